From an optimization exercise on the open Yosys and OpenROAD flow, aimed at small area; shortcuts taken in it are not production practice.
RTL that was checked went through simulation tests only; none was proved equivalent to the original.
Runs are listed by start time; runs that overlapped did not see each other's results, and the first one shown may already differ from the original design.
The series may have gaps, and a smaller design here may also do less where the tests do not look.
The RTL of runs 2, 3 and 7 was laid out without a check of its function.
Power figures rest on the tool's default switching activity, not on a simulated workload.

### design/flow/design.v
`timescale 1ns / 1ps
module debouncer(input clk, input [4:0]btn, input reset, output [4:0]debounced_btn);
	wire hidden, brake, driver, passenger, reprogram;
	synchronize s1(.clk(clk), .in(btn[1]), .out(hidden));
	synchronize s2 (.clk(clk), .in(btn[3]), .out(brake));
	synchronize s3 (.clk(clk), .in(btn[2]), .out(driver));
	synchronize s4 (.clk(clk), .in(btn[4]), .out(passenger));
	synchronize s5 (.clk(clk), .in(btn[0]), .out(reprogram));
	debounce d1 (.clock_in(clk), .noisy_in(hidden), .clean_out(debounced_btn[1]), .reset_in(reset));
	debounce d2 (.clock_in(clk), .noisy_in(brake), .clean_out(debounced_btn[3]), .reset_in(reset));
	debounce d3 (.clock_in(clk), .noisy_in(driver), .clean_out(debounced_btn[2]), .reset_in(reset));
	debounce d4 (.clock_in(clk), .noisy_in(passenger), .clean_out(debounced_btn[4]), .reset_in(reset));
	debounce d5 (.clock_in(clk), .noisy_in(reprogram), .clean_out(debounced_btn[0]), .reset_in(reset));
endmodule
module synchronize 
#(parameter NSYNC = 3)   
(input clk,in, output reg out);
  reg [NSYNC-2:0] sync;
  always @ (posedge clk)
  begin
    {out,sync} <= {sync[NSYNC-2:0],in};
  end
endmodule
module debounce (input reset_in, clock_in, noisy_in,output reg clean_out);
   reg [9:0] count;
   reg new_input;
   always @(posedge clock_in)
     if (reset_in) begin 
        new_input <= noisy_in; 
        clean_out <= noisy_in; 
        count <= 0; end
     else if (noisy_in != new_input) begin new_input<=noisy_in; count <= 0; end
     else if (count == 1000) clean_out <= new_input;
     else count <= count+1;
endmodule
module time_parameters(input clk, input reset, input [1:0]interval_signal, input reprogram, 
input [1:0]time_parameter_selector, input [3:0]time_value, 
output reg[3:0]delay);
reg [3:0] time_values [0:3];
reg reprogram_q;
always @(*) begin
	delay = time_values[interval_signal];
end
always @(posedge clk) begin
	reprogram_q <= reprogram;
	if (reset) begin
		time_values[0] <= 4'd6;    
		time_values[1] <= 4'd8;    
		time_values[2] <= 4'd15;   
		time_values[3] <= 4'd10;   
	end else if (reprogram && !reprogram_q) begin
		time_values[time_parameter_selector] <= time_value;
	end
end
endmodule
module timer(input clk, input start_timer, input [3:0]countdown_amount, input reset, input sys_reset,
output reg expired_signal, output reg one_hz_enable, output reg [3:0]internal_counter);
reg [26:0]clk_counter;
reg timer_on;
always @ (posedge clk) begin
	if (reset) begin
		internal_counter <= 0;
		clk_counter <= 0;
		timer_on <= 1;
	end
	if (start_timer) begin
		internal_counter <= countdown_amount;
		clk_counter <= 0;
		timer_on <= 1;
	end
	expired_signal <= 0;
	if (timer_on && internal_counter == 4'b0000) begin
		expired_signal <= 1;
		timer_on <= 0;
	end
	clk_counter <= clk_counter + 1'b1;
	one_hz_enable <= 0;
	if (clk_counter == 5 - 1) begin
		clk_counter <= 0;
		one_hz_enable <= 1;
		if (internal_counter != 4'b0000) begin
			internal_counter <= internal_counter - 4'b0001;
		end
	end
	if (sys_reset) begin
		clk_counter <= 0;
		timer_on <= 0;
		expired_signal <= 0;
	end
end
endmodule
module anti_theft_fsm(input clk, input [4:0]btn, input [3:0]time_value, 
input [1:0]time_parameter_selector, input ignition, input reset, output reg[1:0]led, output power, output [6:0]seg, output [3:0]an);
reg [2:0] state;
wire one_hz_enable, expired_signal;
reg start_timer, timer_reset;
wire [3:0]countdown_amount, internal_counter;
timer t(.clk(clk), .start_timer(start_timer), .countdown_amount(countdown_amount), .reset(timer_reset), .sys_reset(reset),
.expired_signal(expired_signal), .one_hz_enable(one_hz_enable), .internal_counter(internal_counter));
wire hidden, brake, driver, passenger, reprogram;
debouncer d(.clk(clk), .btn(btn), .reset(reset), .debounced_btn({passenger, brake, driver, hidden, reprogram}));
reg [1:0]countdown_type;
time_parameters tp(.clk(clk), .reset(reset), .interval_signal(countdown_type), .reprogram(reprogram), 
.time_parameter_selector(time_parameter_selector), .time_value(time_value),
.delay(countdown_amount));
seven_segment_display ssd(.clk(clk), .number({internal_counter, 1'b0, state}), .reset(reset), .anode(an), .seg(seg));
fuel_pump fp(.clk(clk), .reset(reset), .ignition(ignition), .brake(brake), .hidden(hidden), .power(power));
always @(posedge clk) begin
	start_timer <= 1'b0;
	timer_reset <= 1'b0;
	if (reprogram || reset) begin
		timer_reset <= 1'b1;
		state <= 3'b000;
	end
	if (state == 3'b000) begin	 
		if (one_hz_enable) begin
			led[0] <= !led[0];
		end
		led[1] <= 0;
		if (ignition) begin
			state <= 3'b100;
		end
		if (driver || passenger) begin 
			countdown_type <= driver ? 2'd1:2'd2;
			start_timer <= 1'b1;
			state <= 3'b001;
		end
	end
	if (state == 3'b001) begin	 
		led[0] <= 1;
		led[1] <= 0;
		if (ignition) begin
			state <= 3'b100;
			timer_reset <= 1'b1;
		end
		if (expired_signal && !ignition) begin
			state <= 3'b010;
		end
	end
	if (state == 3'b010) begin	 
		led[0] <= 1;
		led[1] <= 1;
		if (!driver && !passenger) begin
			start_timer <= 1'b1;
			countdown_type <= 2'd3;
			state <= 3'b011;
		end
		if (ignition) begin 
			led[1] <= 0;
			state <= 3'b100;
		end
	end
	if (state == 3'b011) begin	 
		if (expired_signal) begin
			led[1] <= 0;
			state <= 3'b000;
		end
	end
	if (state == 3'b100) begin	 
		led[0] <= 0;
		led[1] <= 0;
		if (!ignition) begin
			state <= 3'b101;
		end
	end
	if (state == 3'b101) begin	 
		if (driver) begin
			state <= 3'b110;
		end
	end
	if (state == 3'b110) begin	 
		if (!driver) begin
			countdown_type <= 2'd0;
			start_timer <= 1'b1;
			state <= 3'b111;
		end
	end
	if (state == 3'b111) begin	 
		if (driver) begin
			state <= 3'b110;
		end
		if (expired_signal) begin
			state <= 3'b000;
		end
	end
	if (reset) begin
		state <= 3'b000;
		led <= 2'b00;
	end
end
endmodule
module fuel_pump (input clk, input reset, input ignition, input brake, input hidden, output reg power);
reg [1:0]state;
always @ (posedge clk) begin
	if (state == 2'b00) begin
		power <= 1'b0;
		if (ignition) begin
			state <= 2'b01;
		end
	end
	if (state == 2'b01) begin
		if (hidden && brake) begin
			state <= 2'b10;
		end
	end
	if (state == 2'b10) begin
		power <= 1'b1;
		if (!ignition) begin
			state <= 2'b00;
		end
	end
	if (reset) begin
		state <= 2'b00;
		power <= 1'b0;
	end
end
endmodule
module seven_segment_display(input clk, input [7:0] number, input reset,
output reg [3:0] anode, output reg [6:0] seg);
reg [3:0] LED_BCD;
reg [19:0] refresh_counter;
wire [1:0] LED_activating_counter;
always @(posedge clk)
begin 
  if(reset==1)
		refresh_counter <= 0;
  else
		refresh_counter <= refresh_counter + 1;
end 
assign LED_activating_counter = refresh_counter[19:18];
always @(*)
begin
  case(LED_activating_counter)
  2'b00: begin
		anode = 4'b1110; 
		LED_BCD = number[3:0];
  end
  2'b10: begin
		anode = 4'b1101; 
		LED_BCD = number[7:4];
  end
  default: begin
		anode = 4'b1111; 
		LED_BCD = 4'b0000;
  end
  endcase
end
always @(*)
begin
  case(LED_BCD)
	  4'b0000: seg = 7'b1000000;  
	  4'b0001: seg = 7'b1111001;  
	  4'b0010: seg = 7'b0100100;  
	  4'b0011: seg = 7'b0110000;  
	  4'b0100: seg = 7'b0011001;  
	  4'b0101: seg = 7'b0010010;  
	  4'b0110: seg = 7'b0000010;  
	  4'b0111: seg = 7'b1111000;  
	  4'b1000: seg = 7'b0000000;  
	  4'b1001: seg = 7'b0010000;  
	  4'b1010: seg = 7'b0001000;  
	  4'b1011: seg = 7'b0000000;  
	  4'b1100: seg = 7'b1000110;  
	  4'b1101: seg = 7'b1000000;  
	  4'b1110: seg = 7'b0000110;  
	  4'b1111: seg = 7'b0001110;  
	  default: seg = 7'b1000000;  
  endcase
end
endmodule
### design/flow/run.sh
#!/bin/bash
# synth_recipe.tcl (not shown) runs the flow's synth.tcl, then flattens the netlist and writes it again
# the make line also repeats each setting of config.mk as NAME=value (left out here)
make -C /OpenROAD-flow-scripts/flow DESIGN_CONFIG=/design/flow/config.mk WORK_HOME=/design/flow/orfs CLKGATE_MAP_FILE= SYNTH_SCRIPT=/design/flow/synth_recipe.tcl finish
### design/flow/config.mk
export PLATFORM = sky130hd
export DESIGN_NAME = anti_theft_fsm
export DESIGN_NICKNAME = anti_theft_fsm
export VERILOG_FILES = /design/flow/design.v
export SDC_FILE = /design/flow/constraint.sdc
export NUM_CORES = 4
export LEC_CHECK = 0
export CAP_MARGIN = 20
export CORE_MARGIN = 2
export CORE_UTILIZATION = 40
export SLEW_MARGIN = 20
### design/flow/constraint.sdc
create_clock -name core_clock -period 10.0 [get_ports {clk}]
set_input_delay 2.0000 -clock core_clock [delete_from_list [all_inputs] [get_ports {clk}]]
set_output_delay 2.0000 -clock core_clock [all_outputs]
set_load 0.01 [all_outputs]
==> summary.txt, run 1 <==
Outcome -> complete, no violations
Routed wire length per instance -> 13.4 um
Tmin final -> 4940 ps
Die area -> 19500 um^2
Post-route DRC -> 0
Htree depth -> 4
CTS Buf Count -> 17
Diode count -> 0
First-pass GRT wire length -> 23800 um
Drt pass-1 iters -> 4
Worst-Margin Slew -> 731 ps
Crit path largest cell delay -> 730 ps
Kind of end point of the critical path -> primary output
Root Buffer -> clkbuf_16
Maxcap violations -> 0
Async SR Flop Fraction -> 0%
Worst clock skew -> 11.7 ps
Slew HR -> 51.2%
Initial antenna violation count -> 0
Die width -> 140 um
Area Overhead vs Synth -> 12.7%
CTS resizes -> 0
Dominant cells by area after synthesis -> dfxtp_1 (36%), edfxtp_1 (11%), nor2_1 (4.3%)
Pleak -> 2.80 nW
Final slew viol count -> 0
Clock Tree Buf Depth -> 2
Seq/Total Area, Yosys -> 46.5%
Number of cell rows -> 49
Mean Syn Cell Area -> 9.54 um^2
Clock transition at the registers of the reported paths -> 70 ps
Dominant synthesized flop cell -> dfxtp_1
Synth top area share -> 35.9%
Yosys warning count -> 7
Worst-skew pair later-pin latency -> 430 ps
Hpwl dp -> 9640 um
PD cells -> 182 nW/um^2
Setup TNS Final -> 0 ps
Yosys top cell by area -> dfxtp_1
Post-synth EDFFs -> 26
Share of cells above drive strength 1 -> 9.47%
RSZ-0062 raised after global routing -> no
Final ANT Viol Nets -> 0
First DRT Iteration DRCs -> 245
Final Power -> 1.51 mW
Postcts setup bufs -> 0
Worst path cell trace -> mux2i_1 > nor2_1 > inv_1 > ha_1 > or2_2 > a21oi_1 > clkdlybuf4s50_1
Final setup viols -> 0
Total Routing Usage GR -> 14.7%
Peak VDD IR -> 0.000122 V
Vias in the first global route -> 5223
Detailed-route via count -> 5388
Largest net degree at the start of global routing -> 52
Core area -> 18000 um^2
GPL Wtd Cong -> 0.758
Register bit total from synthesis -> 158
Req. time, crit path -> 8000 ps
Worst Path Arrival -> 2940 ps
Final worst-path cycle share -> 49.4%
IO Port Bufs -> 25
Via density per instance -> 5.28
# IOs -> 28
Final Hold Viols -> 0
Syn Inst Count -> 772
Type of the most critical hold path -> register to register
Startpoint Class -> register
# hold bufs at CTS -> 0
Clock sinks -> 158
Yosys cell types -> 63
Post-synthesis cell area -> 7370 um^2
CP max stage cell -> dfxtp_1
CTS tree -> yes
WS Path Type -> register to primary output
Remaining global-route overflow -> 0
Starting Density -> 40.9%
Fill cells -> 1731
Worst Path Max Fanout -> 22
Fmax -> 0.202 GHz
DRT Wirelength -> 13700 um
Die height -> 140 um
Crit path buf inv count -> 2
Nets -> 812
Delay-heaviest family, CP -> flip-flops
-- layout make-up --
cell class	count	area, um^2	area share [%]
Clock buffer	19	464	5.59
Tap cell	229	287	3.45
Multi-Input combinational cell	543	3610	43.5
Timing Repair Buffer	26	253	3.04
Clock inverter	13	138	1.66
Sequential cell	158	3420	41.2
Inverter	33	124	1.49
-- state kept, by name, summed over array words and instances (netlist names), 3 cells and up --
signal	flops
t.clk_counter	27
ssd.refresh_counter	20
tp.time_values	16
d.d1.count	10
d.d2.count	10
d.d3.count	10
d.d4.count	10
d.d5.count	10
t.internal_counter	4
state	3
-- cells in the mapped netlist (all sizes together), types with 12 or more instances --
cell / number
dfxtp: 132
nor2: 85
a21oi: 45
nand3: 41
nand2: 34
xnor2: 34
inv: 33
xor2: 32
edfxtp: 26
clkbuf: 25
o21ai: 25
nand4: 21
or3: 21
ha: 19
nor3: 18
o31ai: 16
or4: 15
buf: 14
or2: 14
mux2i: 13
nand2b: 12
-- worst register-to-register path, cell delays in order (launching register included) --
cell and delay (ps):
dfxtp_1 360, inv_1 70, ha_1 170, nor4b_1 260, nand3_1 290, o21bai_4 630, nor2_1 130
-- cells in the final DEF (no fill, tap or decap), drive strengths merged, types with 18 or more instances in the layout --
master and n:
dfxtp 132, nor2 85, a21oi 45, inv 42
nand3 41, xnor2 34, nand2 34, xor2 32
edfxtp 26, o21ai 25, clkdlybuf4s50 24, or3 21
nand4 21, ha 19, clkbuf 19, nor3 18
-- final timing paths --
check,startpoint,to,slack (ps),cells after the start
setup reg to reg,t.clk_counter[0],t.clk_counter[14],7950,6
hold / removal,d.s4.sync[0],d.s4.sync[1],330,0
setup / recovery,state[1],seg[5],5060,7
hold reg to reg,d.s4.sync[0],d.s4.sync[1],330,0
-- logic make-up after synthesis --
logic type | synth area share, %
other cells | 0.0509
simple gates | 24.2
flops | 46.5
compound gates | 9.51
xor+xnor | 7.85
fa+ha+maj | 3.23
mux | 4.21
buf+inv | 4.53
-- where the power goes --
part / total, mW / internal [mW] / switching, mW
sequential: 0.715 / 0.676 / 0.0390
clock: 0.652 / 0.374 / 0.278
combinational: 0.146 / 0.0748 / 0.0713
-- metal layers --
layer / vias up / track usage, % / share of wire (%) / wire [um]
met3: 18 / 4.03 / 3.5 / 486
met1: 2538 / 17.8 / 47 / 6380
met5: - / 0 / 0 / 0
li1: 2753 / - / - / -
met4: 0 / 5.58 / 1.8 / 250
met2: 79 / 24.9 / 48 / 6600
-- per-stage QoR --
| step | utilization (%) | worst slack [ps] | hold WS (ps) | instance area, um^2 | cells |
|---|---|---|---|---|---|
| 2_1_floorplan | - | 5980 | 310 | 7370 | 773 |
| 3_3_place_gp | 42.7 | 5590 | 311 | 7700 | 989 |
| 3_5_place_dp | 42.7 | 5510 | 314 | 7700 | 989 |
| 4_1_cts | 46.1 | 5040 | 330 | 8300 | 1021 |
| 5_1_grt | 46.1 | 4850 | 334 | 8300 | 1021 |
| 6_report | 46.1 | 5060 | 327 | 8300 | 1021 |
==> inputs of run 2 (changes only) <==
==> design/flow/design.v (replaced) <==
`timescale 1ns / 1ps
module btn_debounce(input clk, input reset, input in, output reg clean);
	reg s0, s1, o;
	reg [9:0] c;
	wire chg = s1 ^ o;
	wire hit = (c == 10'd880);
	always @(posedge clk) begin
		s0 <= in;
		s1 <= s0;
		o  <= s1;
		c  <= chg ? 10'd0 : {~c[8:0], c[9] ^ c[6]};
		if (reset | hit) clean <= o;
	end
endmodule
module time_params(input clk, input reset, input reprogram, input [1:0] sel,
	input [3:0] value, input [1:0] rsel, output reg [3:0] amount);
	reg [3:0] tp0, tp1, tp2, tp3;
	reg rq;
	wire we = reprogram & ~rq;
	always @(posedge clk) begin
		rq <= reprogram;
		if (reset) begin
			tp0 <= 4'd6;
			tp1 <= 4'd8;
			tp2 <= 4'd15;
			tp3 <= 4'd10;
		end else if (we) begin
			case (sel)
				2'd0: tp0 <= value;
				2'd1: tp1 <= value;
				2'd2: tp2 <= value;
				2'd3: tp3 <= value;
			endcase
		end
	end
	always @(*) begin
		case (rsel)
			2'd0: amount = tp0;
			2'd1: amount = tp1;
			2'd2: amount = tp2;
			default: amount = tp3;
		endcase
	end
endmodule
module timer(input clk, input reset, input start_timer, input timer_reset,
	input [3:0] amount, output one_hz, output reg expired, output reg [3:0] ic);
	reg [2:0] dv;
	reg timer_on;
	wire dec_tick = dv[1] & ~dv[0];
	assign one_hz = dv[2] & ~dv[1];
	wire ic_zero = (ic == 4'd0);
	always @(posedge clk) begin
		if (reset) dv <= 3'b000;
		else dv <= {dv[1:0], ~(dv[2] & dv[1])};
		if (dec_tick && !ic_zero) ic <= ic - 4'd1;
		else if (start_timer) ic <= amount;
		else if (timer_reset) ic <= 4'd0;
		if (reset) timer_on <= 1'b0;
		else if (timer_on && ic_zero) timer_on <= 1'b0;
		else if (start_timer || timer_reset) timer_on <= 1'b1;
		expired <= !reset && timer_on && ic_zero;
	end
endmodule
module main_fsm(input clk, input reset, input reprogram, input driver, input passenger,
	input ignition, input one_hz, input expired,
	output reg [2:0] state, output reg [1:0] led, output reg start_timer,
	output reg timer_reset, output reg [1:0] ctype);
	always @(posedge clk) begin
		start_timer <= 1'b0;
		timer_reset <= reprogram | reset;
		ctype[0] <= ~state[2] & (state[1] | driver);
		ctype[1] <= ~state[2] & (state[1] | ~driver);
		if (reprogram || reset)
			state <= 3'b000;
		case (state)
		3'b000: begin
			if (one_hz) led[0] <= !led[0];
			led[1] <= 1'b0;
			if (ignition) state <= 3'b100;
			if (driver || passenger) begin
				start_timer <= 1'b1;
				state <= 3'b001;
			end
		end
		3'b001: begin
			led <= 2'b01;
			if (ignition) begin
				state <= 3'b100;
				timer_reset <= 1'b1;
			end
			if (expired && !ignition) state <= 3'b010;
		end
		3'b010: begin
			led <= 2'b11;
			if (!driver && !passenger) begin
				start_timer <= 1'b1;
				state <= 3'b011;
			end
			if (ignition) begin
				led[1] <= 1'b0;
				state <= 3'b100;
			end
		end
		3'b011: begin
			if (expired) begin
				led[1] <= 1'b0;
				state <= 3'b000;
			end
		end
		3'b100: begin
			led <= 2'b00;
			if (!ignition) state <= 3'b101;
		end
		3'b101: begin
			if (driver) state <= 3'b110;
		end
		3'b110: begin
			if (!driver) begin
				start_timer <= 1'b1;
				state <= 3'b111;
			end
		end
		3'b111: begin
			if (driver) state <= 3'b110;
			if (expired) state <= 3'b000;
		end
		endcase
		if (reset) begin
			state <= 3'b000;
			led <= 2'b00;
		end
	end
endmodule
module fuel_pump(input clk, input reset, input ignition, input hidden, input brake,
	output reg power);
	reg [1:0] fp;
	always @(posedge clk) begin
		power <= !reset && fp[1];
		if (reset) fp <= 2'b00;
		else if (fp[1]) begin
			if (!ignition) fp <= 2'b00;
		end else if (fp[0]) begin
			if (hidden && brake) fp <= 2'b10;
		end else if (ignition) fp <= 2'b01;
	end
endmodule
module refresh(input clk, input reset, output reg [1:0] digit);
	localparam [17:0] RP = 18'b101010101010101010;   
	reg [17:0] rf;
	wire [17:0] rr = rf ^ RP;                   
	wire rz = (rr[16:0] == 17'd0);
	wire wrap = rz & rr[17];                    
	always @(posedge clk) begin
		if (reset) begin
			rf <= RP;
			digit <= 2'b00;
		end else begin
			rf <= {~rf[16:0], RP[0] ^ rr[17] ^ rr[10] ^ rz};
			digit <= digit + wrap;
		end
	end
endmodule
module display(input [1:0] digit, input [2:0] state, input [3:0] ic,
	output [3:0] an, output reg [6:0] seg);
	assign an = {2'b11, ~(digit == 2'b10), ~(digit == 2'b00)};
	reg [3:0] bcd;
	always @(*) begin
		case (digit)
			2'b00: bcd = {1'b0, state};
			2'b10: bcd = ic;
			default: bcd = 4'b0000;
		endcase
	end
	always @(*) begin
		case (bcd)
			4'h0: seg = 7'b1000000;
			4'h1: seg = 7'b1111001;
			4'h2: seg = 7'b0100100;
			4'h3: seg = 7'b0110000;
			4'h4: seg = 7'b0011001;
			4'h5: seg = 7'b0010010;
			4'h6: seg = 7'b0000010;
			4'h7: seg = 7'b1111000;
			4'h8: seg = 7'b0000000;
			4'h9: seg = 7'b0010000;
			4'hA: seg = 7'b0001000;
			4'hB: seg = 7'b0000000;
			4'hC: seg = 7'b1000110;
			4'hD: seg = 7'b1000000;
			4'hE: seg = 7'b0000110;
			default: seg = 7'b0001110;
		endcase
	end
endmodule
module anti_theft_fsm(input clk, input [4:0]btn, input [3:0]time_value,
input [1:0]time_parameter_selector, input ignition, input reset, output [1:0]led, output power, output [6:0]seg, output [3:0]an);
wire reprogram, hidden, driver, brake, passenger;
btn_debounce d0(.clk(clk), .reset(reset), .in(btn[0]), .clean(reprogram));
btn_debounce d1(.clk(clk), .reset(reset), .in(btn[1]), .clean(hidden));
btn_debounce d2(.clk(clk), .reset(reset), .in(btn[2]), .clean(driver));
btn_debounce d3(.clk(clk), .reset(reset), .in(btn[3]), .clean(brake));
btn_debounce d4(.clk(clk), .reset(reset), .in(btn[4]), .clean(passenger));
wire [1:0] ctype;
wire [3:0] amount, ic;
wire [2:0] state;
wire start_timer, timer_reset, one_hz, expired;
wire [1:0] digit;
time_params tp(.clk(clk), .reset(reset), .reprogram(reprogram), .sel(time_parameter_selector),
	.value(time_value), .rsel(ctype), .amount(amount));
timer t(.clk(clk), .reset(reset), .start_timer(start_timer), .timer_reset(timer_reset),
	.amount(amount), .one_hz(one_hz), .expired(expired), .ic(ic));
main_fsm f(.clk(clk), .reset(reset), .reprogram(reprogram), .driver(driver), .passenger(passenger),
	.ignition(ignition), .one_hz(one_hz), .expired(expired), .state(state), .led(led),
	.start_timer(start_timer), .timer_reset(timer_reset), .ctype(ctype));
fuel_pump fp(.clk(clk), .reset(reset), .ignition(ignition), .hidden(hidden), .brake(brake), .power(power));
refresh r(.clk(clk), .reset(reset), .digit(digit));
display ds(.digit(digit), .state(state), .ic(ic), .an(an), .seg(seg));
endmodule
--- a/design/flow/config.mk
+++ b/design/flow/config.mk
@@ -7,5 +7,8 @@
 export LEC_CHECK = 0
 export CAP_MARGIN = 20
 export CORE_MARGIN = 2
-export CORE_UTILIZATION = 40
+export CORE_UTILIZATION = 70
+export CTS_BUF_LIST = sky130_fd_sc_hd__clkbuf_4
+export CTS_CLUSTER_DIAMETER = 100
+export CTS_CLUSTER_SIZE = 40
 export SLEW_MARGIN = 20
==> summary.txt, run 2 <==
Outcome -> complete, no violations (unchanged)
Dominant synthesized flop cell -> dfxtp_1 (unchanged)
Delay-heaviest family, CP -> flip-flops (unchanged)
GPL Wtd Cong -> 0.861 (was 0.758)
Detailed-route via count -> 3045 (was 5388)
Slew HR -> 37.1% (was 51.2%)
Dominant cells by area after synthesis -> dfxtp_1 (53%), nor2_1 (7.0%), edfxtp_1 (6.0%) (was dfxtp_1 (36%), edfxtp_1 (11%), nor2_1 (4.3%))
Post-Route Utilization -> 80.9% (was 46.1%)
PD cells -> 217 nW/um^2 (was 182 nW/um^2)
# IOs -> 28 (unchanged)
Type of the most critical hold path -> register to register (unchanged)
Die area -> 7120 um^2 (was 19500 um^2)
Final Power -> 1.11 mW (was 1.51 mW)
Most common cell in the netlist -> dfxtp_1 (unchanged)
Req. time, crit path -> 8000 ps (about the same)
DP Area -> 4790 um^2 (was 7700 um^2)
Async SR Flop Fraction -> 0% (unchanged)
R2R setup slack -> 7970 ps (was 7950 ps)
Final worst-path cycle share -> 49.2% (was 49.4%)
Vias in the first global route -> 2942 (was 5223)
Crit path buf inv count -> 2 (unchanged)
Total Routing Usage GR -> 22.3% (was 14.7%)
Maxcap violations -> 0 (unchanged)
Initial antenna violation count -> 0 (unchanged)
Max reg flops -> 18 (was 27)
Post-synthesis cell area -> 4520 um^2 (was 7370 um^2)
Pleak -> 2.00 nW (was 2.80 nW)
First DRT Iteration DRCs -> 172 (was 245)
Setup TNS Final -> 0 ps (unchanged)
Post-route DRC -> 0 (unchanged)
Most common cell after layout, fill and taps aside -> dfxtp_1 (unchanged)
Die width -> 84.4 um (was 140 um)
CTS Buf Count -> 17 (unchanged)
Starting Density -> 71.6% (was 40.9%)
CTS resizes -> 0 (unchanged)
Final Hold Viols -> 0 (unchanged)
Number of cell rows -> 29 (was 49)
CTS tree -> yes (unchanged)
RSZ-0062 raised after global routing -> no (unchanged)
Synth top area share -> 52.7% (was 35.9%)
Seq/Total Area, Yosys -> 58.7% (was 46.5%)
Crit path largest cell delay -> 670 ps (was 730 ps)
CP max stage cell -> dfxtp_1 (unchanged)
Syn Inst Count -> 428 (was 772)
Yosys warning count -> 7 (unchanged)
Worst Path Max Fanout -> 18 (was 22)
IO Port Bufs -> 25 (unchanged)
Remaining global-route overflow -> 0 (unchanged)
WS Path Type -> register to primary output (unchanged)
Via density per instance -> 5.58 (was 5.28)
Clock sinks -> 128 (was 158)
Startpoint Class -> register (unchanged)
Register bit total from synthesis -> 128 (was 158)
Largest net degree at the start of global routing -> 59 (was 52)
Htree depth -> 4 (unchanged)
Worst-skew pair later-pin latency -> 490 ps (was 430 ps)
Hpwl dp -> 5080 um (was 9640 um)
Mean Syn Cell Area -> 10.6 um^2 (was 9.54 um^2)
Diode count -> 0 (unchanged)
Area Overhead vs Synth -> 13.0% (was 12.7%)
Yosys cell types -> 52 (was 63)
Fmax -> 0.203 GHz (was 0.202 GHz)
Postcts setup bufs -> 0 (unchanged)
Clock Tree Buf Depth -> 2 (unchanged)
Finished layout cell area -> 5110 um^2 (was 8300 um^2)
Peak VDD IR -> 0.000202 V (was 0.000122 V)
Die height -> 84.4 um (was 140 um)
Worst path cell trace -> mux2i_1 > nor2_1 > inv_1 > ha_1 > mux4_2 > clkdlybuf4s50_1 (was mux2i_1 > nor2_1 > inv_1 > ha_1 > or2_2 > a21oi_1 > clkdlybuf4s50_1)
# hold bufs at CTS -> 0 (unchanged)
Worst Path Arrival -> 2920 ps (was 2940 ps)
Share of cells above drive strength 1 -> 9.81% (was 9.47%)
Most frequent cells in the layout -> dfxtp_1 (119), nor2_1 (84), clkdlybuf4s50_1 (24), clkbuf_4 (17), a21oi_1 (16) (was dfxtp_1 (132), nor2_1 (84), a21oi_1 (44), nand3_1 (40), xnor2_1 (34))
Root Buffer -> clkbuf_4 (was clkbuf_16)
Worst clock skew -> 14.6 ps (was 11.7 ps)
Final ANT Viol Nets -> 0 (unchanged)
Drt pass-1 iters -> 5 (was 4)
Post-synth EDFFs -> 9 (was 26)
Yosys top cell by area -> dfxtp_1 (unchanged)
Synth cell count leaders -> dfxtp_1 (119), nor2_1 (84), a21oi_1 (16) (was dfxtp_1 (132), nor2_1 (84), a21oi_1 (44))
Final slew viol count -> 0 (unchanged)
Worst-Margin Slew -> 943 ps (was 731 ps)
Core area -> 6310 um^2 (was 18000 um^2)
DRT Wirelength -> 7440 um (was 13700 um)
Largest Register -> r.rf (was t.clk_counter)
Kind of end point of the critical path -> primary output (unchanged)
Clock transition at the registers of the reported paths -> 120 ps (was 70 ps)
Nets -> 478 (was 812)
Routed wire length per instance -> 13.6 um (was 13.4 um)
First-pass GRT wire length -> 12700 um (was 23800 um)
Tmin final -> 4920 ps (was 4940 ps)
Final setup viols -> 0 (unchanged)
## run 2: cell types whose count changed after synthesis, moves of 13 or more
cell / delta
a21oi_1: -28
clkbuf_1: -16
dfxtp_1: -13
edfxtp_1: -17
inv_1: -24
nand2_1: -18
nand3_1: -33
o21ai_0: -14
o31ai_1: -14
or3_1: -19
or4_1: -13
xnor2_1: -24
xor2_1: -27
## run 2: worst paths after layout
kind              start  endpoint  cells past startpoint
min reg2reg       d2.s0     d2.s1                      0
min               d2.s0     d2.s1                      0
max          f.state[1]    seg[3]                      6
max reg2reg     t.ic[0]   t.ic[0]                      5
## run 2: final cells by class
| type | instances | area, um^2 |
|---|---|---|
| Clock buffer | 17 | 128 |
| Timing Repair Buffer | 26 | 253 |
| Multi-Input combinational cell | 274 | 1750 |
| Inverter | 9 | 33.8 |
| Sequential cell | 128 | 2650 |
| Clock inverter | 15 | 193 |
| Tap cell | 77 | 96.3 |
| Fill cell | 387 | 1200 |
## run 2: report_power, final
group	leakage (nW)	switching [mW]	internal [mW]
clock network	0.175	0.202	0.182
registers	1.08	0.0393	0.567
logic	0.745	0.0559	0.0610
## run 2: cells by family (layout without fill, tap and decap cells)
family,after synthesis,count (layout),share of synthesized area [%]
fa+ha+maj,8,8,2.21
other cells,1,2,0.0829
compound gates,57,57,8.38
flops,128,128,58.7
xor+xnor,15,15,2.91
simple gates,175,175,19.9
mux,17,17,5.17
buf+inv,27,67,2.66
## run 2: routing by layer
metal	vias up	global-route usage (%)	wire, um
met5	-	0	0
met4	0	9.81	159
met3	18	7.18	301
met2	73	37.0	3580
met1	1411	26.8	3400
li1	1543	-	-
## run 2: per-stage QoR
stage / hold WS [ps] / instances / setup WS (ps)
after global routing: 344 / 546 / 4860
after floorplan: 310 / 429 / 6150
after detailed placement: 312 / 514 / 5600
after CTS: 342 / 546 / 5050
final: 341 / 546 / 5080
after global placement: 310 / 514 / 5680
## run 2: worst reg2reg max path, cell delays in order (launching register included)
cell and delay (ps):
edfxtp_1 450, inv_1 90, ha_1 180, or3b_2 510, nand3b_1 310, nand2_1 220
==> inputs of run 3 (changes only) <==
==> design/flow/config.mk (replaced) <==
export PLATFORM = sky130hd
export DESIGN_NAME = anti_theft_fsm
export DESIGN_NICKNAME = anti_theft_fsm
export VERILOG_FILES = /design/flow/design.v
export SDC_FILE = /design/flow/constraint.sdc
export NUM_CORES = 4
export LEC_CHECK = 0
export CAP_MARGIN = 20
export CORE_MARGIN = 2
export CORE_UTILIZATION = 40
export SLEW_MARGIN = 20
==> summary.txt, run 3 <==
Outcome -> complete, no violations (unchanged)
Share of cells above drive strength 1 -> 10.0% (was 9.81%)
Max reg flops -> 18 (unchanged)
Most common cell after layout, fill and taps aside -> dfxtp_1 (unchanged)
Vias in the first global route -> 2892 (was 2942)
Sequential power share -> 46.1% (was 54.8%)
Worst Path Max Fanout -> 18 (unchanged)
Pleak -> 2.10 nW (was 2.00 nW)
Req. time, crit path -> 8000 ps (about the same)
Most frequent cells in the layout -> dfxtp_1 (119), nor2_1 (84), clkdlybuf4s50_1 (24), clkbuf_16 (17), a21oi_1 (16) (was dfxtp_1 (119), nor2_1 (84), clkdlybuf4s50_1 (24), clkbuf_4 (17), a21oi_1 (16))
Slew HR -> 33.8% (was 37.1%)
Critical R2R Launch -> t.ic[0] (unchanged)
Peak VDD IR -> 0.000189 V (was 0.000202 V)
Diode count -> 0 (unchanged)
Fmax -> 0.207 GHz (was 0.203 GHz)
Htree depth -> 4 (unchanged)
Largest Register -> r.rf (unchanged)
Global route hottest layer -> met2 (unchanged)
Register bit total from synthesis -> 128 (unchanged)
# hold bufs at CTS -> 0 (unchanged)
Hold Startpoint -> d1.s0 (was d2.s0)
P_int -> 0.985 mW (was 0.810 mW)
Async SR Flop Fraction -> 0% (unchanged)
Worst-Margin Slew -> 993 ps (was 943 ps)
PD cells -> 241 nW/um^2 (was 217 nW/um^2)
Final worst-path cycle share -> 48.3% (was 49.2%)
Met2 usage -> 22.7% (was 37.0%)
Die area -> 12200 um^2 (was 7120 um^2)
Dominant synthesized flop cell -> dfxtp_1 (unchanged)
Type of the most critical hold path -> register to register (unchanged)
Synth cell count leaders -> dfxtp_1 (119), nor2_1 (84), a21oi_1 (16) (unchanged)
Remaining global-route overflow -> 0 (unchanged)
Worst Path Arrival -> 2830 ps (was 2920 ps)
CTS tree -> yes (unchanged)
Routed wire length per instance -> 12.3 um (was 13.6 um)
First DRT Iteration DRCs -> 121 (was 172)
CP max stage cell -> dfxtp_1 (unchanged)
Met1 GRT Util -> 17.4% (was 26.8%)
Post-route DRC -> 0 (unchanged)
Final ANT Viol Nets -> 0 (unchanged)
Final slew viol count -> 0 (unchanged)
Starting Density -> 41.4% (was 71.6%)
Post-synthesis cell area -> 4520 um^2 (unchanged)
Core area -> 10900 um^2 (was 6310 um^2)
Net Sw Frac -> 25.0% (was 26.8%)
Setup TNS Final -> 0 ps (unchanged)
Yosys top cell by area -> dfxtp_1 (unchanged)
Worst clock skew -> 13.9 ps (was 14.6 ps)
Mean Syn Cell Area -> 10.6 um^2 (unchanged)
Seq/Total Area, Yosys -> 58.7% (unchanged)
Hpwl dp -> 4990 um (was 5080 um)
First-pass GRT wire length -> 13100 um (was 12700 um)
Post-synth EDFFs -> 9 (unchanged)
Worst path cell trace -> mux2i_1 > nor2_1 > inv_1 > ha_1 > mux4_2 > clkdlybuf4s50_1 (unchanged)
GPL Wtd Cong -> 0.787 (was 0.861)
Clock sinks -> 128 (unchanged)
Critical Path Start -> f.state[1] (unchanged)
Startpoint Class -> register (unchanged)
Worst-skew pair later-pin latency -> 400 ps (was 490 ps)
Kind of end point of the critical path -> primary output (unchanged)
CTS resizes -> 0 (unchanged)
Met3 Resource Use GR -> 4.47% (was 7.18%)
Clock Tree Buf Depth -> 2 (unchanged)
DRT Wirelength -> 7520 um (was 7440 um)
Via density per instance -> 4.91 (was 5.58)
CTS Buf Count -> 17 (unchanged)
Most common cell in the netlist -> dfxtp_1 (unchanged)
Postcts setup bufs -> 0 (unchanged)
Detailed-route via count -> 2989 (was 3045)
Syn Inst Count -> 428 (unchanged)
Clock transition at the registers of the reported paths -> 60 ps (was 120 ps)
Maxcap violations -> 0 (unchanged)
RSZ-0062 raised after global routing -> no (unchanged)
Final setup viols -> 0 (unchanged)
WS Path Type -> register to primary output (unchanged)
Synth top area share -> 52.7% (unchanged)
Delay-heaviest family, CP -> flip-flops (unchanged)
Initial antenna violation count -> 0 (unchanged)
Area Overhead vs Synth -> 20.5% (was 13.0%)
Comb pwr share -> 8.7% (was 10.6%)
Die width -> 110 um (was 84.4 um)
Number of cell rows -> 38 (was 29)
Largest net degree at the start of global routing -> 59 (unchanged)
Total Routing Usage GR -> 14.0% (was 22.3%)
Psw -> 0.329 mW (was 0.297 mW)
Yosys cell types -> 52 (unchanged)
Dominant cells by area after synthesis -> dfxtp_1 (53%), nor2_1 (7.0%), edfxtp_1 (6.0%) (unchanged)
Root Buffer -> clkbuf_16 (was clkbuf_4)
Final hold slack -> 326 ps (was 341 ps)
Die height -> 110 um (was 84.4 um)
IO Port Bufs -> 25 (unchanged)
Tmin final -> 4830 ps (was 4920 ps)
# IOs -> 28 (unchanged)
Final Hold Viols -> 0 (unchanged)
Yosys warning count -> 7 (unchanged)
Crit path largest cell delay -> 640 ps (was 670 ps)
Drt pass-1 iters -> 5 (unchanged)
Nets -> 478 (unchanged)
Crit path buf inv count -> 2 (unchanged)
Power share of the clock group -> 45.2% (was 34.7%)
## run 3: cell counts after synthesis
Identical to the previous run, type by type.
## run 3: power groups by stage
stage / Sequential [mW] / Combinational (mW) / Clock (mW)
after CTS: 0.606 / 0.117 / 0.607
after global routing: 0.614 / 0.130 / 0.632
after floorplan: 0.602 / 0.0895 / 0
after global placement: 0.615 / 0.113 / 0
after detailed placement: 0.616 / 0.116 / 0
final: 0.606 / 0.115 / 0.594
## run 3: stage by stage
step           std cells  power [mW]  instance area [um^2]  setup WS [ps]  util [%]
2_1_floorplan        429       0.692                  4530           6150         -
4_1_cts              609        1.33                  5450           5140      49.8
6_report             609        1.31                  5450           5170      49.8
5_1_grt              609        1.38                  5450           4950      49.8
3_5_place_dp         577       0.732                  4870           5580      44.5
3_3_place_gp         577       0.728                  4870           5650      44.5
## run 3: worst register-to-register path: cells and delay by family, from the launching register on
family | cells | cell delay [ps]
fa+ha+maj | 1 | 170
buf+inv | 1 | 90
flops | 1 | 430
simple gates | 3 | 960
## run 3: metal layers
layer  up-vias  wire [um]
met3         8        287
met2        39       3570
li1       1532          -
met4         0         98
met1      1410       3560
met5         -          0
## run 3: cells by family after synthesis
kind of cell               count (synthesis)  synth area share (%)
AOI/OAI and AO/OA                         57                  8.38
xor gates and xnor gates                  15                  2.91
adders and majority gates                  8                  2.21
buffers and inverters                     27                  2.66
DFF                                      128                  58.7
muxes                                     17                  5.17
other                                      1                0.0829
and+or+nand+nor                          175                  19.9
## run 3: final timing paths
path	to	slack, ps	cells past startpoint
setup / recovery	seg[3]	5170	6
hold / removal	d1.s1	330	0
setup reg to reg	t.ic[1]	8070	5
hold reg to reg	d1.s1	330	0
## run 3: layout make-up
| cell class | instances | area (um^2) |
|---|---|---|
| timing repair buffer | 26 | 253 |
| clock inverter | 14 | 144 |
| inverter | 9 | 33.8 |
| clock buffer | 18 | 439 |
| multi-input combinational | 274 | 1750 |
| fill | 1027 | 5490 |
| sequential | 128 | 2650 |
| tap | 140 | 175 |
==> inputs of run 4 (changes only) <==
--- a/design/flow/design.v
+++ b/design/flow/design.v
@@ -17,21 +17,18 @@
 	reg [3:0] tp0, tp1, tp2, tp3;
 	reg rq;
 	wire we = reprogram & ~rq;
+	wire [3:0] d1 = value | {4{reset}};     
+	wire [3:0] d0 = value & ~{4{reset}};    
+	wire e0 = reset | (we & (sel == 2'd0));
+	wire e1 = reset | (we & (sel == 2'd1));
+	wire e2 = reset | (we & (sel == 2'd2));
+	wire e3 = reset | (we & (sel == 2'd3));
 	always @(posedge clk) begin
 		rq <= reprogram;
-		if (reset) begin
-			tp0 <= 4'd6;
-			tp1 <= 4'd8;
-			tp2 <= 4'd15;
-			tp3 <= 4'd10;
-		end else if (we) begin
-			case (sel)
-				2'd0: tp0 <= value;
-				2'd1: tp1 <= value;
-				2'd2: tp2 <= value;
-				2'd3: tp3 <= value;
-			endcase
-		end
+		if (e0) tp0 <= {d0[3], d1[2], d1[1], d0[0]};   
+		if (e1) tp1 <= {d1[3], d0[2], d0[1], d0[0]};   
+		if (e2) tp2 <= {d1[3], d1[2], d1[1], d1[0]};   
+		if (e3) tp3 <= {d1[3], d0[2], d1[1], d0[0]};   
 	end
 	always @(*) begin
 		case (rsel)
@@ -50,15 +47,14 @@
 	assign one_hz = dv[2] & ~dv[1];
 	wire ic_zero = (ic == 4'd0);
 	always @(posedge clk) begin
-		if (reset) dv <= 3'b000;
-		else dv <= {dv[1:0], ~(dv[2] & dv[1])};
+		dv <= {dv[1:0], ~reset & ~(dv[2] & dv[1])};
 		if (dec_tick && !ic_zero) ic <= ic - 4'd1;
 		else if (start_timer) ic <= amount;
 		else if (timer_reset) ic <= 4'd0;
 		if (reset) timer_on <= 1'b0;
 		else if (timer_on && ic_zero) timer_on <= 1'b0;
 		else if (start_timer || timer_reset) timer_on <= 1'b1;
-		expired <= !reset && timer_on && ic_zero;
+		expired <= timer_on && ic_zero;
 	end
 endmodule
 module main_fsm(input clk, input reset, input reprogram, input driver, input passenger,
@@ -150,14 +146,16 @@
 	wire [17:0] rr = rf ^ RP;                   
 	wire rz = (rr[16:0] == 17'd0);
 	wire wrap = rz & rr[17];                    
-	always @(posedge clk) begin
+	wire [17:0] nx = {~rf[16:0], RP[0] ^ rr[17] ^ rr[10] ^ rz};
+	always @(posedge clk) begin
+		rf <= nx;
 		if (reset) begin
-			rf <= RP;
-			digit <= 2'b00;
-		end else begin
-			rf <= {~rf[16:0], RP[0] ^ rr[17] ^ rr[10] ^ rz};
-			digit <= digit + wrap;
-		end
+			rf[0] <= RP[0];
+			rf[8] <= RP[8];
+			rf[16] <= RP[16];
+		end
+		if (reset) digit <= 2'b00;
+		else digit <= digit + wrap;
 	end
 endmodule
 module display(input [1:0] digit, input [2:0] state, input [3:0] ic,
--- a/design/flow/config.mk
+++ b/design/flow/config.mk
@@ -7,5 +7,6 @@
 export LEC_CHECK = 0
 export CAP_MARGIN = 20
 export CORE_MARGIN = 2
-export CORE_UTILIZATION = 40
+export CORE_UTILIZATION = 70
+export CTS_BUF_LIST = sky130_fd_sc_hd__clkbuf_4
 export SLEW_MARGIN = 20
==> summary.txt, run 4 <==
Worst-skew pair later-pin latency -> 500 ps (was 400 ps)
Yosys cell types -> 50 (was 52)
Multi-input logic area -> 1490 um^2 (was 1750 um^2)
Post-synth EDFFs -> 25 (was 9)
Clock Tree Buf Depth -> 2 (unchanged)
# IOs -> 28 (unchanged)
Final Hold Viols -> 0 (unchanged)
Dominant cells by area after synthesis -> dfxtp_1 (46%), edfxtp_1 (17%), nor2_1 (5.8%) (was dfxtp_1 (53%), nor2_1 (7.0%), edfxtp_1 (6.0%))
Dominant synthesized flop cell -> dfxtp_1 (unchanged)
Startpoint Class -> register (unchanged)
First-pass GRT wire length -> 12100 um (was 13100 um)
Postcts setup bufs -> 0 (unchanged)
Post-synthesis cell area -> 4450 um^2 (was 4520 um^2)
Hpwl dp -> 4840 um (was 4990 um)
Most common cell in the netlist -> dfxtp_1 (unchanged)
Final ANT Viol Nets -> 0 (unchanged)
Htree depth -> 4 (unchanged)
Largest net degree at the start of global routing -> 40 (was 59)
Share of cells above drive strength 1 -> 11.0% (was 10.0%)
PnR worst setup slack -> 5000 ps (was 5170 ps)
Root Buffer -> clkbuf_4 (was clkbuf_16)
Worst clock skew -> 14.3 ps (was 13.9 ps)
Worst slack at placement -> 5580 ps (about the same)
Nets -> 456 (was 478)
Total Routing Usage GR -> 22.0% (was 14.0%)
Pleak -> 1.98 nW (was 2.10 nW)
PD cells -> 227 nW/um^2 (was 241 nW/um^2)
WS Path Type -> register to primary output (unchanged)
Synth top area share -> 46.3% (was 52.7%)
Async SR Flop Fraction -> 0% (unchanged)
Die width -> 83.8 um (was 110 um)
Via density per instance -> 5.51 (was 4.91)
Core area -> 6240 um^2 (was 10900 um^2)
Max reg flops -> 18 (unchanged)
Clock transition at the registers of the reported paths -> 120 ps (was 60 ps)
Type of the most critical hold path -> register to register (unchanged)
CTS resizes -> 0 (unchanged)
Final slew viol count -> 0 (unchanged)
Syn Inst Count -> 403 (was 428)
Yosys warning count -> 7 (unchanged)
Most common cell after layout, fill and taps aside -> dfxtp_1 (unchanged)
Drt pass-1 iters -> 5 (unchanged)
Outcome -> complete, no violations (unchanged)
Worst Path Arrival -> 3000 ps (was 2830 ps)
DRT Wirelength -> 7150 um (was 7520 um)
Sequential cell area -> 2810 um^2 (was 2650 um^2)
Post-route DRC -> 0 (unchanged)
Number of cell rows -> 29 (was 38)
Starting Density -> 71.4% (was 41.4%)
Peak VDD IR -> 0.000192 V (was 0.000189 V)
Initial antenna violation count -> 0 (unchanged)
Vias in the first global route -> 2779 (was 2892)
Final setup viols -> 0 (unchanged)
Detailed-route via count -> 2888 (was 2989)
Maxcap violations -> 0 (unchanged)
Synth cell count leaders -> dfxtp_1 (103), nor2_1 (69), edfxtp_1 (25) (was dfxtp_1 (119), nor2_1 (84), a21oi_1 (16))
Area Overhead vs Synth -> 12.5% (was 20.5%)
Setup TNS Final -> 0 ps (unchanged)
Clock sinks -> 128 (unchanged)
CTS tree -> yes (unchanged)
Seq/Total Area, Yosys -> 63.1% (was 58.7%)
Die height -> 83.8 um (was 110 um)
Worst-Margin Slew -> 713 ps (was 993 ps)
Kind of end point of the critical path -> primary output (unchanged)
Worst Path Max Fanout -> 19 (was 18)
GPL Wtd Cong -> 0.834 (was 0.787)
Slew HR -> 52.3% (was 33.8%)
Register-to-Register Path Depth -> 5 (unchanged)
Yosys top cell by area -> dfxtp_1 (unchanged)
Diode count -> 0 (unchanged)
Tmin final -> 5000 ps (was 4830 ps)
IO Port Bufs -> 25 (unchanged)
Die area -> 7020 um^2 (was 12200 um^2)
WHS Path Cells -> 0 (unchanged)
Most frequent cells in the layout -> dfxtp_1 (103), nor2_1 (69), edfxtp_1 (25), clkdlybuf4s50_1 (25), inv_1 (23) (was dfxtp_1 (119), nor2_1 (84), clkdlybuf4s50_1 (24), clkbuf_16 (17), a21oi_1 (16))
Final worst-path cycle share -> 50.0% (was 48.3%)
Fmax -> 0.200 GHz (was 0.207 GHz)
Req. time, crit path -> 8000 ps (about the same)
Remaining global-route overflow -> 0 (unchanged)
Mean Syn Cell Area -> 11.1 um^2 (was 10.6 um^2)
Largest Register -> r.rf (unchanged)
Routed wire length per instance -> 13.6 um (was 12.3 um)
RSZ-0062 raised after global routing -> no (unchanged)
First DRT Iteration DRCs -> 129 (was 121)
Register bit total from synthesis -> 128 (unchanged)
CTS Buf Count -> 17 (unchanged)
Fill cells -> 387 (was 1027)
# hold bufs at CTS -> 0 (unchanged)
[run 4: cell type report]
cell class                 count  share of cell area [%]
sequential                   128                    56.1
clock buffer                  18                    2.70
tap                           77                    1.92
timing repair buffer          26                    5.14
clock inverter                14                    2.57
multi-input combinational    238                    29.8
inverter                      23                    1.72
[run 4: cell families (layout without fill, tap and decap cells)]
kind of cell,count (synthesis),count (layout),share of synthesized area [%]
AND/OR/NAND/NOR,145,145,16.1
flip-flops,128,128,63.1
AO/OA/AOI/OAI,59,59,8.60
buffers and inverters,38,81,3.43
XOR/XNOR,15,15,2.95
multiplexers,9,9,3.46
adder cells (fa/ha/maj),8,8,2.25
other,1,2,0.0842
[run 4: per-layer routing]
metal	vias to the layer above	part of all wire [%]	GRT usage [%]
li1	1455	-	-
met1	1351	44	26.7
met2	71	50	36.7
met3	11	4.7	7.52
met4	0	1.3	7.62
met5	-	0	0
[run 4: worst paths after layout]
path,from,end,slack [ps]
worst min register to register,d1.s0,d1.s1,340
worst max-delay path,f.state[1],seg[3],5000
worst max register to register,t.ic[0],t.ic[1],8050
worst min-delay path,d1.s0,d1.s1,340
[run 4: power breakdown]
part | internal, mW | leakage, nW | switching [mW]
combinational | 0.0814 | 0.737 | 0.0775
sequential | 0.600 | 1.10 | 0.0520
clock | 0.130 | 0.143 | 0.195
total | 0.811 | 1.98 | 0.324
[run 4: critical path, stage by stage, from the launching register on]
cell             delay (ps)
dfxtp_1                 700
mux2i_1                 140
nor2_1                  310
inv_1                   140
ha_1                    250
mux4_2                  460
clkdlybuf4s50_1         480
[run 4: through the flow]
stage	utilization (%)	instances	hold WS [ps]	power, mW	instance area, um^2
2_1_floorplan	-	404	310	0.765	4460
3_3_place_gp	76.0	492	311	0.809	4750
3_5_place_dp	76.0	492	315	0.821	4750
4_1_cts	80.3	524	343	1.14	5010
5_1_grt	80.3	524	351	1.19	5010
6_report	80.3	524	340	1.14	5010
==> inputs of run 5 (changes only) <==
==> design/flow/flow/run.sh (new file) <==
#!/bin/bash
# Standard ORFS layout with two changes: the clock tree is built without
# dummy balancing loads from small clock buffers, and the port buffers are
# the smallest buffer. Each tool's output goes to the ORFS logs under orfs/.
set -euo pipefail
export CTS_ARGS="-sink_clustering_enable -repair_clock_nets -dont_use_dummy_load -buf_list sky130_fd_sc_hd__clkbuf_4"
export BUFFER_PORTS_ARGS="-buffer_cell sky130_fd_sc_hd__buf_1"
bash standard.sh > flow_make.log 2>&1
==> design/flow/standard.sh (new file) <==
#!/bin/bash
# synth_recipe.tcl (not shown) runs the flow's synth.tcl, then flattens the netlist and writes it again
# the make line also repeats each setting of config.mk as NAME=value (left out here)
make -C /OpenROAD-flow-scripts/flow DESIGN_CONFIG=/design/flow/config.mk WORK_HOME=/design/flow/orfs CLKGATE_MAP_FILE= SYNTH_SCRIPT=/design/flow/synth_recipe.tcl "${@:-finish}"
--- a/design/flow/config.mk
+++ b/design/flow/config.mk
@@ -8,5 +8,4 @@
 export CAP_MARGIN = 20
 export CORE_MARGIN = 2
 export CORE_UTILIZATION = 70
-export CTS_BUF_LIST = sky130_fd_sc_hd__clkbuf_4
 export SLEW_MARGIN = 20
removed: design/flow/run.sh
==> summary.txt, run 5 <==
Setup TNS Final -> 0 ps (unchanged)
Worst Path Max Fanout -> 19 (unchanged)
Final setup viols -> 0 (unchanged)
Post-synth EDFFs -> 25 (unchanged)
Htree depth -> 4 (unchanged)
Diode count -> 0 (unchanged)
Comb pwr share -> 14.4% (was 14.0%)
Peak VDD IR -> 0.000164 V (was 0.000192 V)
Worst Path Arrival -> 2660 ps (was 3000 ps)
Drt pass-1 iters -> 5 (unchanged)
Startpoint Class -> register (unchanged)
Most common cell in the netlist -> dfxtp_1 (unchanged)
GPL Wtd Cong -> 0.842 (was 0.834)
Worst-Margin Slew -> 664 ps (was 713 ps)
Sequential cell area -> 2810 um^2 (unchanged)
Hpwl dp -> 4730 um (was 4840 um)
PnR worst setup slack -> 5340 ps (was 5000 ps)
CTS tree -> yes (unchanged)
Power share of the clock group -> 21.4% (was 28.6%)
Compound-gate portion of the synthesized area -> 8.60% (unchanged)
Outcome -> complete, no violations (unchanged)
Fmax -> 0.214 GHz (was 0.200 GHz)
Starting Density -> 71.4% (unchanged)
Slew HR -> 55.6% (was 52.3%)
Pleak -> 1.85 nW (was 1.98 nW)
Clock transition at the registers of the reported paths -> 100 ps (was 120 ps)
RSZ-0062 raised after global routing -> no (unchanged)
Share of cells above drive strength 1 -> 8.10% (was 11.0%)
First-pass GRT wire length -> 11700 um (was 12100 um)
IO Port Bufs -> 25 (unchanged)
Yosys top cell by area -> dfxtp_1 (unchanged)
Detailed-route via count -> 2853 (was 2888)
PD cells -> 215 nW/um^2 (was 227 nW/um^2)
Global route hottest layer -> met2 (unchanged)
Multi-input logic area -> 1490 um^2 (unchanged)
WHS Path Cells -> 0 (unchanged)
Met2 usage -> 34.7% (was 36.7%)
# hold bufs at CTS -> 0 (unchanged)
WS Path Type -> register to primary output (unchanged)
Type of the most critical hold path -> register to register (unchanged)
Adder-Cell Fraction of Synth Area -> 2.25% (unchanged)
Vias in the first global route -> 2709 (was 2779)
Post-route DRC -> 0 (unchanged)
Via density per instance -> 5.61 (was 5.51)
Largest net degree at the start of global routing -> 40 (unchanged)
Synth cell count leaders -> dfxtp_1 (103), nor2_1 (69), edfxtp_1 (25) (unchanged)
CTS Buf Count -> 17 (unchanged)
Final Hold Viols -> 0 (unchanged)
Synth top area share -> 46.3% (unchanged)
Remaining global-route overflow -> 0 (unchanged)
Core area -> 6240 um^2 (unchanged)
Routed wire length per instance -> 13.4 um (was 13.6 um)
# IOs -> 28 (unchanged)
Syn Inst Count -> 403 (unchanged)
Met3 Resource Use GR -> 6.92% (was 7.52%)
Number of cell rows -> 29 (unchanged)
Worst-skew pair later-pin latency -> 490 ps (was 500 ps)
Yosys cell types -> 50 (unchanged)
CTS resizes -> 0 (unchanged)
Mean Syn Cell Area -> 11.1 um^2 (unchanged)
Fill cells -> 457 (was 387)
Initial antenna violation count -> 0 (unchanged)
Most common cell after layout, fill and taps aside -> dfxtp_1 (unchanged)
Clock sinks -> 128 (unchanged)
Largest Register -> r.rf (unchanged)
Net Sw Frac -> 26.2% (was 28.6%)
Worst slack at placement -> 5840 ps (was 5580 ps)
First DRT Iteration DRCs -> 165 (was 129)
Clock Tree Buf Depth -> 2 (unchanged)
Seq/Total Area, Yosys -> 63.1% (unchanged)
Die area -> 7020 um^2 (unchanged)
Sequential power share -> 64.2% (was 57.4%)
Dominant cells by area after synthesis -> dfxtp_1 (46%), edfxtp_1 (17%), nor2_1 (5.8%) (unchanged)
Psw -> 0.266 mW (was 0.324 mW)
Nets -> 456 (unchanged)
Dominant synthesized flop cell -> dfxtp_1 (unchanged)
Area Overhead vs Synth -> 5.90% (was 12.5%)
Tmin final -> 4660 ps (was 5000 ps)
Req. time, crit path -> 8000 ps (about the same)
Most frequent cells in the layout -> dfxtp_1 (103), nor2_1 (69), edfxtp_1 (25), buf_1 (25), inv_1 (23) (was dfxtp_1 (103), nor2_1 (69), edfxtp_1 (25), clkdlybuf4s50_1 (25), inv_1 (23))
Die width -> 83.8 um (unchanged)
Met1 GRT Util -> 25.7% (was 26.7%)
P_int -> 0.747 mW (was 0.811 mW)
Total Routing Usage GR -> 20.9% (was 22.0%)
Register-to-Register Path Depth -> 5 (unchanged)
Worst clock skew -> 33.0 ps (was 14.3 ps)
Register bit total from synthesis -> 128 (unchanged)
Post-synthesis cell area -> 4450 um^2 (unchanged)
DRT Wirelength -> 6810 um (was 7150 um)
Kind of end point of the critical path -> primary output (unchanged)
Die height -> 83.8 um (unchanged)
Maxcap violations -> 0 (unchanged)
Post-Route Utilization -> 75.6% (was 80.3%)
Yosys warning count -> 7 (unchanged)
Mux share of post-synthesis cell area -> 3.46% (unchanged)
Final slew viol count -> 0 (unchanged)
Synth Area in Simple Gates -> 16.1% (unchanged)
Final worst-path cycle share -> 46.6% (was 50.0%)
Root Buffer -> clkbuf_4 (unchanged)
Postcts setup bufs -> 0 (unchanged)
Max reg flops -> 18 (unchanged)
Post-Synth XOR/XNOR Area -> 2.95% (unchanged)
Final ANT Viol Nets -> 0 (unchanged)
Async SR Flop Fraction -> 0% (unchanged)
Largest family of logic cells by synthesized area -> simple AND/OR/NAND/NOR gates (unchanged)
## run 5: cell counts after synthesis
No cell type changed its count.
## run 5: cell type report
cell class / instances / share of cell area (%)
Sequential cell: 128 / 59.6
Tap cell: 77 / 2.04
Inverter: 23 / 1.83
Clock buffer: 17 / 2.71
Multi-Input combinational cell: 238 / 31.6
Timing Repair Buffer: 26 / 2.15
## run 5: cells by family after synthesis
family | after synthesis
simple gates | 145
flops | 128
compound gates | 59
buf+inv | 38
xor+xnor | 15
mux | 9
fa+ha+maj | 8
other cells | 1
## run 5: metrics by stage
| step | std cells | hold WS, ps | power (mW) | cell area [um^2] |
|---|---|---|---|---|
| 2_1_floorplan | 404 | 310 | 0.765 | 4460 |
| 3_3_place_gp | 492 | 310 | 0.798 | 4590 |
| 3_5_place_dp | 492 | 316 | 0.807 | 4590 |
| 4_1_cts | 509 | 331 | 1.02 | 4720 |
| 5_1_grt | 509 | 338 | 1.07 | 4720 |
| 6_report | 509 | 327 | 1.01 | 4720 |
## run 5: layer usage
metal,vias up,routed length (um)
met1,1350,3120
li1,1438,-
met2,58,3320
met4,0,83
met5,-,0
met3,7,291
## run 5: power groups by stage
| stage | sequential [mW] | clock, mW | combinational, mW |
|---|---|---|---|
| floorplan | 0.642 | 0 | 0.123 |
| finish | 0.650 | 0.217 | 0.146 |
| global placement | 0.659 | 0 | 0.139 |
| detailed placement | 0.661 | 0 | 0.145 |
| global route | 0.660 | 0.244 | 0.167 |
| CTS | 0.651 | 0.225 | 0.147 |
## run 5: worst paths after layout
path,startpoint,to,slack (ps)
max,f.state[1],seg[3],5340
min,d3.s0,d3.s1,330
max reg2reg,t.ic[0],t.ic[3],8110
min reg2reg,d3.s0,d3.s1,330
## run 5: critical path, stage by stage, from the launching register on
cell and delay, ps:
dfxtp_1 690, mux2i_1 140, nor2_1 320, inv_1 150, ha_1 270, mux4_2 480
buf_1 140
==> inputs of run 6 (changes only) <==
==> design/flow/flow/run.sh (replaced) <==
#!/bin/bash
# The standard layout (standard.sh) with three changes:
# - synthesis maps logic with an area-oriented ABC script (flow/synth.tcl);
# - port buffers use the smallest buffer;
# - the clock tree uses small clock buffers and no dummy balancing loads.
# make's output goes to flow_make.log; each tool's log is under orfs/logs/.
set -euo pipefail
HERE=$(pwd)
export CTS_ARGS="-sink_clustering_enable -repair_clock_nets -dont_use_dummy_load -buf_list sky130_fd_sc_hd__clkbuf_4"
export BUFFER_PORTS_ARGS="-buffer_cell sky130_fd_sc_hd__buf_1"
sed "s|SYNTH_SCRIPT=[^ ]*|SYNTH_SCRIPT=$HERE/flow/synth.tcl|" standard.sh > own_standard.sh
grep -q "SYNTH_SCRIPT=$HERE/flow/synth.tcl" own_standard.sh
bash own_standard.sh > flow_make.log 2>&1
==> design/flow/flow/area.abc (new file) <==
strash
&get -n
&st
&syn2
&dch -f
&nf -R 1000
&put
==> design/flow/flow/synth.tcl (new file) <==
# synth_recipe.tcl with one change: the technology-mapping ABC call uses an
# area-oriented script (flow/area.abc) instead of ORFS's speed script. The
# flip-flops are mapped before ABC runs, so the registers are unchanged.
set ::my_abc_script [file join [file dirname [file normalize [info script]]] area.abc]
proc synth {args} { yosys synth -nofsm -noshare {*}$args }
proc abc {args} {
  set i [lsearch -exact $args -script]
  if { $i >= 0 } { set args [lreplace $args [expr {$i + 1}] [expr {$i + 1}] $::my_abc_script] }
  yosys abc {*}$args
}
source $::env(SCRIPTS_DIR)/synth.tcl
# left out here: clear keep_hierarchy, flatten, clean up, hide names made inside functions, write 1_2_yosys.v
==> summary.txt, run 6 <==
Outcome -> complete, no violations (unchanged)
Die width -> 82.4 um (was 83.8 um)
Hpwl dp -> 4800 um (was 4730 um)
Maxcap violations -> 0 (unchanged)
Adder-Cell Fraction of Synth Area -> 2.33% (was 2.25%)
RSZ-0062 raised after global routing -> no (unchanged)
First-pass GRT wire length -> 11000 um (was 11700 um)
Seq/Total Area, Yosys -> 65.4% (was 63.1%)
Nets -> 453 (was 456)
Final Hold Viols -> 0 (unchanged)
Synth top area share -> 47.9% (was 46.3%)
Fill cells -> 410 (was 457)
Clock transition at the registers of the reported paths -> 90 ps (was 100 ps)
Dominant synthesized flop cell -> dfxtp_1 (unchanged)
Slew HR -> 49.2% (was 55.6%)
Yosys top cell by area -> dfxtp_1 (unchanged)
Post-Synth XOR/XNOR Area -> 2.44% (was 2.95%)
Final setup viols -> 0 (unchanged)
# IOs -> 28 (unchanged)
Final worst-path cycle share -> 47.4% (was 46.6%)
Synth cell count leaders -> dfxtp_1 (103), nor2_1 (73), clkinv_1 (28) (was dfxtp_1 (103), nor2_1 (69), edfxtp_1 (25))
Worst clock skew -> 37.6 ps (was 33.0 ps)
Peak VDD IR -> 0.000203 V (was 0.000164 V)
Initial antenna violation count -> 0 (unchanged)
Root Buffer -> clkbuf_4 (unchanged)
Starting Density -> 72.6% (was 71.4%)
Syn Inst Count -> 387 (was 403)
Startpoint Class -> register (unchanged)
CTS Buf Count -> 17 (unchanged)
Worst-skew pair later-pin latency -> 490 ps (about the same)
Kind of end point of the critical path -> primary output (unchanged)
CTS tree -> yes (unchanged)
Worst Path Arrival -> 2740 ps (was 2660 ps)
Vias in the first global route -> 2634 (was 2709)
Largest Register -> r.rf (unchanged)
Area Overhead vs Synth -> 7.24% (was 5.90%)
Largest net degree at the start of global routing -> 36 (was 40)
Die height -> 82.4 um (was 83.8 um)
Yosys warning count -> 7 (unchanged)
WS Path Type -> register to primary output (unchanged)
Post-synth EDFFs -> 25 (unchanged)
Clock sinks -> 128 (unchanged)
Compound-gate portion of the synthesized area -> 9.02% (was 8.60%)
Max reg flops -> 18 (unchanged)
Drt pass-1 iters -> 4 (was 5)
Core area -> 5920 um^2 (was 6240 um^2)
Final slew viol count -> 0 (unchanged)
First DRT Iteration DRCs -> 76 (was 165)
Most common cell after layout, fill and taps aside -> dfxtp_1 (unchanged)
Number of cell rows -> 28 (was 29)
Htree depth -> 4 (unchanged)
Routed wire length per instance -> 13.6 um (was 13.4 um)
Req. time, crit path -> 8000 ps (about the same)
Remaining global-route overflow -> 0 (unchanged)
Setup TNS Final -> 0 ps (unchanged)
Diode count -> 0 (unchanged)
Largest family of logic cells by synthesized area -> simple AND/OR/NAND/NOR gates (unchanged)
Postcts setup bufs -> 0 (unchanged)
Share of cells above drive strength 1 -> 5.36% (was 8.10%)
Yosys cell types -> 40 (was 50)
PD cells -> 217 nW/um^2 (was 215 nW/um^2)
Synth Area in Simple Gates -> 15.3% (was 16.1%)
Register bit total from synthesis -> 128 (unchanged)
Async SR Flop Fraction -> 0% (unchanged)
Detailed-route via count -> 2773 (was 2853)
Clock Tree Buf Depth -> 2 (unchanged)
Via density per instance -> 5.50 (was 5.61)
# hold bufs at CTS -> 0 (unchanged)
Most frequent cells in the layout -> dfxtp_1 (103), nor2_1 (73), clkinv_1 (28), edfxtp_1 (25), buf_1 (25) (was dfxtp_1 (103), nor2_1 (69), edfxtp_1 (25), buf_1 (25), inv_1 (23))
Type of the most critical hold path -> register to register (unchanged)
Final ANT Viol Nets -> 0 (unchanged)
Mean Syn Cell Area -> 11.1 um^2 (about the same)
Die area -> 6790 um^2 (was 7020 um^2)
GPL Wtd Cong -> 0.802 (was 0.842)
CTS resizes -> 0 (unchanged)
Fmax -> 0.211 GHz (was 0.214 GHz)
Most common cell in the netlist -> dfxtp_1 (unchanged)
Dominant cells by area after synthesis -> dfxtp_1 (48%), edfxtp_1 (17%), nor2_1 (6.4%) (was dfxtp_1 (46%), edfxtp_1 (17%), nor2_1 (5.8%))
Pleak -> 1.80 nW (was 1.85 nW)
Worst Path Max Fanout -> 6 (was 19)
DRT Wirelength -> 6850 um (was 6810 um)
Tmin final -> 4740 ps (was 4660 ps)
PnR worst setup slack -> 5260 ps (was 5340 ps)
Mux share of post-synthesis cell area -> 2.62% (was 3.46%)
Total Routing Usage GR -> 22.0% (was 20.9%)
Post-synthesis cell area -> 4300 um^2 (was 4450 um^2)
Post-route DRC -> 0 (unchanged)
Worst slack at placement -> 5730 ps (was 5840 ps)
IO Port Bufs -> 25 (unchanged)
Worst-Margin Slew -> 754 ps (was 664 ps)
## run 6: cell count changes in the layout (fill, tap and decap cells not counted), moves of 4 or more
cell / before / now
a41o_1: 0 / 5
nand4_1: 6 / 2
nor4b_1: 1 / 5
or2_2: 8 / 0
nand3b_1: 7 / 1
o21bai_1: 7 / 3
or2_0: 0 / 6
inv_1: 23 / 0
a22oi_1: 0 / 5
clkinv_1: 0 / 28
nor3_1: 5 / 14
nor2_1: 69 / 73
## run 6: path summary, 6_finish.rpt
path | startpoint | endpoint | slack [ps] | cells after the start
max | r.digit[1] | seg[3] | 5260 | 7
min | d0.s0 | d0.s1 | 330 | 0
max reg2reg | r.rf[11] | r.digit[0] | 8180 | 5
min reg2reg | d0.s0 | d0.s1 | 330 | 0
## run 6: power by group
part	internal [mW]	switching, mW
clock network	0.0778	0.142
registers	0.601	0.0481
logic	0.0593	0.0734
total	0.738	0.264
## run 6: per-layer routing
layer / routed length [um] / share of wire (%) / global-route usage [%] / vias up
li1: - / - / - / 1418
met5: 0 / 0 / 0 / -
met4: 94 / 1.4 / 9.67 / 0
met1: 3170 / 46 / 26.5 / 1283
met2: 3270 / 48 / 35.8 / 62
met3: 314 / 4.6 / 7.72 / 10
## run 6: layout make-up
cell class / instances / area (um^2) / area share, %
Clock buffer: 17 / 128 / 2.77
Sequential cell: 128 / 2810 / 61.0
Timing Repair Buffer: 26 / 101 / 2.20
Inverter: 28 / 105 / 2.28
Tap cell: 75 / 93.8 / 2.03
Multi-Input combinational cell: 230 / 1370 / 29.7
## run 6: logic make-up (layout without fill, tap and decap cells)
| logic type | Yosys count | count (layout) |
|---|---|---|
| compound gates | 60 | 60 |
| xor+xnor | 12 | 12 |
| fa+ha+maj | 8 | 8 |
| buf+inv | 30 | 71 |
| flops | 128 | 128 |
| mux | 5 | 5 |
| other cells | 1 | 2 |
| simple gates | 143 | 143 |
## run 6: per-stage QoR
stage	cell area [um^2]	hold slack [ps]	total power, mW	utilization, %	std cells
global route	4610	337	1.06	77.9	504
floorplan	4300	310	0.750	-	388
global placement	4480	311	0.784	75.7	487
finish	4610	335	1.00	77.9	504
CTS	4610	336	1.01	77.9	504
detailed placement	4480	313	0.793	75.7	487
## run 6: critical path, stage by stage, from the launching register on
cell and delay [ps]:
dfxtp_1 360, nor2b_1 350, clkinv_1 150, o22ai_1 340, clkinv_1 230, ha_1 260
mux4_2 460, buf_1 140
==> inputs of run 7 (changes only) <==
--- a/design/flow/design.v
+++ b/design/flow/design.v
@@ -61,71 +61,89 @@
 	input ignition, input one_hz, input expired,
 	output reg [2:0] state, output reg [1:0] led, output reg start_timer,
 	output reg timer_reset, output reg [1:0] ctype);
-	always @(posedge clk) begin
-		start_timer <= 1'b0;
-		timer_reset <= reprogram | reset;
-		ctype[0] <= ~state[2] & (state[1] | driver);
-		ctype[1] <= ~state[2] & (state[1] | ~driver);
-		if (reprogram || reset)
-			state <= 3'b000;
-		case (state)
-		3'b000: begin
-			if (one_hz) led[0] <= !led[0];
-			led[1] <= 1'b0;
-			if (ignition) state <= 3'b100;
-			if (driver || passenger) begin
-				start_timer <= 1'b1;
-				state <= 3'b001;
-			end
-		end
-		3'b001: begin
-			led <= 2'b01;
-			if (ignition) begin
-				state <= 3'b100;
-				timer_reset <= 1'b1;
-			end
-			if (expired && !ignition) state <= 3'b010;
-		end
-		3'b010: begin
-			led <= 2'b11;
-			if (!driver && !passenger) begin
-				start_timer <= 1'b1;
-				state <= 3'b011;
-			end
-			if (ignition) begin
-				led[1] <= 1'b0;
-				state <= 3'b100;
-			end
-		end
-		3'b011: begin
-			if (expired) begin
-				led[1] <= 1'b0;
-				state <= 3'b000;
-			end
-		end
-		3'b100: begin
-			led <= 2'b00;
-			if (!ignition) state <= 3'b101;
-		end
-		3'b101: begin
-			if (driver) state <= 3'b110;
-		end
-		3'b110: begin
-			if (!driver) begin
-				start_timer <= 1'b1;
-				state <= 3'b111;
-			end
-		end
-		3'b111: begin
-			if (driver) state <= 3'b110;
-			if (expired) state <= 3'b000;
-		end
-		endcase
-		if (reset) begin
-			state <= 3'b000;
-			led <= 2'b00;
-		end
-	end
+	wire [2:0] state_n;
+	wire [1:0] led_n, ctype_n;
+	wire start_n, treset_n;
+	fsm_next nx(.state(state), .led(led), .reset(reset), .reprogram(reprogram),
+		.driver(driver), .passenger(passenger), .ignition(ignition), .one_hz(one_hz),
+		.expired(expired), .state_n(state_n), .led_n(led_n), .start_n(start_n),
+		.treset_n(treset_n), .ctype_n(ctype_n));
+	always @(posedge clk) begin
+		state <= state_n;
+		led <= led_n;
+		start_timer <= start_n;
+		timer_reset <= treset_n;
+		ctype <= ctype_n;
+	end
+endmodule
+module fsm_next(state, led, reset, reprogram, driver, passenger, ignition, one_hz, expired, state_n, led_n, start_n, treset_n, ctype_n);
+	input [2:0] state;
+	input [1:0] led;
+	input reset;
+	input reprogram;
+	input driver;
+	input passenger;
+	input ignition;
+	input one_hz;
+	input expired;
+	output [2:0] state_n;
+	output [1:0] led_n;
+	output start_n;
+	output treset_n;
+	output [1:0] ctype_n;
+	wire _00_;
+	wire _01_;
+	wire _02_;
+	wire _03_;
+	wire _04_;
+	wire _05_;
+	wire _06_;
+	wire _07_;
+	wire _08_;
+	wire _09_;
+	wire _10_;
+	wire _11_;
+	wire _12_;
+	wire _13_;
+	wire _14_;
+	wire _15_;
+	wire _16_;
+	wire _17_;
+	wire _18_;
+	wire _19_;
+	wire _20_;
+	wire _21_;
+	assign _00_ = ~state[2];
+	assign _01_ = ~state[1];
+	assign _02_ = ~(state[0] | state[1]);
+	assign _03_ = ~((passenger | driver) & _02_);
+	assign _04_ = ~(~driver & state[2]);
+	assign _05_ = ~((passenger & _00_) | state[0] | _01_ | driver);
+	assign start_n = ~((state[2] | _03_) & ~_05_);
+	assign _06_ = ~((state[2] | expired) & _04_);
+	assign _07_ = ~((state[2] | expired) & _04_ & state[0]);
+	assign _08_ = ~(state[0] & state[1]);
+	assign _09_ = ~(state[0] & state[1] & expired);
+	assign _10_ = _00_ & ignition & _08_;
+	assign _11_ = ~((state[0] & state[1] & expired) | _10_ | reset);
+	assign _12_ = ~(reprogram & _07_);
+	assign _13_ = ~((start_n | _12_) & _11_);
+	assign state_n[1] = ~((_01_ & _07_) | _13_);
+	assign _14_ = ~(_03_ & _10_);
+	assign _15_ = ~(_00_ | state[0] | state[1] | ignition);
+	assign _16_ = ~((start_n & _14_) | _15_);
+	assign treset_n = (state[0] & _10_) | reprogram | reset;
+	assign _17_ = ~(state[0] & _06_ & _09_);
+	assign state_n[0] = ~((reset | _16_) & (treset_n | _17_));
+	assign _18_ = ~(~one_hz & led[0]);
+	assign _19_ = ~(~led[0] & one_hz);
+	assign led_n[0] = ~((_02_ & _18_ & _19_) | reset | state[2]);
+	assign _20_ = ~((_03_ & _10_) | _15_);
+	assign state_n[2] = ~((_00_ | _13_) & (_20_ | reset));
+	assign led_n[1] = _00_ & state[1] & _11_;
+	assign ctype_n[1] = ~((driver & _01_) | state[2]);
+	assign _21_ = ~(driver | state[1]);
+	assign ctype_n[0] = ~(state[2] | _21_);
 endmodule
 module fuel_pump(input clk, input reset, input ignition, input hidden, input brake,
 	output reg power);
@@ -158,37 +176,50 @@
 		else digit <= digit + wrap;
 	end
 endmodule
-module display(input [1:0] digit, input [2:0] state, input [3:0] ic,
-	output [3:0] an, output reg [6:0] seg);
-	assign an = {2'b11, ~(digit == 2'b10), ~(digit == 2'b00)};
-	reg [3:0] bcd;
-	always @(*) begin
-		case (digit)
-			2'b00: bcd = {1'b0, state};
-			2'b10: bcd = ic;
-			default: bcd = 4'b0000;
-		endcase
-	end
-	always @(*) begin
-		case (bcd)
-			4'h0: seg = 7'b1000000;
-			4'h1: seg = 7'b1111001;
-			4'h2: seg = 7'b0100100;
-			4'h3: seg = 7'b0110000;
-			4'h4: seg = 7'b0011001;
-			4'h5: seg = 7'b0010010;
-			4'h6: seg = 7'b0000010;
-			4'h7: seg = 7'b1111000;
-			4'h8: seg = 7'b0000000;
-			4'h9: seg = 7'b0010000;
-			4'hA: seg = 7'b0001000;
-			4'hB: seg = 7'b0000000;
-			4'hC: seg = 7'b1000110;
-			4'hD: seg = 7'b1000000;
-			4'hE: seg = 7'b0000110;
-			default: seg = 7'b0001110;
-		endcase
-	end
+module display(digit, state, ic, an, seg);
+	input [1:0] digit;
+	input [2:0] state;
+	input [3:0] ic;
+	output [3:0] an;
+	output [6:0] seg;
+	wire _00_;
+	wire _01_;
+	wire _02_;
+	wire _03_;
+	wire _04_;
+	wire _05_;
+	wire _06_;
+	wire _07_;
+	wire _08_;
+	wire _09_;
+	wire _10_;
+	wire _11_;
+	wire _12_;
+	wire _13_;
+	assign _00_ = ~(digit[1] | digit[0]);
+	assign an[0] = ~_00_;
+	assign _01_ = ~(digit[0] | ~digit[1]);
+	assign an[1] = ~_01_;
+	assign _02_ = ic[3] & _01_;
+	assign _03_ = ~(ic[3] & _01_);
+	assign _04_ = ~((state[2] & _00_) | (_01_ & ic[2]));
+	assign _05_ = ~((state[0] & _00_) | (_01_ & ic[0]));
+	assign _06_ = _04_ ^ _05_;
+	assign _07_ = ~((state[1] & _00_) | (_01_ & ic[1]));
+	assign _08_ = ~(_06_ & _07_);
+	assign seg[0] = ~(_02_ | _08_);
+	assign _09_ = (_03_ & _04_) | _06_ | _07_;
+	assign seg[3] = ~((_02_ | _08_) & _09_);
+	assign _10_ = ~(_02_ | _04_ | _05_ | _07_);
+	assign _11_ = ~(_03_ ^ _04_);
+	assign seg[6] = (_07_ & _11_) | _10_;
+	assign _12_ = ~(_06_ | ~seg[6]);
+	assign _13_ = ~((_02_ | _05_) & _11_);
+	assign seg[2] = ~(_12_ | _13_);
+	assign seg[1] = ~(_04_ | seg[0] | _12_);
+	assign seg[4] = ~((_02_ | _05_) & (_08_ | _11_));
+	assign seg[5] = ~((_05_ & _07_) | seg[1] | _02_);
+	assign an[3:2] = 2'h3;
 endmodule
 module anti_theft_fsm(input clk, input [4:0]btn, input [3:0]time_value,
 input [1:0]time_parameter_selector, input ignition, input reset, output [1:0]led, output power, output [6:0]seg, output [3:0]an);
==> design/flow/flow/area.abc (replaced) <==
strash
&get -n
&dch -f
&nf -R 1000
&put
==> summary.txt, run 7 <==
Mux share of post-synthesis cell area -> 0.244% (was 2.62%)
GPL Wtd Cong -> 0.867 (was 0.802)
Mean Syn Cell Area -> 11.2 um^2 (was 11.1 um^2)
Worst Path Max Fanout -> 6 (unchanged)
Share of cells above drive strength 1 -> 4.40% (was 5.36%)
Syn Inst Count -> 367 (was 387)
Peak VDD IR -> 0.000171 V (was 0.000203 V)
# IOs -> 28 (unchanged)
Hpwl dp -> 4470 um (was 4800 um)
Final setup viols -> 0 (unchanged)
Kind of end point of the critical path -> primary output (unchanged)
Startpoint Class -> register (unchanged)
Yosys cell types -> 37 (was 40)
IO Port Bufs -> 25 (unchanged)
Final worst-path cycle share -> 47.9% (was 47.4%)
Via density per instance -> 5.40 (was 5.50)
Area Overhead vs Synth -> 7.51% (was 7.24%)
Total Routing Usage GR -> 22.9% (was 22.0%)
Adder-Cell Fraction of Synth Area -> 1.22% (was 2.33%)
Compound-gate portion of the synthesized area -> 8.61% (was 9.02%)
First-pass GRT wire length -> 10800 um (was 11000 um)
Htree depth -> 4 (unchanged)
First DRT Iteration DRCs -> 169 (was 76)
Yosys top cell by area -> dfxtp_1 (unchanged)
Final slew viol count -> 0 (unchanged)
Synth cell count leaders -> dfxtp_1 (103), nor2_1 (67), clkinv_1 (28) (was dfxtp_1 (103), nor2_1 (73), clkinv_1 (28))
Post-route DRC -> 0 (unchanged)
Largest Register -> r.rf (unchanged)
Die height -> 80.5 um (was 82.4 um)
Outcome -> complete, no violations (unchanged)
Diode count -> 0 (unchanged)
CTS tree -> yes (unchanged)
Critical R2R Launch -> r.rf[13] (was r.rf[11])
R2R setup slack -> 8110 ps (was 8180 ps)
Largest net degree at the start of global routing -> 33 (was 36)
Slew HR -> 53.4% (was 49.2%)
Dominant synthesized flop cell -> dfxtp_1 (unchanged)
Clock transition at the registers of the reported paths -> 80 ps (was 90 ps)
Die width -> 80.5 um (was 82.4 um)
Number of cell rows -> 27 (was 28)
PD cells -> 235 nW/um^2 (was 217 nW/um^2)
Worst path cell trace -> nor2b_1 > clkinv_1 > o22ai_1 > xnor2_1 > clkinv_1 > nand2_1 > a21oi_1 > a211oi_1 > a221oi_1 > buf_1 (was nor2b_1 > clkinv_1 > o22ai_1 > clkinv_1 > ha_1 > mux4_2 > buf_1)
Fill cells -> 371 (was 410)
Crit path largest cell delay -> 360 ps (was 460 ps)
Seq/Total Area, Yosys -> 68.7% (was 65.4%)
Postcts setup bufs -> 0 (unchanged)
Dominant cells by area after synthesis -> dfxtp_1 (50%), edfxtp_1 (18%), nor2_1 (6.1%) (was dfxtp_1 (48%), edfxtp_1 (17%), nor2_1 (6.4%))
Vias in the first global route -> 2517 (was 2634)
Most frequent cells in the layout -> dfxtp_1 (103), nor2_1 (67), clkinv_1 (28), edfxtp_1 (25), buf_1 (25) (was dfxtp_1 (103), nor2_1 (73), clkinv_1 (28), edfxtp_1 (25), buf_1 (25))
DRT Wirelength -> 6360 um (was 6850 um)
Largest family of logic cells by synthesized area -> simple AND/OR/NAND/NOR gates (unchanged)
Remaining global-route overflow -> 0 (unchanged)
Synth Area in Simple Gates -> 15.2% (was 15.3%)
Initial antenna violation count -> 0 (unchanged)
Core area -> 5570 um^2 (was 5920 um^2)
WS Path Type -> register to primary output (unchanged)
Max reg flops -> 18 (unchanged)
# hold bufs at CTS -> 0 (unchanged)
Worst-skew pair later-pin latency -> 480 ps (was 490 ps)
Routed wire length per instance -> 13.2 um (was 13.6 um)
Clock sinks -> 128 (unchanged)
Most common cell after layout, fill and taps aside -> dfxtp_1 (unchanged)
Type of the most critical hold path -> register to register (unchanged)
Detailed-route via count -> 2595 (was 2773)
Nets -> 429 (was 453)
Final ANT Viol Nets -> 0 (unchanged)
Post-synthesis cell area -> 4100 um^2 (was 4300 um^2)
CP max stage cell -> dfxtp_1 (was mux4_2)
CTS resizes -> 0 (unchanged)
Die area -> 6480 um^2 (was 6790 um^2)
Most frequent CP cell -> clkinv_1 (unchanged)
Pleak -> 1.73 nW (was 1.80 nW)
Register bit total from synthesis -> 128 (unchanged)
Worst R2R End -> r.digit[0] (unchanged)
CTS Buf Count -> 17 (unchanged)
Final Power -> 1.03 mW (was 1.00 mW)
Async SR Flop Fraction -> 0% (unchanged)
Post-Synth XOR/XNOR Area -> 2.99% (was 2.44%)
Root Buffer -> clkbuf_4 (unchanged)
Synth top area share -> 50.3% (was 47.9%)
Drt pass-1 iters -> 5 (was 4)
Clock Tree Buf Depth -> 2 (unchanged)
Worst clock skew -> 30.6 ps (was 37.6 ps)
Hold path endpoint -> d1.s1 (was d0.s1)
Maxcap violations -> 0 (unchanged)
Post-synth EDFFs -> 25 (unchanged)
Hold Startpoint -> d1.s0 (was d0.s0)
Most common cell in the netlist -> dfxtp_1 (unchanged)
WHS Path Cells -> 0 (unchanged)
Worst Path Arrival -> 2790 ps (was 2740 ps)
Final Hold Viols -> 0 (unchanged)
Register-to-Register Path Depth -> 7 (was 5)
Yosys warning count -> 6 (was 7)
Tmin final -> 4790 ps (was 4740 ps)
Req. time, crit path -> 8000 ps (about the same)
Setup TNS Final -> 0 ps (unchanged)
Starting Density -> 73.5% (was 72.6%)
Fmax -> 0.209 GHz (was 0.211 GHz)
Worst-Margin Slew -> 697 ps (was 754 ps)
RSZ-0062 raised after global routing -> no (unchanged)
## run 7: power by group
part           total (mW)  switching [mW]  internal [mW]
Clock               0.218           0.140         0.0777
Sequential          0.655          0.0494          0.605
Combinational       0.162          0.0939         0.0678
Total                1.03           0.283          0.751
## run 7: area by class of cell
type	instances	area, um^2	area share [%]
timing repair buffer	26	101	2.30
inverter	28	105	2.39
clock buffer	17	128	2.90
multi-input combinational	210	1170	26.5
tap	72	90.1	2.05
sequential	128	2810	63.9
## run 7: per-layer routing
metal / vias to the layer above / part of all wire [%] / global-route usage, %
met3: 7 / 5.0 / 7.98
met2: 66 / 48 / 36.0
li1: 1328 / - / -
met5: - / 0 / 0
met1: 1194 / 46 / 27.1
met4: 0 / 1.2 / 13.4
## run 7: logic make-up (layout without fill, tap and decap cells)
| logic type | count (synthesis) | in the layout |
|---|---|---|
| and+or+nand+nor | 136 | 136 |
| DFF | 128 | 128 |
| AOI/OAI and AO/OA | 53 | 53 |
| buffers and inverters | 30 | 71 |
| xor gates and xnor gates | 14 | 14 |
| adders and majority gates | 4 | 4 |
| other | 1 | 2 |
| muxes | 1 | 1 |
## run 7: critical path, delay by kind of cell (launching register included)
family                 cells  cell delay, ps
AO/OA/AOI/OAI              4             780
AND/OR/NAND/NOR            2             480
buffers and inverters      3             450
flip-flops                 1             360
XOR/XNOR                   1             260
## run 7: worst max path at each step
stage                     startpoint  endpoint  slack, ps  depth (start not counted)
after global placement    r.digit[1]    seg[5]       5880                         10
final                     r.digit[1]    seg[5]       5210                         10
after floorplan           r.digit[1]    seg[5]       5760                          9
after CTS                 r.digit[1]    seg[5]       5190                         10
after global routing      r.digit[1]    seg[5]       4880                         10
after detailed placement  r.digit[1]    seg[5]       5720                         10
## run 7: metrics by stage
step	instance area, um^2	cells	hold slack, ps	setup WS [ps]	utilization (%)
after floorplan	4100	368	310	5760	-
after global placement	4280	464	311	5880	76.7
after detailed placement	4280	464	313	5720	76.7
after CTS	4400	481	337	5190	79.0
after global routing	4400	481	339	4880	79.0
final	4400	481	332	5210	79.0
==> inputs of run 8 (changes only) <==
--- a/design/flow/design.v
+++ b/design/flow/design.v
@@ -59,24 +59,19 @@
 endmodule
 module main_fsm(input clk, input reset, input reprogram, input driver, input passenger,
 	input ignition, input one_hz, input expired,
-	output reg [2:0] state, output reg [1:0] led, output reg start_timer,
-	output reg timer_reset, output reg [1:0] ctype);
-	wire [2:0] state_n;
-	wire [1:0] led_n, ctype_n;
-	wire start_n, treset_n;
+	output reg [2:0] state, output reg [1:0] led, output reg [2:0] tcmd);
+	wire [2:0] state_n, tcmd_n;
+	wire [1:0] led_n;
 	fsm_next nx(.state(state), .led(led), .reset(reset), .reprogram(reprogram),
 		.driver(driver), .passenger(passenger), .ignition(ignition), .one_hz(one_hz),
-		.expired(expired), .state_n(state_n), .led_n(led_n), .start_n(start_n),
-		.treset_n(treset_n), .ctype_n(ctype_n));
+		.expired(expired), .state_n(state_n), .led_n(led_n), .tcmd_n(tcmd_n));
 	always @(posedge clk) begin
 		state <= state_n;
 		led <= led_n;
-		start_timer <= start_n;
-		timer_reset <= treset_n;
-		ctype <= ctype_n;
-	end
-endmodule
-module fsm_next(state, led, reset, reprogram, driver, passenger, ignition, one_hz, expired, state_n, led_n, start_n, treset_n, ctype_n);
+		tcmd <= tcmd_n;
+	end
+endmodule
+module fsm_next(state, led, reset, reprogram, driver, passenger, ignition, one_hz, expired, state_n, led_n, tcmd_n);
 	input [2:0] state;
 	input [1:0] led;
 	input reset;
@@ -88,9 +83,7 @@
 	input expired;
 	output [2:0] state_n;
 	output [1:0] led_n;
-	output start_n;
-	output treset_n;
-	output [1:0] ctype_n;
+	output [2:0] tcmd_n;
 	wire _00_;
 	wire _01_;
 	wire _02_;
@@ -113,37 +106,44 @@
 	wire _19_;
 	wire _20_;
 	wire _21_;
+	wire _22_;
+	wire _23_;
+	wire _24_;
+	wire _25_;
 	assign _00_ = ~state[2];
 	assign _01_ = ~state[1];
-	assign _02_ = ~(state[0] | state[1]);
-	assign _03_ = ~((passenger | driver) & _02_);
-	assign _04_ = ~(~driver & state[2]);
-	assign _05_ = ~((passenger & _00_) | state[0] | _01_ | driver);
-	assign start_n = ~((state[2] | _03_) & ~_05_);
-	assign _06_ = ~((state[2] | expired) & _04_);
-	assign _07_ = ~((state[2] | expired) & _04_ & state[0]);
-	assign _08_ = ~(state[0] & state[1]);
-	assign _09_ = ~(state[0] & state[1] & expired);
-	assign _10_ = _00_ & ignition & _08_;
-	assign _11_ = ~((state[0] & state[1] & expired) | _10_ | reset);
-	assign _12_ = ~(reprogram & _07_);
-	assign _13_ = ~((start_n | _12_) & _11_);
-	assign state_n[1] = ~((_01_ & _07_) | _13_);
-	assign _14_ = ~(_03_ & _10_);
-	assign _15_ = ~(_00_ | state[0] | state[1] | ignition);
-	assign _16_ = ~((start_n & _14_) | _15_);
-	assign treset_n = (state[0] & _10_) | reprogram | reset;
-	assign _17_ = ~(state[0] & _06_ & _09_);
-	assign state_n[0] = ~((reset | _16_) & (treset_n | _17_));
-	assign _18_ = ~(~one_hz & led[0]);
-	assign _19_ = ~(~led[0] & one_hz);
-	assign led_n[0] = ~((_02_ & _18_ & _19_) | reset | state[2]);
-	assign _20_ = ~((_03_ & _10_) | _15_);
-	assign state_n[2] = ~((_00_ | _13_) & (_20_ | reset));
-	assign led_n[1] = _00_ & state[1] & _11_;
-	assign ctype_n[1] = ~((driver & _01_) | state[2]);
-	assign _21_ = ~(driver | state[1]);
-	assign ctype_n[0] = ~(state[2] | _21_);
+	assign _02_ = ~(passenger & _00_);
+	assign _03_ = ~(driver | state[0]);
+	assign _04_ = ~(state[1] & _02_ & _03_);
+	assign _05_ = ~(state[0] | state[1]);
+	assign _06_ = ~((state[1] | _03_) & _04_);
+	assign _07_ = ~((passenger | _06_) & _05_ & _00_);
+	assign tcmd_n[2] = ~(_04_ & _07_);
+	assign _08_ = state[2] ? driver : expired;
+	assign _09_ = ~(state[0] & _08_);
+	assign _10_ = ~(reset | reprogram);
+	assign _11_ = ~((tcmd_n[2] | _10_) & state[1]);
+	assign _12_ = ~(state[0] & state[1]);
+	assign _13_ = ~(ignition & _12_);
+	assign _14_ = ~((state[0] & state[1] & expired) | reset);
+	assign _15_ = ~((state[2] | _13_) & _14_);
+	assign state_n[1] = ~((_09_ & _11_) | _15_);
+	assign _16_ = ~((state[1] | reset) & _15_);
+	assign _17_ = ~((state[2] | _13_) & state[0]);
+	assign _18_ = ~(state[2] & _05_);
+	assign _19_ = ~((reprogram | _08_ | _17_) & (_18_ | ignition));
+	assign state_n[0] = (tcmd_n[2] | _19_) & _16_;
+	assign _20_ = ~(~one_hz & led[0]);
+	assign _21_ = ~(~led[0] & one_hz);
+	assign led_n[0] = ~((_05_ & _20_ & _21_) | reset | state[2]);
+	assign _22_ = ~(~state_n[0] & ignition);
+	assign _23_ = ~((state[2] & reprogram) | reset);
+	assign _24_ = ~((_12_ & _23_) | state_n[0] | state_n[1]);
+	assign state_n[2] = ~((_00_ & _22_) | _24_);
+	assign led_n[1] = ~(state[2] | _01_ | _15_);
+	assign _25_ = ~(_00_ & _06_ & _17_);
+	assign tcmd_n[0] = ~((tcmd_n[2] | _10_) & _25_);
+	assign tcmd_n[1] = ~((driver & _01_) | state[2]);
 endmodule
 module fuel_pump(input clk, input reset, input ignition, input hidden, input brake,
 	output reg power);
@@ -159,18 +159,15 @@
 	end
 endmodule
 module refresh(input clk, input reset, output reg [1:0] digit);
-	localparam [17:0] RP = 18'b101010101010101010;   
 	reg [17:0] rf;
-	wire [17:0] rr = rf ^ RP;                   
-	wire rz = (rr[16:0] == 17'd0);
-	wire wrap = rz & rr[17];                    
-	wire [17:0] nx = {~rf[16:0], RP[0] ^ rr[17] ^ rr[10] ^ rz};
-	always @(posedge clk) begin
-		rf <= nx;
+	wire rz = (rf[16:0] == 17'd0);
+	wire wrap = rz & rf[17];                    
+	always @(posedge clk) begin
+		rf <= {rf[16:0], rf[17] ^ rf[10] ^ rz};
 		if (reset) begin
-			rf[0] <= RP[0];
-			rf[8] <= RP[8];
-			rf[16] <= RP[16];
+			rf[0] <= 1'b0;
+			rf[8] <= 1'b0;
+			rf[16] <= 1'b0;
 		end
 		if (reset) digit <= 2'b00;
 		else digit <= digit + wrap;
@@ -229,18 +226,18 @@
 btn_debounce d2(.clk(clk), .reset(reset), .in(btn[2]), .clean(driver));
 btn_debounce d3(.clk(clk), .reset(reset), .in(btn[3]), .clean(brake));
 btn_debounce d4(.clk(clk), .reset(reset), .in(btn[4]), .clean(passenger));
-wire [1:0] ctype;
+wire [2:0] tcmd;
 wire [3:0] amount, ic;
 wire [2:0] state;
-wire start_timer, timer_reset, one_hz, expired;
+wire one_hz, expired;
 wire [1:0] digit;
 time_params tp(.clk(clk), .reset(reset), .reprogram(reprogram), .sel(time_parameter_selector),
-	.value(time_value), .rsel(ctype), .amount(amount));
-timer t(.clk(clk), .reset(reset), .start_timer(start_timer), .timer_reset(timer_reset),
+	.value(time_value), .rsel(tcmd[1:0]), .amount(amount));
+timer t(.clk(clk), .reset(reset), .start_timer(tcmd[2]), .timer_reset(tcmd[0]),
 	.amount(amount), .one_hz(one_hz), .expired(expired), .ic(ic));
 main_fsm f(.clk(clk), .reset(reset), .reprogram(reprogram), .driver(driver), .passenger(passenger),
 	.ignition(ignition), .one_hz(one_hz), .expired(expired), .state(state), .led(led),
-	.start_timer(start_timer), .timer_reset(timer_reset), .ctype(ctype));
+	.tcmd(tcmd));
 fuel_pump fp(.clk(clk), .reset(reset), .ignition(ignition), .hidden(hidden), .brake(brake), .power(power));
 refresh r(.clk(clk), .reset(reset), .digit(digit));
 display ds(.digit(digit), .state(state), .ic(ic), .an(an), .seg(seg));
==> summary.txt, run 8 <==
First-pass GRT wire length -> 11000 um (was 10800 um)
Yosys cell types -> 38 (was 37)
Syn Inst Count -> 351 (was 367)
Worst Path Max Fanout -> 6 (unchanged)
Largest net degree at the start of global routing -> 33 (unchanged)
Post-route DRC -> 0 (unchanged)
Root Buffer -> clkbuf_4 (unchanged)
WHS Path Cells -> 0 (unchanged)
WS Path Type -> register to primary output (unchanged)
Hpwl dp -> 4640 um (was 4470 um)
Most common cell in the netlist -> dfxtp_1 (unchanged)
Final setup viols -> 0 (unchanged)
Diode count -> 0 (unchanged)
Final Power -> 1.11 mW (was 1.03 mW)
Final worst-path cycle share -> 49.2% (was 47.9%)
RSZ-0062 raised after global routing -> no (unchanged)
Number of cell rows -> 27 (unchanged)
Startpoint Class -> register (unchanged)
Most common cell after layout, fill and taps aside -> dfxtp_1 (unchanged)
Worst Path Arrival -> 2920 ps (was 2790 ps)
Max reg flops -> 18 (unchanged)
Met2 wire len -> 3180 um (was 3060 um)
GPL Wtd Cong -> 0.785 (was 0.867)
Slew HR -> 51.6% (was 53.4%)
Pleak -> 1.68 nW (was 1.73 nW)
Mean Syn Cell Area -> 11.5 um^2 (was 11.2 um^2)
Largest Register -> r.rf (unchanged)
Die area -> 6370 um^2 (was 6480 um^2)
Final Hold Viols -> 0 (unchanged)
Remaining global-route overflow -> 0 (unchanged)
Synth top area share -> 50.8% (was 50.3%)
Htree depth -> 4 (unchanged)
Dominant cells by area after synthesis -> dfxtp_1 (51%), edfxtp_1 (19%), nor2_1 (6.1%) (was dfxtp_1 (50%), edfxtp_1 (18%), nor2_1 (6.1%))
Post-synth EDFFs -> 25 (unchanged)
DRT Wirelength -> 6750 um (was 6360 um)
M1 wire length -> 3130 um (was 2910 um)
Nets -> 413 (was 429)
Starting Density -> 72.6% (was 73.5%)
Tmin final -> 4920 ps (was 4790 ps)
Initial antenna violation count -> 0 (unchanged)
IO Port Bufs -> 25 (unchanged)
Area Overhead vs Synth -> 7.65% (was 7.51%)
Outcome -> complete, no violations (unchanged)
Share of cells above drive strength 1 -> 4.58% (was 4.40%)
Met3 wire len -> 355 um (was 317 um)
Req. time, crit path -> 8000 ps (about the same)
Top sig layer -> met4 (unchanged)
CTS tree -> yes (unchanged)
Vias in the first global route -> 2506 (was 2517)
Yosys warning count -> 6 (unchanged)
Fmax -> 0.203 GHz (was 0.209 GHz)
# IOs -> 28 (unchanged)
Final slew viol count -> 0 (unchanged)
CTS resizes -> 0 (unchanged)
Register-to-Register Path Depth -> 8 (was 7)
Register bit total from synthesis -> 127 (was 128)
Die height -> 79.8 um (was 80.5 um)
Worst-Margin Slew -> 723 ps (was 697 ps)
Core area -> 5540 um^2 (was 5570 um^2)
Post-synthesis cell area -> 4020 um^2 (was 4100 um^2)
# hold bufs at CTS -> 0 (unchanged)
CTS Buf Count -> 17 (unchanged)
Routed wire length per instance -> 14.5 um (was 13.2 um)
Clock sinks -> 127 (was 128)
Setup TNS Final -> 0 ps (unchanged)
Fill cells -> 370 (was 371)
Via density per instance -> 5.65 (was 5.40)
Peak VDD IR -> 0.000180 V (was 0.000171 V)
Critical R2R Launch -> f.state[2] (was r.rf[13])
Worst clock skew -> 47.8 ps (was 30.6 ps)
Total Routing Usage GR -> 23.5% (was 22.9%)
Seq/Total Area, Yosys -> 69.4% (was 68.7%)
Dominant synthesized flop cell -> dfxtp_1 (unchanged)
Clock Tree Buf Depth -> 2 (unchanged)
Clock transition at the registers of the reported paths -> 120 ps (was 80 ps)
Synth cell count leaders -> dfxtp_1 (102), nor2_1 (65), edfxtp_1 (25) (was dfxtp_1 (103), nor2_1 (67), clkinv_1 (28))
Maxcap violations -> 0 (unchanged)
Type of the most critical hold path -> register to register (unchanged)
Die width -> 79.8 um (was 80.5 um)
Final ANT Viol Nets -> 0 (unchanged)
Kind of end point of the critical path -> primary output (unchanged)
Yosys top cell by area -> dfxtp_1 (unchanged)
Worst-skew pair later-pin latency -> 500 ps (was 480 ps)
Critical Path Start -> r.digit[1] (unchanged)
Postcts setup bufs -> 0 (unchanged)
Async SR Flop Fraction -> 0% (unchanged)
Post-Route Utilization -> 78.2% (was 79.0%)
PD cells -> 256 nW/um^2 (was 235 nW/um^2)
Drt pass-1 iters -> 4 (was 5)
Detailed-route via count -> 2626 (was 2595)
Hold Startpoint -> r.rf[3] (was d1.s0)
First DRT Iteration DRCs -> 164 (was 169)
Most frequent cells in the layout -> dfxtp_1 (102), nor2_1 (65), edfxtp_1 (25), buf_1 (25), nand2_1 (24) (was dfxtp_1 (103), nor2_1 (67), clkinv_1 (28), edfxtp_1 (25), buf_1 (25))
run 8: final timing paths:
kind / endpoint / slack, ps
max reg2reg: f.state[2] / 7950
max: seg[5] / 5080
min: r.rf[4] / 310
min reg2reg: r.rf[4] / 310
run 8: critical path: stages (launching register included):
cell,delay (ps)
dfxtp_1,360
nor2b_1,380
clkinv_1,150
o21ai_0,420
xor2_1,340
clkinv_1,110
nand2_1,90
a21oi_1,70
a211oi_1,300
a221oi_1,90
buf_1,160
run 8: cell families after synthesis:
kind of cell,count (synthesis),synth area share (%)
muxes,1,0.280
buffers and inverters,13,1.40
xor gates and xnor gates,13,2.83
adders and majority gates,4,1.24
DFF,127,69.4
AOI/OAI and AO/OA,58,9.49
and+or+nand+nor,134,15.2
other,1,0.0932
run 8: stage by stage:
| step | setup slack, ps | hold WS [ps] | instances | cell area (um^2) |
|---|---|---|---|---|
| 3_5_place_dp | 5640 | 312 | 448 | 4200 |
| 3_3_place_gp | 5730 | 311 | 448 | 4200 |
| 2_1_floorplan | 5650 | 310 | 352 | 4030 |
| 4_1_cts | 5120 | 318 | 465 | 4330 |
| 5_1_grt | 4870 | 322 | 465 | 4330 |
| 6_report | 5080 | 315 | 465 | 4330 |
run 8: metal layers:
metal  vias to the layer above  global-route usage (%)
li1                       1308                       -
met3                        10                    9.84
met1                      1238                    28.8
met5                         -                       0
met4                         0                    9.49
met2                        70                    36.8
run 8: layout make-up:
type	instances	area (um^2)	share of cell area, %
flip-flops and latches	127	2790	64.5
well taps	72	90.1	2.08
inverters	11	41.3	0.953
clock buffers	17	128	2.95
multi-input cells	212	1180	27.2
repair buffers	26	101	2.34
run 8: report_power, final:
group | internal, mW | switching, mW | total (mW)
Sequential | 0.609 | 0.0631 | 0.672
Clock | 0.0777 | 0.141 | 0.219
Combinational | 0.0890 | 0.128 | 0.217
Total | 0.775 | 0.333 | 1.11
==> inputs of run 9 (changes only) <==
--- a/design/flow/config.mk
+++ b/design/flow/config.mk
@@ -7,5 +7,5 @@
 export LEC_CHECK = 0
 export CAP_MARGIN = 20
 export CORE_MARGIN = 2
-export CORE_UTILIZATION = 70
+export CORE_UTILIZATION = 80
 export SLEW_MARGIN = 20
==> summary.txt, run 9 <==
Power share of the clock group -> 19.8% (about the same)
Comb pwr share -> 20.0% (was 19.6%)
Async SR Flop Fraction -> 0% (unchanged)
Via density per instance -> 5.84 (was 5.65)
CTS tree -> yes (unchanged)
Yosys top cell by area -> dfxtp_1 (unchanged)
First DRT Iteration DRCs -> 169 (was 164)
Peak VDD IR -> 0.000158 V (was 0.000180 V)
Final worst-path cycle share -> 49.7% (was 49.2%)
Total Routing Usage GR -> 29.8% (was 23.5%)
Final Hold Viols -> 0 (unchanged)
P_int -> 0.775 mW (about the same)
Postcts setup bufs -> 0 (unchanged)
Sequential power share -> 60.2% (was 60.6%)
# IOs -> 28 (unchanged)
# hold bufs at CTS -> 0 (unchanged)
Nets -> 413 (unchanged)
Worst-Margin Slew -> 726 ps (was 723 ps)
Diode count -> 0 (unchanged)
Worst Path Max Fanout -> 6 (unchanged)
Share of cells above drive strength 1 -> 4.58% (unchanged)
Core area -> 4790 um^2 (was 5540 um^2)
Syn Inst Count -> 351 (unchanged)
Hpwl dp -> 4820 um (was 4640 um)
Maxcap violations -> 0 (unchanged)
Worst-skew pair later-pin latency -> 510 ps (was 500 ps)
Routed wire length per instance -> 16.0 um (was 14.5 um)
CTS Buf Count -> 17 (unchanged)
IO Port Bufs -> 25 (unchanged)
CP max stage cell -> o21ai_0 (unchanged)
Most common cell in the netlist -> dfxtp_1 (unchanged)
Dominant cells by area after synthesis -> dfxtp_1 (51%), edfxtp_1 (19%), nor2_1 (6.1%) (unchanged)
Most frequent CP cell -> clkinv_1 (unchanged)
Most common cell after layout, fill and taps aside -> dfxtp_1 (unchanged)
Largest Register -> r.rf (unchanged)
Root Buffer -> clkbuf_4 (unchanged)
Detailed-route via count -> 2687 (was 2626)
Area Overhead vs Synth -> 7.50% (was 7.65%)
Die height -> 74.9 um (was 79.8 um)
Synth cell count leaders -> dfxtp_1 (102), nor2_1 (65), edfxtp_1 (25) (unchanged)
Type of the most critical hold path -> register to register (unchanged)
Initial antenna violation count -> 0 (unchanged)
Remaining global-route overflow -> 0 (unchanged)
Synth top area share -> 50.8% (unchanged)
Final slew viol count -> 0 (unchanged)
Die area -> 5610 um^2 (was 6370 um^2)
Final ANT Viol Nets -> 0 (unchanged)
CTS resizes -> 0 (unchanged)
Starting Density -> 84.1% (was 72.6%)
Yosys cell types -> 38 (unchanged)
Worst path cell trace -> nor2b_1 > clkinv_1 > o21ai_0 > xor2_1 > clkinv_1 > nand2_1 > a21oi_1 > a211oi_1 > a221oi_1 > buf_1 (unchanged)
Tmin final -> 4970 ps (was 4920 ps)
Req. time, crit path -> 8000 ps (about the same)
Kind of end point of the critical path -> primary output (unchanged)
Setup TNS Final -> 0 ps (unchanged)
RSZ-0062 raised after global routing -> no (unchanged)
Dominant synthesized flop cell -> dfxtp_1 (unchanged)
DRT Wirelength -> 7350 um (was 6750 um)
Clock Tree Buf Depth -> 2 (unchanged)
Die width -> 74.9 um (was 79.8 um)
Crit path largest cell delay -> 420 ps (about the same)
Vias in the first global route -> 2698 (was 2506)
Final setup viols -> 0 (unchanged)
GPL Wtd Cong -> 0.833 (was 0.785)
Clock transition at the registers of the reported paths -> 90 ps (was 120 ps)
Worst Path Arrival -> 2970 ps (was 2920 ps)
Htree depth -> 4 (unchanged)
Drt pass-1 iters -> 5 (was 4)
Outcome -> complete, no violations (unchanged)
Post-route DRC -> 0 (unchanged)
PD cells -> 258 nW/um^2 (was 256 nW/um^2)
First-pass GRT wire length -> 12000 um (was 11000 um)
Worst clock skew -> 35.8 ps (was 47.8 ps)
Startpoint Class -> register (unchanged)
Yosys warning count -> 6 (unchanged)
Final hold slack -> 320 ps (was 315 ps)
Seq/Total Area, Yosys -> 69.4% (unchanged)
WS Path Type -> register to primary output (unchanged)
Net Sw Frac -> 30.7% (was 30.0%)
Pleak -> 1.68 nW (unchanged)
Fmax -> 0.201 GHz (was 0.203 GHz)
Psw -> 0.343 mW (was 0.333 mW)
Post-synthesis cell area -> 4020 um^2 (unchanged)
Clock sinks -> 127 (unchanged)
Mean Syn Cell Area -> 11.5 um^2 (unchanged)
Largest net degree at the start of global routing -> 33 (unchanged)
Most frequent cells in the layout -> dfxtp_1 (102), nor2_1 (65), edfxtp_1 (25), buf_1 (25), nand2_1 (24) (unchanged)
Number of cell rows -> 25 (was 27)
Slew HR -> 51.5% (was 51.6%)
Post-synth EDFFs -> 25 (unchanged)
Register bit total from synthesis -> 127 (unchanged)
Max reg flops -> 18 (unchanged)
[run 9: cell counts after synthesis]
Identical to the previous run, type by type.
[run 9: kinds of logic after synthesis]
logic type	Yosys count	share of synthesized area, %
adder cells (fa/ha/maj)	4	1.24
AO/OA/AOI/OAI	58	9.49
XOR/XNOR	13	2.83
AND/OR/NAND/NOR	134	15.2
other	1	0.0932
buffers and inverters	13	1.40
flip-flops	127	69.4
multiplexers	1	0.280
[run 9: power groups by stage]
stage,clock [mW],sequential (mW),combinational (mW)
2_1_floorplan,0,0.663,0.163
3_3_place_gp,0,0.675,0.205
3_5_place_dp,0,0.681,0.215
4_1_cts,0.223,0.671,0.222
5_1_grt,0.239,0.684,0.254
6_report,0.221,0.673,0.224
[run 9: area by class of cell]
cell class                      count  area (um^2)
Tap cell                           67         83.8
Multi-Input combinational cell    212         1180
Inverter                           11         41.3
Fill cell                         210          462
Clock buffer                       17          128
Timing Repair Buffer               26          101
Sequential cell                   127         2790
[run 9: metal layers]
| metal | track usage (%) | share of wire [%] | up-vias |
|---|---|---|---|
| li1 | - | - | 1298 |
| met1 | 34.1 | 41 | 1269 |
| met2 | 49.9 | 50 | 101 |
| met3 | 10.6 | 6.4 | 19 |
| met4 | 14.3 | 1.8 | 0 |
| met5 | 0 | 0 | - |
[run 9: per-stage QoR]
step | cells | setup WS (ps) | power [mW] | utilization [%] | cell area, um^2
floorplan | 352 | 5650 | 0.826 | - | 4030
global placement | 443 | 5720 | 0.880 | 87.7 | 4200
detailed placement | 443 | 5610 | 0.896 | 87.7 | 4200
CTS | 460 | 5050 | 1.12 | 90.4 | 4320
global route | 460 | 4720 | 1.18 | 90.4 | 4320
finish | 460 | 5030 | 1.12 | 90.4 | 4320
[run 9: path summary, 6_finish.rpt]
path / from / end / slack [ps] / depth (start not counted)
worst min-delay path: d4.s0 / d4.s1 / 320 / 0
worst max-delay path: r.digit[1] / seg[5] / 5030 / 10
worst max register to register: f.state[2] / f.state[2] / 7930 / 8
worst min register to register: d4.s0 / d4.s1 / 320 / 0
[run 9: worst max-delay path, delay by kind of cell, from the launching register on]
family | cells | cell delay (ps)
buf+inv | 3 | 440
flops | 1 | 360
simple gates | 2 | 480
xor+xnor | 1 | 320
compound gates | 4 | 880
==> inputs of run 10 (changes only) <==
--- a/design/flow/design.v
+++ b/design/flow/design.v
@@ -150,12 +150,8 @@
 	reg [1:0] fp;
 	always @(posedge clk) begin
 		power <= !reset && fp[1];
-		if (reset) fp <= 2'b00;
-		else if (fp[1]) begin
-			if (!ignition) fp <= 2'b00;
-		end else if (fp[0]) begin
-			if (hidden && brake) fp <= 2'b10;
-		end else if (ignition) fp <= 2'b01;
+		fp[1] <= !reset && fp[0] && (fp[1] ? ignition : (hidden && brake));
+		fp[0] <= !reset && (ignition || (fp[0] && !fp[1]));
 	end
 endmodule
 module refresh(input clk, input reset, output reg [1:0] digit);
==> summary.txt, run 10 <==
Outcome -> complete, no violations (unchanged)
Routed wire length per instance -> 17.8 um (was 16.0 um)
Clock Tree Buf Depth -> 2 (unchanged)
Delay-heaviest family, CP -> compound AO/OA/AOI/OAI gates (unchanged)
Net Sw Frac -> 31.0% (was 30.7%)
PD cells -> 262 nW/um^2 (was 258 nW/um^2)
Via density per instance -> 6.12 (was 5.84)
Yosys warning count -> 6 (unchanged)
Htree depth -> 4 (unchanged)
Maxcap violations -> 0 (unchanged)
Worst path cell trace -> nor2b_1 > clkinv_1 > o21ai_0 > xor2_1 > clkinv_1 > nand2_1 > a21oi_1 > a211oi_1 > a221oi_1 > buf_1 (unchanged)
Yosys cell types -> 39 (was 38)
Dominant cells by area after synthesis -> dfxtp_1 (51%), edfxtp_1 (19%), nor2_1 (6.0%) (was dfxtp_1 (51%), edfxtp_1 (19%), nor2_1 (6.1%))
Final worst-path cycle share -> 50.1% (was 49.7%)
Comb pwr share -> 20.7% (was 20.0%)
Final hold slack -> 327 ps (was 320 ps)
Worst-Margin Slew -> 844 ps (was 726 ps)
Async SR Flop Fraction -> 0% (unchanged)
Starting Density -> 84.0% (was 84.1%)
Final Hold Viols -> 0 (unchanged)
Slew HR -> 43.5% (was 51.5%)
First DRT Iteration DRCs -> 160 (was 169)
WS Path Type -> register to primary output (unchanged)
Root Buffer -> clkbuf_4 (unchanged)
# IOs -> 28 (unchanged)
Nets -> 409 (was 413)
Largest net degree at the start of global routing -> 33 (unchanged)
Largest Register -> r.rf (unchanged)
Final slew viol count -> 0 (unchanged)
Most frequent cells in the layout -> dfxtp_1 (102), nor2_1 (64), edfxtp_1 (25), buf_1 (25), nand2_1 (22) (was dfxtp_1 (102), nor2_1 (65), edfxtp_1 (25), buf_1 (25), nand2_1 (24))
Area Overhead vs Synth -> 7.50% (about the same)
Sequential power share -> 59.7% (was 60.2%)
Die height -> 74.9 um (about the same)
Power share of the clock group -> 19.6% (was 19.8%)
Fmax -> 0.199 GHz (was 0.201 GHz)
Register bit total from synthesis -> 127 (unchanged)
Synth top area share -> 50.8% (about the same)
Finished layout cell area -> 4320 um^2 (about the same)
Worst Path Max Fanout -> 6 (unchanged)
Psw -> 0.351 mW (was 0.343 mW)
Yosys top cell by area -> dfxtp_1 (unchanged)
Post-synth EDFFs -> 25 (unchanged)
Mean Syn Cell Area -> 11.6 um^2 (was 11.5 um^2)
Syn Inst Count -> 347 (was 351)
GPL Wtd Cong -> 0.929 (was 0.833)
Remaining global-route overflow -> 0 (unchanged)
Clock sinks -> 127 (unchanged)
Crit path buf inv count -> 3 (unchanged)
P_int -> 0.780 mW (was 0.775 mW)
Tmin final -> 5010 ps (was 4970 ps)
Dominant synthesized flop cell -> dfxtp_1 (unchanged)
CTS tree -> yes (unchanged)
Number of cell rows -> 25 (unchanged)
Req. time, crit path -> 8000 ps (about the same)
Hpwl dp -> 5000 um (was 4820 um)
Worst-skew pair later-pin latency -> 490 ps (was 510 ps)
Diode count -> 0 (unchanged)
Worst clock skew -> 33.3 ps (was 35.8 ps)
Most frequent CP cell -> clkinv_1 (unchanged)
Worst slack at placement -> 5550 ps (was 5610 ps)
Share of cells above drive strength 1 -> 4.63% (was 4.58%)
Post-synthesis cell area -> 4020 um^2 (about the same)
Synth cell count leaders -> dfxtp_1 (102), nor2_1 (64), edfxtp_1 (25) (was dfxtp_1 (102), nor2_1 (65), edfxtp_1 (25))
Most common cell in the netlist -> dfxtp_1 (unchanged)
Startpoint Class -> register (unchanged)
Most common cell after layout, fill and taps aside -> dfxtp_1 (unchanged)
Max reg flops -> 18 (unchanged)
Vias in the first global route -> 2738 (was 2698)
Pleak -> 1.68 nW (about the same)
DP Area -> 4190 um^2 (was 4200 um^2)
Clock transition at the registers of the reported paths -> 100 ps (was 90 ps)
Seq/Total Area, Yosys -> 69.5% (was 69.4%)
First-pass GRT wire length -> 12800 um (was 12000 um)
RSZ-0062 raised after global routing -> no (unchanged)
# hold bufs at CTS -> 0 (unchanged)
Crit path largest cell delay -> 460 ps (was 420 ps)
Kind of end point of the critical path -> primary output (unchanged)
Detailed-route via count -> 2789 (was 2687)
DRT Wirelength -> 8100 um (was 7350 um)
CTS resizes -> 0 (unchanged)
Drt pass-1 iters -> 4 (was 5)
Final setup viols -> 0 (unchanged)
CP max stage cell -> o21ai_0 (unchanged)
Postcts setup bufs -> 0 (unchanged)
PnR worst setup slack -> 4990 ps (was 5030 ps)
Type of the most critical hold path -> register to register (unchanged)
Fill cells -> 205 (was 210)
IO Port Bufs -> 25 (unchanged)
Worst Path Arrival -> 3010 ps (was 2970 ps)
Initial antenna violation count -> 0 (unchanged)
Final ANT Viol Nets -> 0 (unchanged)
Post-route DRC -> 0 (unchanged)
Setup TNS Final -> 0 ps (unchanged)
Peak VDD IR -> 0.000181 V (was 0.000158 V)
Total Routing Usage GR -> 32.5% (was 29.8%)
Die area -> 5610 um^2 (about the same)
Core area -> 4790 um^2 (unchanged)
CTS Buf Count -> 17 (unchanged)
Die width -> 74.9 um (about the same)
## run 10: final cells by class
type / instances / area (um^2) / area share [%]
Timing Repair Buffer: 26 / 101 / 2.35
Tap cell: 67 / 83.8 / 1.94
Sequential cell: 127 / 2790 / 64.6
Inverter: 11 / 41.3 / 0.955
Clock buffer: 17 / 128 / 2.95
Multi-Input combinational cell: 208 / 1170 / 27.2
## run 10: cell families after synthesis
group / Yosys count / synth area share [%]
DFF: 127 / 69.5
buffers and inverters: 13 / 1.40
other: 1 / 0.0933
AOI/OAI and AO/OA: 52 / 8.84
muxes: 1 / 0.280
and+or+nand+nor: 135 / 15.6
adders and majority gates: 4 / 1.24
xor gates and xnor gates: 14 / 3.05
## run 10: routing by layer
layer / up-vias / routed length [um] / global-route usage (%)
met1: 1355 / 3080 / 35.5
li1: 1296 / - / -
met3: 18 / 470 / 10.8
met5: - / 0 / 0
met4: 0 / 149 / 13.1
met2: 120 / 4390 / 57.9
## run 10: final timing paths
| path | from | depth (start not counted) | slack, ps | end |
|---|---|---|---|---|
| hold reg to reg | d2.s0 | 0 | 330 | d2.s1 |
| setup reg to reg | f.state[2] | 8 | 7940 | f.state[2] |
| hold / removal | d2.s0 | 0 | 330 | d2.s1 |
| setup / recovery | r.digit[1] | 10 | 4990 | seg[5] |
## run 10: power groups by stage
stage	clock network, mW	registers [mW]	logic (mW)
after floorplan	0	0.662	0.170
after global placement	0	0.674	0.213
after detailed placement	0	0.681	0.225
after CTS	0.224	0.673	0.232
after global routing	0.244	0.683	0.264
final	0.222	0.675	0.234
## run 10: through the flow
stage	utilization [%]	power (mW)	std cells
5_1_grt	90.3	1.19	456
3_3_place_gp	87.6	0.887	439
3_5_place_dp	87.6	0.906	439
6_report	90.3	1.13	456
4_1_cts	90.3	1.13	456
2_1_floorplan	-	0.833	348
==> inputs of run 11 (changes only) <==
==> design/flow/flow/area.abc (replaced) <==
strash
dch -f
amap
==> summary.txt, run 11 <==
GPL Wtd Cong -> 0.813 (was 0.929)
Type of the most critical hold path -> register to register (unchanged)
Fin cells -> 473 (was 456)
Routed wire length per instance -> 16.2 um (was 17.8 um)
Mux share of post-synthesis cell area -> 0% (was 0.280%)
Final worst-path cycle share -> 47.6% (was 50.1%)
Syn Inst Count -> 365 (was 347)
Worst clock skew -> 34.6 ps (was 33.3 ps)
Final Hold Viols -> 0 (unchanged)
Most frequent cells in the layout -> dfxtp_1 (102), nor2_1 (81), clkinv_1 (27), edfxtp_1 (25), buf_1 (25) (was dfxtp_1 (102), nor2_1 (64), edfxtp_1 (25), buf_1 (25), nand2_1 (22))
Sequential power share -> 58.8% (was 59.7%)
CTS Buf Count -> 17 (unchanged)
Seq/Total Area, Yosys -> 69.6% (was 69.5%)
CTS resizes -> 0 (unchanged)
Synth top area share -> 50.9% (was 50.8%)
Remaining global-route overflow -> 0 (unchanged)
CTS tree -> yes (unchanged)
RSZ-0062 raised after global routing -> no (unchanged)
Post-synth EDFFs -> 25 (unchanged)
Most common cell after layout, fill and taps aside -> dfxtp_1 (unchanged)
Register bit total from synthesis -> 127 (unchanged)
Hpwl dp -> 5070 um (was 5000 um)
Total Routing Usage GR -> 30.2% (was 32.5%)
Crit path largest cell delay -> 540 ps (was 460 ps)
PD cells -> 258 nW/um^2 (was 262 nW/um^2)
Final ANT Viol Nets -> 0 (unchanged)
Maxcap violations -> 0 (unchanged)
Req. time, crit path -> 8000 ps (about the same)
Worst-skew pair later-pin latency -> 490 ps (about the same)
Worst Path Arrival -> 2760 ps (was 3010 ps)
Share of cells above drive strength 1 -> 4.19% (was 4.63%)
Nets -> 426 (was 409)
Htree depth -> 4 (unchanged)
Clock Tree Buf Depth -> 2 (unchanged)
Largest family of logic cells by synthesized area -> simple AND/OR/NAND/NOR gates (unchanged)
Yosys cell types -> 37 (was 39)
First DRT Iteration DRCs -> 189 (was 160)
Synth cell count leaders -> dfxtp_1 (102), nor2_1 (81), clkinv_1 (27) (was dfxtp_1 (102), nor2_1 (64), edfxtp_1 (25))
Die width -> 74.8 um (was 74.9 um)
Clock sinks -> 127 (unchanged)
Startpoint Class -> register (unchanged)
Worst path cell trace -> clkinv_1 > o22ai_1 > clkinv_1 > o22ai_1 > nand2_1 > nor2_1 > nor3_1 > a211oi_1 > buf_1 (was nor2b_1 > clkinv_1 > o21ai_0 > xor2_1 > clkinv_1 > nand2_1 > a21oi_1 > a211oi_1 > a221oi_1 > buf_1)
Peak VDD IR -> 0.000169 V (was 0.000181 V)
Tmin final -> 4760 ps (was 5010 ps)
Starting Density -> 83.8% (was 84.0%)
Post-Synth XOR/XNOR Area -> 0% (was 3.05%)
Slew HR -> 38.6% (was 43.5%)
Kind of end point of the critical path -> primary output (unchanged)
Post-route DRC -> 0 (unchanged)
Power share of the clock group -> 20.1% (was 19.6%)
Largest Register -> r.rf (unchanged)
Diode count -> 0 (unchanged)
Die area -> 5600 um^2 (was 5610 um^2)
Dpl cells -> 456 (was 439)
Comb pwr share -> 21.1% (was 20.7%)
Drt pass-1 iters -> 4 (unchanged)
Core area -> 4790 um^2 (unchanged)
Worst Path Max Fanout -> 10 (was 6)
Die height -> 74.8 um (was 74.9 um)
Fmax -> 0.210 GHz (was 0.199 GHz)
Most common cell in the netlist -> dfxtp_1 (unchanged)
Worst-Margin Slew -> 922 ps (was 844 ps)
Root Buffer -> clkbuf_4 (unchanged)
P_int -> 0.765 mW (was 0.780 mW)
Largest net degree at the start of global routing -> 20 (was 33)
Yosys top cell by area -> dfxtp_1 (unchanged)
Detailed-route via count -> 2803 (was 2789)
Initial antenna violation count -> 0 (unchanged)
Final setup viols -> 0 (unchanged)
Adder-Cell Fraction of Synth Area -> 1.25% (was 1.24%)
Final slew viol count -> 0 (unchanged)
Max reg flops -> 18 (unchanged)
Yosys warning count -> 6 (unchanged)
Vias in the first global route -> 2706 (was 2738)
# hold bufs at CTS -> 0 (unchanged)
# IOs -> 28 (unchanged)
Via density per instance -> 5.93 (was 6.12)
Clock transition at the registers of the reported paths -> 110 ps (was 100 ps)
DRT Wirelength -> 7680 um (was 8100 um)
Dominant cells by area after synthesis -> dfxtp_1 (51%), edfxtp_1 (19%), nor2_1 (7.6%) (was dfxtp_1 (51%), edfxtp_1 (19%), nor2_1 (6.0%))
Dominant synthesized flop cell -> dfxtp_1 (unchanged)
CP max stage cell -> dfxtp_1 (was o21ai_0)
Async SR Flop Fraction -> 0% (unchanged)
Psw -> 0.344 mW (was 0.351 mW)
Postcts setup bufs -> 0 (unchanged)
First-pass GRT wire length -> 12000 um (was 12800 um)
Net Sw Frac -> 31.0% (about the same)
Compound-gate portion of the synthesized area -> 9.61% (was 8.84%)
Mean Syn Cell Area -> 11.0 um^2 (was 11.6 um^2)
Area Overhead vs Synth -> 7.33% (was 7.50%)
IO Port Bufs -> 25 (unchanged)
Setup TNS Final -> 0 ps (unchanged)
Pleak -> 1.64 nW (was 1.68 nW)
WS Path Type -> register to primary output (unchanged)
Outcome -> complete, no violations (unchanged)
Synth Area in Simple Gates -> 16.5% (was 15.6%)
Post-synthesis cell area -> 4010 um^2 (was 4020 um^2)
Number of cell rows -> 25 (unchanged)
run 11: cell types whose count changed after synthesis, sizes merged, moves of 7 or more:
cell	previous run	this run
nor4	4	11
a211oi	2	9
nor2	64	81
xnor2	8	0
clkinv	11	27
o21ai	15	7
run 11: path summary, 6_finish.rpt:
kind	start	to	slack, ps	depth (start not counted)
max	f.state[2]	seg[5]	5240	9
min	d4.s0	d4.s1	320	0
max reg2reg	f.state[2]	f.state[2]	7690	11
min reg2reg	d4.s0	d4.s1	320	0
run 11: cell families after synthesis:
logic type | Yosys count
and+or+nand+nor | 148
adders and majority gates | 4
AOI/OAI and AO/OA | 56
DFF | 127
buffers and inverters | 29
other | 1
run 11: stage by stage:
stage | util, % | area, um^2 | power, mW | setup slack [ps] | hold WS [ps]
3_5_place_dp | 87.3 | 4180 | 0.885 | 5810 | 312
2_1_floorplan | - | 4020 | 0.814 | 5930 | 310
5_1_grt | 90.0 | 4310 | 1.17 | 4970 | 327
6_report | 90.0 | 4310 | 1.11 | 5240 | 322
3_3_place_gp | 87.3 | 4180 | 0.866 | 5940 | 311
4_1_cts | 90.0 | 4310 | 1.11 | 5250 | 322
run 11: area by class of cell:
class	instances	area (um^2)
clock buffer	17	128
inverter	27	101
multi-input combinational	210	1110
timing repair buffer	25	93.8
fill	205	480
tap	67	83.8
sequential	127	2790
run 11: layer usage:
| metal | vias to the layer above | GRT usage [%] | part of all wire [%] |
|---|---|---|---|
| met1 | 1334 | 32.5 | 40 |
| li1 | 1349 | - | - |
| met5 | - | 0 | 0 |
| met3 | 12 | 11.8 | 5.4 |
| met4 | 0 | 13.5 | 1.6 |
| met2 | 108 | 52.8 | 53 |
run 11: power by group through the flow:
stage / combinational [mW] / sequential [mW] / clock (mW)
5_1_grt: 0.263 / 0.659 / 0.243
6_report: 0.234 / 0.653 / 0.223
3_3_place_gp: 0.212 / 0.654 / 0
3_5_place_dp: 0.225 / 0.660 / 0
2_1_floorplan: 0.169 / 0.645 / 0
4_1_cts: 0.231 / 0.650 / 0.225
run 11: critical path, delay by kind of cell, from the launching register on:
kind            cells  cell delay, ps
compound gates      3             770
flops               1             540
simple gates        3             380
buf+inv             3             580

## static timing again, ports no longer ideal
Ports are ideal in the flow. The routed layouts listed here were re-timed in OpenROAD.
Step 1 (the two cells are an assumption about what drives the block):
set clk [get_ports {clk}]
set_driving_cell -lib_cell sky130_fd_sc_hd__clkbuf_16 $clk
set_driving_cell -lib_cell sky130_fd_sc_hd__buf_2 [delete_from_list [all_inputs] $clk]
Step 2 moves the port delays by t, midway between the first and last clock arrival at a register: inputs arrive t later, outputs are due t later. That takes back most of the time a late clock gives input paths.
a / b / c = no drivers / after step 1 / after step 2; a / b = the first two.
run | t (ns) | slack for setup (ns) | latest minus earliest clock arrival (ns) | worst data-port slew with drivers (ns)
run 1 | 0.468 | 5.059 / 5.014 / 5.482 | 0.012 / 0.012 | 0.05
run 2 | 0.516 | 5.085 / 5.055 / 5.571 | 0.017 / 0.016 | 0.03
run 3 | 0.432 | 5.170 / 5.135 / 5.567 | 0.016 / 0.016 | 0.04
run 4 | 0.522 | 5.001 / 4.972 / 5.495 | 0.017 / 0.017 | 0.04
run 5 | 0.498 | 5.337 / 5.309 / 5.807 | 0.049 / 0.048 | 0.04
run 6 | 0.508 | 5.259 / 5.229 / 5.737 | 0.049 / 0.049 | 0.04
run 7 | 0.495 | 5.205 / 5.178 / 5.674 | 0.032 / 0.031 | 0.03
run 8 | 0.508 | 5.078 / 5.049 / 5.556 | 0.048 / 0.049 | 0.05
run 9 | 0.518 | 5.026 / 4.998 / 5.515 | 0.047 / 0.047 | 0.04
run 10 | 0.506 | 4.986 / 4.958 / 5.465 | 0.042 / 0.041 | 0.05
run 11 | 0.510 | 5.236 / 5.206 / 5.714 | 0.040 / 0.041 | 0.03
After both steps setup and hold are still met in every run listed.
